Context: an optimization exercise on an open-source flow, tuned for small area and a short achievable clock period. The choices shown serve that exercise and are no tape-out recipe. Only simulation tests tie the RTL to the original design; equivalence was not proved. Order is by start time. A run may have started before the one above it ended, and the first run may already hold edits. The series may have gaps, and a smaller design here may also do less where the tests do not look. The clock input has no modelled driver; a real chip could not lean on it and would need a root buffer or a full tree.

File: flow/design.v
 module fifo #(
    parameter WIDTH = 32,
    parameter DEPTH = 16
 )
 (
    input  logic             clk_i,
    input  logic             rst_n_i,
    input  logic [WIDTH-1:0] wdata_i,
    input  logic             wr_en_i,
    output logic             full_o,
    output logic [WIDTH-1:0] rdata_o,
    input  logic             rd_en_i,
    output logic             empty_o
 );
    localparam ADDR_WIDTH = $clog2(DEPTH);
    logic [ADDR_WIDTH-1:0] rptr, wptr;
    logic full, empty;
    logic last_was_read;
    logic [WIDTH-1:0] mem [0:DEPTH-1];
    always_ff @(posedge clk_i or negedge rst_n_i) begin
        if (!rst_n_i) begin
            wptr <= 0;
        end else begin
            if (wr_en_i && !full) begin
                mem[wptr] <= wdata_i;
                wptr      <= wptr + 1'b1;
            end
        end
    end
    always_ff @(posedge clk_i or negedge rst_n_i) begin
        if (!rst_n_i) begin
            rptr <= 0;
        end else begin
            if (rd_en_i && !empty) begin
                rptr    <= rptr + 1'b1;
                rdata_o <= mem[rptr];
            end
        end
    end
    always_ff @(posedge clk_i or negedge rst_n_i) begin
        if (!rst_n_i) begin
            last_was_read <= 1;  
        end else begin
            if (rd_en_i && !empty) begin
                last_was_read <= 1;
            end else if (wr_en_i && !full) begin
                last_was_read <= 0;
            end else begin
                last_was_read <= last_was_read;
            end
        end
    end
    assign full    = (wptr == rptr) && !last_was_read;  
    assign empty   = (wptr == rptr) &&  last_was_read;  
    assign full_o  = full;
    assign empty_o = empty;
endmodule
File: flow/run.sh
#!/bin/bash
# synth_recipe.tcl (not shown) runs the flow's synth.tcl, then flattens the netlist and writes it again
# the make line also repeats each setting of config.mk as NAME=value (left out here)
make -C /OpenROAD-flow-scripts/flow DESIGN_CONFIG=/design/flow/config.mk WORK_HOME=/design/flow/orfs CLKGATE_MAP_FILE= SYNTH_SCRIPT=/design/flow/synth_recipe.tcl finish
File: flow/config.mk
export PLATFORM = sky130hd
export DESIGN_NAME = fifo
export DESIGN_NICKNAME = fifo
export VERILOG_FILES = /design/flow/design.v
export SDC_FILE = /design/flow/constraint.sdc
export NUM_CORES = 4
export LEC_CHECK = 0
export CAP_MARGIN = 20
export CORE_MARGIN = 2
export CORE_UTILIZATION = 40
export SLEW_MARGIN = 20
File: flow/constraint.sdc
create_clock -name core_clock -period 3.2 [get_ports {clk_i}]
set_input_delay 0.6400 -clock core_clock [delete_from_list [all_inputs] [get_ports {clk_i}]]
set_output_delay 0.6400 -clock core_clock [all_outputs]
set_load 0.01 [all_outputs]
==> results of run 1 <==
## state kept, by name (all words and copies together) (netlist names)
register and count:
mem 512, rdata_o 32, rptr 4, wptr 4
last_was_read 1
## cells in the final DEF, fill, tap and decap left out, types with 10 or more instances in the layout
cell             instances
a221oi_1                26
edfxtp_1               544
clkinv_1                12
mux2i_1                 33
buf_12                  14
mux2_2                  28
buf_4                   48
a211oi_1                11
a21oi_1                 47
nand2_1                 63
clkdlybuf4s50_1         69
nor2_4                  10
a22o_1                  21
o2bb2ai_1               11
a222oi_1                18
a221o_1                 15
o22ai_1                 14
a22oi_1                 75
xnor2_1                 10
clkbuf_1                19
clkbuf_16               55
nor2_1                  47
## worst max-delay path, stage by stage (launching register included)
cell and delay, ns:
dfrtp_4 0.50, xnor2_1 0.19, nand4_1 0.21, buf_4 0.21, nor2_1 0.10, clkdlybuf4s50_1 0.55
## worst paths after layout
kind	startpoint	to	slack, ns	cells after the start
min in group core_clock	mem[0][27]	rdata_o[27]	0.53	2
max in group asynchronous	rst_n_i	rptr[3]	2.43	2
worst max register to register	rptr[0]	rdata_o[3]	0.53	6
worst max-delay path	rptr[3]	empty_o	0.22	5
worst min register to register	mem[0][27]	rdata_o[27]	0.53	2
worst min-delay path	rst_n_i	wptr[0]	0.34	1
## synth_stat cells, types with 8 or more instances
cell,number
a211oi_1,11
a21oi_1,47
a22oi_1,75
ha_1,8
buf_2,28
nand2_1,63
o22ai_1,14
mux2i_1,33
nand3b_1,8
inv_1,8
or4_1,8
o2bb2ai_1,11
nand3_1,9
clkbuf_1,45
and4_1,9
a221oi_1,26
xnor2_1,10
edfxtp_1,544
o221ai_1,9
or3_1,8
buf_1,8
mux2_2,28
a31oi_1,9
a222oi_1,18
dfrtp_1,8
a22o_1,21
a221o_1,15
nor2_1,57
## final cells by class
| cell class | instances | area (sq um) |
|---|---|---|
| Clock inverter | 24 | 191 |
| Inverter | 8 | 30.0 |
| Tap cell | 688 | 861 |
| Fill cell | 4381 | 27600 |
| Clock buffer | 74 | 1450 |
| Multi-Input combinational cell | 566 | 4230 |
| Timing Repair Buffer | 131 | 1330 |
| Sequential cell | 553 | 16600 |
## through the flow
stage                     TNS (ns)  utilization, %  setup slack [ns]
final                            0            47.2             0.220
after global routing             0            47.2             0.138
after CTS                        0            47.2             0.170
after detailed placement         0            44.0             0.325
after global placement           0            44.0             0.351
after floorplan             -69.47               -            -0.724
## layer usage
layer | wire [um] | global-route usage, %
met1 | 20600 | 23.8
met2 | 25300 | 31.9
met3 | 2700 | 3.20
met4 | 1050 | 5.45
met5 | 26 | 0
## cells by family after synthesis
logic type	share of synthesized area, %
fa+ha+maj	0.476
flops	78.7
buf+inv	2.04
mux	3.32
simple gates	4.47
xor+xnor	0.416
compound gates	10.6
## timing repair
action / CTS / global route
hold buffers: 0 / 0
endpoints found under the setup margin: 1 / 0
buffers inserted: 2 / 0
==> impl_metrics.yaml, run 1 <==
grt:
  grt.total_usage_pct: 18.4
  grt_pass1_wl_um: 74000
  antenna_found_initial: 2
  grt_overflow: 0
  grt_max_degree: 92
  grt_pass1_vias: 11684
routing:
  wl_um: 49700
  routedWlPerCell_um: 24.3
  drc_errors: 0
  via_per_inst: 5.66
  dr_total_vias: 11561
  dr.pass1.iters: 5
  drtAntennaViolNets: 0
  first_iter_violations: 950
final_layout:
  syn2layout_area_growth_pct: 17.2
  instances_no_fill: 2044
  drive_above_1_share_pct: 13.8
  antenna-diode-count: 0
  final_cell_area_sq_mm: 0.0247
  nets: 1359
timing:
  timing.hold.ws_ns: 0.339
  setup_viol: 0
  rsz0062_at_grt: "no"
  maxSlewViolCount: 0
  period_needed_ns: 2.98
  final-hold-violation-count: 0
  fmax_mhz: 336
  clock_skew_ns: 0.0219
  min_period_over_period_pct: 93.1
  tightestPinTransition_ns: 0.857
  slew-limit-headroom_pct: 42.8
synthesis:
  seq_area_frac_synth_pct: 78.7
  syn_avg_cell_area_sq_um: 17.3
  synth_edf_count: 544
  synthTopCellsByArea: "edfxtp_1 (78%), a22oi_1 (2.7%), mux2i_1 (1.6%), mux2_2 (1.5%), nand2_1 (1.1%)"
  synth_top_cell_area_share_pct: 77.6
  synth_seq_cells: 553
  syn_nets: 1259
  netlist_instances: 1215
  synth_ff_type: "edfxtp_1"
  async_flop_share_pct: 1.63
  synth_cell_types: 54
  synth_area_sq_mm: 0.0210
  synth_top_area_cell: "edfxtp_1"
  synth_warnings: 2
placed_design:
  placedCellCount: 1944
  post-dp-hpwl_um: 27500
  routabilityCongestion: 0.765
  dpl_cell_area_sq_mm: 0.0230
  port_buffers: 69
worst_setup_path:
  cp_max_fo: 4
  worst_ep_arrival_time_ns: 2.34
  crit_type: "register to output port"
  endpoint_kind: "output port"
  cp.required_ns: 2.56
  startpoint_type: "register"
clock_network:
  cts-htree-levels: 2
  path_clk_slew_ns: 0.06
  cts-buffers-inserted: 55
  cts_tree: "done"
  cts_root_buffer: "clkbuf_16"
  clock_path_buffers: 3
  cts_resized: 0
  cts_num_sinks: 553
  clk_latency_ns: 0.61
die:
  die_width_um: 233
  row_count: 84
  coreArea_sq_mm: 0.0522
  dieArea_sq_mm: 0.0544
  start_util_pct: 40.3
  pin_count: 70
  die_h_um: 233
hold_path:
  hold_class: "input pin to asynchronous set/reset pin"
job:
  cap_violations: 0
run_status:
  status: "complete, no violations"
Power of run 1 is not shown: the default activity estimate is doubtful for this run.
==> run 2: changes to the inputs <==
==> flow/design.v (replaced) <==
module fifo #(
    parameter WIDTH = 32,
    parameter DEPTH = 16
)
(
    input  logic             clk_i,
    input  logic             rst_n_i,
    input  logic [WIDTH-1:0] wdata_i,
    input  logic             wr_en_i,
    output logic             full_o,
    output logic [WIDTH-1:0] rdata_o,
    input  logic             rd_en_i,
    output logic             empty_o
);
    localparam AW = $clog2(DEPTH);
    logic [AW-1:0] wptr, rptr;
    logic          full_r, empty_r;
    logic [WIDTH-1:0] mem [0:DEPTH-1];
    wire wr_acc = wr_en_i & ~full_r;
    wire rd_acc = rd_en_i & ~empty_r;
    genvar i;
    generate
        for (i = 0; i < DEPTH; i = i + 1) begin : g_mem
            always_ff @(posedge clk_i) begin
                if (wptr == i && !full_r)
                    mem[i] <= wdata_i;
            end
        end
    endgenerate
    always_ff @(posedge clk_i) begin
        if (rd_acc)
            rdata_o <= mem[rptr];
    end
    always_ff @(posedge clk_i or negedge rst_n_i) begin
        if (!rst_n_i) begin
            wptr    <= '0;
            rptr    <= '0;
            full_r  <= 1'b0;
            empty_r <= 1'b1;
        end else begin
            wptr <= wptr + {{(AW-1){1'b0}}, wr_acc};
            rptr <= rptr + {{(AW-1){1'b0}}, rd_acc};
            if (wr_acc && !rd_acc) begin
                empty_r <= 1'b0;
                full_r  <= (wptr + 1'b1 == rptr);
            end else if (rd_acc && !wr_acc) begin
                full_r  <= 1'b0;
                empty_r <= (rptr + 1'b1 == wptr);
            end
        end
    end
    assign full_o  = full_r;
    assign empty_o = empty_r;
endmodule
==> run 2 against run 1 <==
Still clean. Clock skew up 0.0029 ns. Design area rose by 0.13%. Clock-buffer cell count fell by 4. Sequential cell count grew 1. Final cell count increased by 0.98%. Register-to-register slack barely moved. First-iteration DRC count rose by 36%. Critical path depth fell by 4. Global-route usage rose by 1.2 points. Via count is 3.0% higher. Non-clock buffer count is 3 lower.
==> impl_metrics.yaml, run 2 <==
timing:
  period_needed_ns: 2.73
  min_period_over_period_pct: 85.3
  clock_skew_ns: 0.0248
  fmax_mhz: 366
  setup_viol: 0
  final-hold-violation-count: 0
  final.setup.worst_slack_ns: 0.469
  rsz0062_at_grt: "no"
  maxSlewViolCount: 0
  tightestPinTransition_ns: 1.10
  slew-limit-headroom_pct: 26.6
job:
  cap_violations: 0
clock_network:
  clock_path_buffers: 3
  cts_resized: 0
  clk_latency_ns: 0.60
  cts_root_buffer: "clkbuf_16"
  cts-buffers-inserted: 55
  path_clk_slew_ns: 0.06
  cts-htree-levels: 2
  post_cts_buffers: 0
  cts_tree: "done"
  cts_num_sinks: 554
  ctsHoldBuffers: 0
final_layout:
  fillers: 4361
  drive_above_1_share_pct: 13.4
  max_flop_register: "mem"
  largest_register_ffs: 512
  syn2layout_area_growth_pct: 17.4
  nets: 1382
  layout_commonest_cell: "edfxtp_1"
  final_cell_mix: "edfxtp_1 (544), a22oi_1 (89), nand2_1 (74), clkdlybuf4s50_1 (69), clkbuf_16 (57)"
  post-route-util_pct: 47.3
  top_regs: "mem (512), rdata_o (32)"
synthesis:
  syn_nets: 1288
  synth_area_sq_mm: 0.0210
  syn_avg_cell_area_sq_um: 17.0
  synth_common_cells: "edfxtp_1 (544), a22oi_1 (89), nand2_1 (74)"
  async_flop_share_pct: 1.81
  synth_seq_cells: 554
  synth_ff_type: "edfxtp_1"
  yosysMostFrequentCell: "edfxtp_1"
  synthTopCellsByArea: "edfxtp_1 (78%), a22oi_1 (3.2%), mux2i_1 (1.5%), nand2_1 (1.3%), a31oi_1 (1.3%)"
  synth_warnings: 2
  seq_area_frac_synth_pct: 78.9
  synth_cell_types: 47
  synth_top_cell_area_share_pct: 77.7
  netlist_instances: 1239
  synth_edf_count: 544
  synth_top_area_cell: "edfxtp_1"
die:
  row_count: 84
  die_h_um: 233
  start_util_pct: 40.3
  pin_count: 70
  die_width_um: 233
  coreArea_sq_mm: 0.0522
  dieArea_sq_mm: 0.0544
placed_design:
  routabilityCongestion: 0.783
  dp_slack_ns: 0.570
  post-dp-hpwl_um: 28900
  port_buffers: 69
grt:
  antenna_found_initial: 3
  grt_max_degree: 43
  grt_pass1_vias: 11957
  grt_pass1_wl_um: 78400
  grt_overflow: 0
  grt.total_usage_pct: 19.6
routing:
  dr.pass1.iters: 7
  wl_um: 52700
  routedWlPerCell_um: 25.6
  drtAntennaViolNets: 0
  wl_met1_um: 22700
  first_iter_violations: 1292
  wl_met2_um: 25100
  dr_total_vias: 11908
  drc_errors: 0
  via_per_inst: 5.77
  wl_met3_um: 3690
  dr.max_layer_used: "met5"
worst_setup_path:
  slowest_stage: "dfrtp_1"
  cp_top_family: "flip-flops"
  crit_type: "register to output port"
  critical_path.cell_chain: "clkdlybuf4s50_1"
  startpoint_type: "register"
  cp.required_ns: 2.56
  critPathBufInv: 1
  worst_path_largest_cell_delay_ns: 0.78
  cp_max_fo: 13
  endpoint_kind: "output port"
  worst_ep_arrival_time_ns: 2.09
hold_path:
  hold_class: "input pin to asynchronous set/reset pin"
run_status:
  status: "complete, no violations"
run 2: layout make-up:
cell class / instances / area (sq um) / share of cell area [%]
flip-flops and latches: 554 / 16600 / 67.2
repair buffers: 128 / 1230 / 5.00
diodes: 1 / 2.50 / 0.0101
inverters: 6 / 22.5 / 0.0912
well taps: 688 / 861 / 3.49
multi-input cells: 588 / 4180 / 16.9
clock inverters: 29 / 322 / 1.30
clock buffers: 70 / 1480 / 5.97
run 2: path summary, 6_finish.rpt:
path	slack (ns)	endpoint	cells after the start	start
max in group asynchronous	2.48	rptr[3]	1	rst_n_i
worst max-delay path	0.47	full_o	1	full_r
min in group core_clock	0.54	rdata_o[31]	1	mem[0][31]
worst min register to register	0.54	rdata_o[31]	1	mem[0][31]
worst max register to register	0.52	rdata_o[24]	7	rptr[1]
worst min-delay path	0.36	wptr[2]	1	rst_n_i
run 2: cell families (layout without fill, tap and decap cells):
kind of cell | count (synthesis) | in the layout | synth area share [%]
simple gates | 220 | 220 | 4.94
compound gates | 311 | 311 | 11.3
xor+xnor | 13 | 13 | 0.541
fa+ha+maj | 13 | 13 | 0.773
flops | 554 | 554 | 78.9
mux | 31 | 31 | 1.48
buf+inv | 97 | 233 | 2.07
other cells | 0 | 1 | 0
run 2: metal layers:
layer / GRT usage, % / up-vias
met5: 0 / -
met4: 5.63 / 2
met3: 3.39 / 71
met2: 31.5 / 472
met1: 27.6 / 6127
li1: - / 5236
run 2: metrics by stage:
step / cell area, sq um / setup TNS (ns) / cells / hold WS [ns]
floorplan: 21000 / -44.34 / 1239 / 0.344
global placement: 22900 / 0 / 1964 / 0.519
detailed placement: 22900 / 0 / 1964 / 0.526
CTS: 24700 / 0 / 2063 / 0.350
global route: 24700 / 0 / 2064 / 0.379
finish: 24700 / 0 / 2064 / 0.361
run 2: worst register-to-register path, stage by stage, from the launching register on:
cell     delay (ns)
dfrtp_1        0.51
inv_1          0.18
ha_4           0.29
nor2b_4        0.54
buf_4          0.38
a22oi_1        0.13
o221a_2        0.29
a31oi_1        0.19
Power of run 2 is not shown: the default activity estimate is doubtful for this run.
==> run 3: changes to the inputs <==
==> flow/design.v (replaced) <==
module fifo #(
    parameter WIDTH = 32,
    parameter DEPTH = 16
)
(
    input  logic             clk_i,
    input  logic             rst_n_i,
    input  logic [WIDTH-1:0] wdata_i,
    input  logic             wr_en_i,
    output logic             full_o,
    output logic [WIDTH-1:0] rdata_o,
    input  logic             rd_en_i,
    output logic             empty_o
);
    logic [DEPTH-1:0] woh;           
    logic [DEPTH-1:0] roh;           
    logic             full_r;        
    logic             nempty_r;      
    logic             one_r;         
    logic             fifteen_r;     
    logic             full_q;        
    logic             nempty_q;      
    logic [WIDTH-1:0] mem [0:DEPTH-1];
    wire wr_acc  = wr_en_i & ~full_r;
    wire rd_acc  = rd_en_i & nempty_r;
    wire wr_only = wr_acc & ~rd_acc;
    wire rd_only = rd_acc & ~wr_acc;
    wire two      = |(woh & {roh[DEPTH-3:0], roh[DEPTH-1:DEPTH-2]});
    wire fourteen = |(roh & {woh[DEPTH-3:0], woh[DEPTH-1:DEPTH-2]});
    genvar i;
    generate
        for (i = 0; i < DEPTH; i = i + 1) begin : g_mem
            always_ff @(posedge clk_i) begin
                if (woh[i])
                    mem[i] <= wdata_i;
            end
        end
    endgenerate
    logic [WIDTH-1:0] rsel;
    always_comb begin
        rsel = '0;
        for (int k = 0; k < DEPTH; k = k + 1)
            rsel = rsel | (mem[k] & {WIDTH{roh[k]}});
    end
    always_ff @(posedge clk_i) begin
        if (rd_acc)
            rdata_o <= rsel;
    end
    always_ff @(posedge clk_i or negedge rst_n_i) begin
        if (!rst_n_i) begin
            woh <= {{(DEPTH-1){1'b0}}, 1'b1};
        end else if (full_r) begin
            if (rd_acc)
                woh <= roh;
        end else if (wr_acc) begin
            if (wr_only && fifteen_r)
                woh <= '0;
            else
                woh <= {woh[DEPTH-2:0], woh[DEPTH-1]};
        end
    end
    always_ff @(posedge clk_i or negedge rst_n_i) begin
        if (!rst_n_i)
            roh <= {{(DEPTH-1){1'b0}}, 1'b1};
        else if (rd_acc)
            roh <= {roh[DEPTH-2:0], roh[DEPTH-1]};
    end
    always_ff @(posedge clk_i or negedge rst_n_i) begin
        if (!rst_n_i) begin
            full_r    <= 1'b0;
            nempty_r  <= 1'b0;
            one_r     <= 1'b0;
            fifteen_r <= 1'b0;
        end else if (wr_only) begin
            full_r    <= fifteen_r;
            nempty_r  <= 1'b1;
            one_r     <= ~nempty_r;
            fifteen_r <= fourteen;
        end else if (rd_only) begin
            full_r    <= 1'b0;
            nempty_r  <= ~one_r;
            one_r     <= two;
            fifteen_r <= full_r;
        end
    end
    always_ff @(posedge clk_i or negedge rst_n_i) begin
        if (!rst_n_i) begin
            full_q   <= 1'b0;
            nempty_q <= 1'b0;
        end else begin
            full_q   <= (full_q & ~rd_acc) | (wr_only & fifteen_r);
            nempty_q <= wr_acc | (nempty_q & ~(rd_acc & one_r));
        end
    end
    assign full_o  = full_q;
    assign empty_o = ~nempty_q;
endmodule
==> flow/flow/run.sh (new file) <==
#!/bin/bash
# The standard layout (standard.sh) with these changes:
# - the ports get buf_2 buffers, which the resizer may then size freely
#   (MATCH_CELL_FOOTPRINT 0), instead of delay cells it may not swap;
# - clock tree: larger sink clusters and no dummy loads;
# - after CTS the root buffer of the clock tree is removed, so the clock port
#   drives the two buffers below it directly (post_cts.tcl).
# make's output goes to make.log here; each step's log is under orfs/logs/.
set -euo pipefail
here=$(pwd)
bash standard.sh \
  "BUFFER_PORTS_ARGS=-buffer_cell sky130_fd_sc_hd__buf_2" \
  MATCH_CELL_FOOTPRINT=0 \
  "CTS_ARGS=-sink_clustering_enable -repair_clock_nets -dont_use_dummy_load -sink_clustering_size 20 -sink_clustering_max_diameter 60" \
  "POST_CTS_TCL=$here/flow/post_cts.tcl" \
  finish > "$here/make.log" 2>&1
==> flow/flow/post_cts.tcl (new file) <==
# Remove the root buffer of the clock tree: the clock port then drives the
# few buffers below it directly.
set block [ord::get_db_block]
set port_net [[$block findBTerm clk_i] getNet]
set roots {}
foreach it [$port_net getITerms] { lappend roots [$it getInst] }
puts "clock port drives [llength $roots] cells"
if {[llength $roots] == 1} {
  set root [lindex $roots 0]
  set master [[$root getMaster] getName]
  if {[string match "sky130_fd_sc_hd__clkbuf*" $master]} {
    set out_net ""
    foreach it [$root getITerms] {
      if {[$it isOutputSignal]} { set out_net [$it getNet] }
    }
    set loads {}
    foreach it [$out_net getITerms] {
      if {[$it getInst] ne $root} { lappend loads $it }
    }
    puts "root $master [$root getName] drives [llength $loads] cells"
    if {[llength $loads] <= 4} {
      foreach it $loads { $it disconnect }
      foreach it [$root getITerms] { if {[$it getNet] ne "NULL"} { $it disconnect } }
      odb::dbInst_destroy $root
      odb::dbNet_destroy $out_net
      foreach it $loads { $it connect $port_net }
      puts "removed the root clock buffer"
    }
  }
}
estimate_parasitics -placement
report_clock_latency -include_internal_latency 
==> flow/standard.sh (new file) <==
#!/bin/bash
# synth_recipe.tcl (not shown) runs the flow's synth.tcl, then flattens the netlist and writes it again
# the make line also repeats each setting of config.mk as NAME=value (left out here)
make -C /OpenROAD-flow-scripts/flow DESIGN_CONFIG=/design/flow/config.mk WORK_HOME=/design/flow/orfs CLKGATE_MAP_FILE= SYNTH_SCRIPT=/design/flow/synth_recipe.tcl "${@:-finish}"
--- a/flow/config.mk
+++ b/flow/config.mk
@@ -8,4 +8,5 @@
 export CAP_MARGIN = 20
 export CORE_MARGIN = 2
-export CORE_UTILIZATION = 40
+export CORE_UTILIZATION = 70
+export SETUP_SLACK_MARGIN = 1.5
 export SLEW_MARGIN = 20
removed: flow/run.sh
==> run 3 against run 2 <==
Fmax is 54% higher. Critical path depth is 3 higher. Synthesized area is 0.31% lower. Via count is 2.5% higher. Non-clock buffer count is 23 higher. Global-route usage is 17 points higher. Clock-buffer cell count is 34 lower. Critical path type is now register to register. Critical endpoint is now rdata_o[22]. Largest cell class unchanged. Highest routed layer is now met4.
==> impl_metrics.yaml, run 3 <==
die:
  die_width_um: 177
  dieArea_sq_mm: 0.0314
  pin_count: 70
  die_h_um: 177
  coreArea_sq_mm: 0.0296
  row_count: 63
  start_util_pct: 70.9
synthesis:
  synth_warnings: 2
  synth_top_area_cell: "edfxtp_1"
  synthTopCellsByArea: "edfxtp_1 (78%), a22o_1 (5.5%), a221oi_1 (5.4%), dfrtp_1 (4.3%), buf_6 (1.3%)"
  syn_nets: 1087
  syn_avg_cell_area_sq_um: 20.0
  synth_cell_types: 35
  synth_common_cells: "edfxtp_1 (544), a22o_1 (131), a221oi_1 (130)"
  synth_edf_count: 544
  synth_seq_cells: 582
  async_flop_share_pct: 6.53
  yosysMostFrequentCell: "edfxtp_1"
  synth_top_cell_area_share_pct: 77.9
  seq_area_frac_synth_pct: 82.5
  netlist_instances: 1050
  synth_area_sq_mm: 0.0210
  synth_ff_type: "edfxtp_1"
grt:
  grt_pass1_vias: 11338
  grt.total_usage_pct: 37.1
  grt_max_degree: 39
  grt_overflow: 0
  antenna_found_initial: 1
  grt_pass1_wl_um: 80000
worst_setup_path:
  worst_ep_arrival_time_ns: 1.85
  crit_type: "register to register"
  startpoint_type: "register"
  cp_max_fo: 8
  endpoint_kind: "register"
  cp.required_ns: 3.28
  r2r_setup_slack_ns: 1.43
  r2r_end: "rdata_o[22]"
  r2r_start: "roh[5]"
  reg2reg_depth: 4
final_layout:
  max_flop_register: "mem"
  instances_no_fill: 1556
  layout_commonest_cell: "edfxtp_1"
  drive_above_1_share_pct: 23.1
  final_cell_area_sq_mm: 0.0237
  largest_register_ffs: 512
  final_cell_mix: "edfxtp_1 (544), a22o_1 (131), a221oi_1 (102), buf_2 (69), buf_4 (40)"
  nets: 1204
  syn2layout_area_growth_pct: 13.2
  top_regs: "mem (512), rdata_o (32)"
routing:
  dr.pass1.iters: 6
  drtAntennaViolNets: 0
  drc_errors: 0
  wl_um: 61300
  routedWlPerCell_um: 39.4
  first_iter_violations: 2203
  via_per_inst: 7.84
  dr_total_vias: 12201
timing:
  setup_viol: 0
  clock_skew_ns: 0.0385
  tightestPinTransition_ns: 0.962
  fmax_mhz: 565
  rsz0062_at_grt: "yes"
  final-hold-violation-count: 0
  tns_ns: 0
  timing.hold.ws_ns: 0.425
  min_period_over_period_pct: 55.3
  period_needed_ns: 1.77
  slew-limit-headroom_pct: 35.8
  maxSlewViolCount: 0
run_status:
  status: "complete, no violations"
hold_path:
  hold_class: "input pin to asynchronous set/reset pin"
placed_design:
  placedCellCount: 1461
  post-dp-hpwl_um: 25000
  port_buffers: 69
  routabilityCongestion: 0.757
  dpl_cell_area_sq_mm: 0.0216
clock_network:
  clk_latency_ns: 0.38
  cts_num_sinks: 582
  path_clk_slew_ns: 0.08
job:
  cap_violations: 0
-- run 3: changes by cell type after synthesis, moves of 30 or more --
cell / change
nand3_1: -51
a22o_1: +119
a22oi_1: -67
mux2i_1: -30
nand4_1: +32
nor2_1: -40
a31oi_1: -42
nand2_1: -49
a221oi_1: +118
a21oi_1: -42
-- run 3: routing by layer --
layer | up-vias | GRT usage, % | part of all wire (%)
li1 | 4722 | - | -
met5 | - | 0 | 0
met2 | 1160 | 57.1 | 46
met4 | 0 | 14.2 | 4.6
met3 | 210 | 6.81 | 16
met1 | 6109 | 54.4 | 33
-- run 3: final cells by class --
cell class                 instances  area, sq um
tap                              390          488
antenna                            1         2.50
timing repair buffer             151         1530
inverter                           3         15.0
multi-input combinational        393         3400
fill                            1442         5830
sequential                       582        17400
clock buffer                      36          901
-- run 3: how the worst max path moves through the flow --
stage               startpoint  slack (ns)          end
global route            roh[0]        1.39  rdata_o[17]
detailed placement     rd_en_i        0.98     nempty_q
global placement       rd_en_i        1.02     nempty_q
floorplan              rd_en_i        1.40        one_r
finish                  roh[5]        1.43  rdata_o[22]
-- run 3: cells by family (layout without fill, tap and decap cells) --
| logic type | after synthesis | count (layout) | synth area share [%] |
|---|---|---|---|
| muxes | 17 | 17 | 0.907 |
| AOI/OAI and AO/OA | 311 | 311 | 12.6 |
| other | 0 | 1 | 0 |
| DFF | 582 | 582 | 82.5 |
| buffers and inverters | 75 | 190 | 2.38 |
| and+or+nand+nor | 64 | 64 | 1.62 |
| adders and majority gates | 1 | 1 | 0.0597 |
-- run 3: worst max-delay path: stages, from the launching register on --
cell and delay, ns:
dfrtp_4 0.58, buf_12 0.19, a22o_1 0.21, a221oi_1 0.30, nand4_1 0.19
-- run 3: metrics by stage --
step / setup slack, ns / util [%]
after global routing: 1.39 / 80.3
after floorplan: 1.40 / -
final: 1.43 / 80.3
after detailed placement: 0.984 / 72.9
after global placement: 1.02 / 72.9
Power of run 3 is not shown: the default activity estimate is doubtful for this run.
==> run 4: changes to the inputs <==
--- a/flow/config.mk
+++ b/flow/config.mk
@@ -8,5 +8,5 @@
 export CAP_MARGIN = 20
 export CORE_MARGIN = 2
-export CORE_UTILIZATION = 70
+export CORE_UTILIZATION = 55
 export SETUP_SLACK_MARGIN = 1.5
 export SLEW_MARGIN = 20
==> run 4 against run 3 <==
Non-clock buffer count grew 10. Synthesized cell count unchanged. Register-to-register slack gained 0.07 ns. Via count decreased by 4.8%. Die area grew 27%. Setup slack improved by 0.075 ns. Global-route usage shrank 7.0 points. Final cell count grew 8.4%. First-iteration DRC count down 25%. Synthesized area unchanged. Design area is 0.49% lower. Routed wire length decreased by 4.3%. Critical path type unchanged. Largest cell class unchanged. Highest routed layer unchanged.
==> impl_metrics.yaml, run 4 <==
run_status:
  status: "complete, no violations"
routing:
  wl_um: 58600
  drtAntennaViolNets: 0
  first_iter_violations: 1653
  routedWlPerCell_um: 34.8
  via_per_inst: 6.89
  dr_total_vias: 11621
  dr.pass1.iters: 6
  drc_errors: 0
worst_setup_path:
  startpoint_type: "register"
  slowest_stage: "dfrtp_2"
  cp.required_ns: 3.22
  endpoint_kind: "register"
  r2r_start: "woh[8]"
  reg2reg_depth: 1
  worstSetupPathDepth: 1
  worst_path_largest_cell_delay_ns: 0.89
  critPathLaunch: "woh[8]"
  cp_top_family: "flip-flops"
  critPathBufInv: 1
  r2r_end: "mem[8][12]"
  cp_max_fo: 22
  worst_ep_arrival_time_ns: 1.72
  critical_path.cell_chain: "buf_4"
  r2r_setup_slack_ns: 1.51
  crit_type: "register to register"
  critPathCapture: "mem[8][12]"
synthesis:
  synthTopCellsByArea: "edfxtp_1 (78%), a22o_1 (5.5%), a221oi_1 (5.4%), dfrtp_1 (4.3%), buf_6 (1.3%)"
  syn_nets: 1087
  synth_warnings: 2
  synth_top_area_cell: "edfxtp_1"
  async_flop_share_pct: 6.53
  synthAdderAreaFrac_pct: 0.0597
  synth_common_cells: "edfxtp_1 (544), a22o_1 (131), a221oi_1 (130)"
  synth_top_cell_area_share_pct: 77.9
  synth_cell_types: 35
  synth_compound_area_share_pct: 12.6
  seq_area_frac_synth_pct: 82.5
  yosysMostFrequentCell: "edfxtp_1"
  yosys.area_share.xor_xnor_pct: 0
  synth_edf_count: 544
  synth_top_family_by_area: "compound AO/OA/AOI/OAI gates"
  netlist_instances: 1050
  synth_area_sq_mm: 0.0210
  synthMuxAreaShare_pct: 0.907
  syn_avg_cell_area_sq_um: 20.0
  synth_seq_cells: 582
  synthSimpleGateAreaFrac_pct: 1.62
  synth_ff_type: "edfxtp_1"
grt:
  grt.total_usage_pct: 30.1
  grt_use_met1_pct: 45.1
  grt-busiest-layer: "met2"
  grt_overflow: 0
  antenna_found_initial: 1
  grt_pass1_vias: 11008
  met2_usage_pct: 45.3
  grt_pass1_wl_um: 81400
  grt_max_degree: 39
  grt_use_met3_pct: 5.55
hold_path:
  hold_class: "input pin to asynchronous set/reset pin"
timing:
  min_period_over_period_pct: 52.9
  rsz0062_at_grt: "yes"
  period_needed_ns: 1.69
  maxSlewViolCount: 0
  fmax_mhz: 590
  final-hold-violation-count: 0
  tns_ns: 0
  setup_viol: 0
  slew-limit-headroom_pct: 40.2
  tightestPinTransition_ns: 0.897
  clock_skew_ns: 0.0591
placed_design:
  placedCellCount: 1593
  post-dp-hpwl_um: 27400
  port_buffers: 69
  routabilityCongestion: 0.756
die:
  die_h_um: 199
  die_width_um: 199
  dieArea_sq_mm: 0.0397
  row_count: 71
  start_util_pct: 55.8
  pin_count: 70
  coreArea_sq_mm: 0.0376
final_layout:
  largest_register_ffs: 512
  nets: 1214
  drive_above_1_share_pct: 22.1
  top_regs: "mem (512), rdata_o (32)"
  max_flop_register: "mem"
  final_cell_mix: "edfxtp_1 (544), a22o_1 (131), a221oi_1 (120), buf_2 (69), buf_4 (63)"
  post-route-util_pct: 62.8
  instances_no_fill: 1687
  fillers: 2656
  layout_commonest_cell: "edfxtp_1"
  syn2layout_area_growth_pct: 12.6
clock_network:
  cts_num_sinks: 582
  path_clk_slew_ns: 0.08
  clk_latency_ns: 0.39
job:
  cap_violations: 0
run 4: area by class of cell:
| cell class | count | area [sq um] | area share [%] |
|---|---|---|---|
| inverters | 3 | 15.0 | 0.0636 |
| multi-input cells | 393 | 3280 | 13.9 |
| clock buffers | 36 | 901 | 3.82 |
| well taps | 511 | 639 | 2.71 |
| diodes | 1 | 2.50 | 0.0106 |
| repair buffers | 161 | 1380 | 5.84 |
| flip-flops and latches | 582 | 17400 | 73.7 |
run 4: routing by layer:
metal	up-vias	routed length [um]
met5	-	0
met4	0	1530
met3	102	6220
met2	690	26800
met1	6092	24100
li1	4737	-
run 4: cell families after synthesis:
family	count (synthesis)
DFF	582
AOI/OAI and AO/OA	311
buffers and inverters	75
and+or+nand+nor	64
muxes	17
adders and majority gates	1
run 4: worst min path at each step:
stage | slack, ns | cells past startpoint | end | start
global placement | 0.51 | 1 | nempty_q | nempty_q
finish | 0.40 | 1 | one_r | rst_n_i
detailed placement | 0.50 | 1 | nempty_q | nempty_q
floorplan | 0.34 | 0 | fifteen_r | rst_n_i
global route | 0.45 | 1 | one_r | rst_n_i
run 4: metrics by stage:
stage | area [sq um] | setup WS [ns] | hold slack, ns
after floorplan | 21000 | 1.40 | 0.344
after global placement | 21800 | 0.840 | 0.511
after detailed placement | 21800 | 0.797 | 0.503
after global routing | 23600 | 1.45 | 0.446
final | 23600 | 1.51 | 0.396
Power of run 4 is not shown: the default activity estimate is doubtful for this run.
==> run 5: changes to the inputs <==
--- a/flow/config.mk
+++ b/flow/config.mk
@@ -8,5 +8,5 @@
 export CAP_MARGIN = 20
 export CORE_MARGIN = 2
-export CORE_UTILIZATION = 55
-export SETUP_SLACK_MARGIN = 1.5
+export CORE_UTILIZATION = 50
+export SETUP_SLACK_MARGIN = 1.45
 export SLEW_MARGIN = 20
==> run 5 against run 4 <==
Still clean. Routed wire length grew 2.3%. Final cell count grew 1.7%. Critical path depth grew 3. Clock skew shrank 0.017 ns. Non-clock buffer count shrank 3. Utilization shrank 5.8 points.
==> impl_metrics.yaml, run 5 <==
run_status:
  status: "complete, no violations"
synthesis:
  netlist_instances: 1050
  synth_top_cell_area_share_pct: 77.9
  synth_compound_area_share_pct: 12.6
  seq_area_frac_synth_pct: 82.5
  syn_avg_cell_area_sq_um: 20.0
  synthAdderAreaFrac_pct: 0.0597
  yosys.area_share.xor_xnor_pct: 0
  synth_seq_cells: 582
  synthSimpleGateAreaFrac_pct: 1.62
  synth_cell_types: 35
  synth_ff_type: "edfxtp_1"
  synthMuxAreaShare_pct: 0.907
  synth_common_cells: "edfxtp_1 (544), a22o_1 (131), a221oi_1 (130)"
  synth_edf_count: 544
  synth_top_family_by_area: "compound AO/OA/AOI/OAI gates"
  synth_warnings: 2
  async_flop_share_pct: 6.53
  yosysMostFrequentCell: "edfxtp_1"
  synth_top_area_cell: "edfxtp_1"
  synthTopCellsByArea: "edfxtp_1 (78%), a22o_1 (5.5%), a221oi_1 (5.4%), dfrtp_1 (4.3%), buf_6 (1.3%)"
  synth_area_sq_mm: 0.0210
  syn_nets: 1087
grt:
  grt.total_usage_pct: 27.3
  antenna_found_initial: 2
  grt_pass1_vias: 10949
  grt_overflow: 0
  grt_pass1_wl_um: 83300
  grt_max_degree: 39
final_layout:
  final_cell_mix: "edfxtp_1 (544), a22o_1 (131), a221oi_1 (126), buf_2 (68), buf_4 (55)"
  syn2layout_area_growth_pct: 13.3
  top_regs: "mem (512), rdata_o (32)"
  max_flop_register: "mem"
  nets: 1215
  instances_no_fill: 1716
  largest_register_ffs: 512
  layout_commonest_cell: "edfxtp_1"
  drive_above_1_share_pct: 21.7
worst_setup_path:
  cp_max_fo: 8
  crit_type: "register to register"
  r2r_setup_slack_ns: 1.48
  startpoint_type: "register"
  worst_ep_arrival_time_ns: 1.79
  cp.required_ns: 3.27
  endpoint_kind: "register"
die:
  coreArea_sq_mm: 0.0417
  dieArea_sq_mm: 0.0436
  die_h_um: 209
  pin_count: 70
  start_util_pct: 50.3
  die_width_um: 209
  row_count: 75
timing:
  timing.hold.ws_ns: 0.378
  period_needed_ns: 1.72
  min_period_over_period_pct: 53.8
  setup_viol: 0
  fmax_mhz: 581
  tns_ns: 0
  final-hold-violation-count: 0
  slew-limit-headroom_pct: 42.0
  clock_skew_ns: 0.0419
  maxSlewViolCount: 0
  tightestPinTransition_ns: 0.870
  rsz0062_at_grt: "yes"
placed_design:
  post-dp-hpwl_um: 26800
  routabilityCongestion: 0.741
  port_buffers: 69
  placedCellCount: 1619
job:
  cap_violations: 0
routing:
  drtAntennaViolNets: 0
  wl_um: 60000
  drc_errors: 0
  dr_total_vias: 11638
  routedWlPerCell_um: 35.0
  dr.pass1.iters: 7
  first_iter_violations: 1392
  via_per_inst: 6.78
hold_path:
  hold_class: "input pin to asynchronous set/reset pin"
clock_network:
  path_clk_slew_ns: 0.09
  clk_latency_ns: 0.39
  cts_num_sinks: 582
run 5: cell type report:
class                      instances  area, sq um
timing repair buffer             158         1460
antenna                            1         2.50
clock buffer                      39          976
timing repair inverter             1         7.51
fill                            3118        17900
inverter                           3         15.0
sequential                       582        17400
tap                              539          674
multi-input combinational        393         3250
run 5: through the flow:
step | setup WS (ns) | area [sq um] | util [%]
global placement | 0.756 | 21800 | 52.4
detailed placement | 0.731 | 21800 | 52.4
global route | 1.40 | 23800 | 57.0
floorplan | 1.40 | 21000 | -
finish | 1.48 | 23800 | 57.0
run 5: cell families (layout without fill, tap and decap cells):
kind of cell | after synthesis | after routing
buffers and inverters | 75 | 201
AOI/OAI and AO/OA | 311 | 311
adders and majority gates | 1 | 1
DFF | 582 | 582
muxes | 17 | 17
other | 0 | 1
and+or+nand+nor | 64 | 64
run 5: worst max-delay path, stage by stage (launching register included):
cell and delay, ns:
dfrtp_4 0.59, buf_6 0.20, a22o_1 0.21, a221oi_1 0.23
nand4_1 0.20
run 5: routing by layer:
layer	vias to the layer above	GRT usage, %	wire length, um
met2	655	43.3	28700
li1	4732	-	-
met3	102	4.60	5630
met1	6147	39.3	24100
met4	2	8.03	1500
met5	-	0	13
run 5: worst paths after layout:
check	to	from	cells past startpoint
max	rdata_o[11]	roh[10]	4
min	woh[3]	rst_n_i	1
max reg2reg	rdata_o[11]	roh[10]	4
min reg2reg	rdata_o[1]	mem[13][1]	2
max in group asynchronous	roh[12]	rst_n_i	1
min in group core_clock	rdata_o[1]	mem[13][1]	2
Power of run 5 is not shown: the default activity estimate is doubtful for this run.
==> run 6: changes to the inputs <==
--- a/flow/flow/run.sh
+++ b/flow/flow/run.sh
@@ -3,5 +3,7 @@
 # - the ports get buf_2 buffers, which the resizer may then size freely
 #   (MATCH_CELL_FOOTPRINT 0), instead of delay cells it may not swap;
-# - clock tree: larger sink clusters and no dummy loads;
+# - timing-driven global placement weights more nets, and more strongly;
+# - clock tree: sink clusters of at most 20 flip-flops within 60 um, and no
+#   dummy loads;
 # - after CTS the root buffer of the clock tree is removed, so the clock port
 #   drives the two buffers below it directly (post_cts.tcl).
@@ -12,4 +14,5 @@
   "BUFFER_PORTS_ARGS=-buffer_cell sky130_fd_sc_hd__buf_2" \
   MATCH_CELL_FOOTPRINT=0 \
+  "GLOBAL_PLACEMENT_ARGS=-timing_driven_net_weight_max 10 -timing_driven_nets_percentage 30" \
   "CTS_ARGS=-sink_clustering_enable -repair_clock_nets -dont_use_dummy_load -sink_clustering_size 20 -sink_clustering_max_diameter 60" \
   "POST_CTS_TCL=$here/flow/post_cts.tcl" \
--- a/flow/config.mk
+++ b/flow/config.mk
@@ -8,5 +8,5 @@
 export CAP_MARGIN = 20
 export CORE_MARGIN = 2
-export CORE_UTILIZATION = 50
-export SETUP_SLACK_MARGIN = 1.45
+export CORE_UTILIZATION = 55
+export SETUP_SLACK_MARGIN = 1.5
 export SLEW_MARGIN = 20
==> run 6 against run 5 <==
Via count rose by 0.82%. Sequential share of layout area fell by 0.23 points. Still clean. Fmax decreased by 0.48%. Critical path depth fell by 3. Final cell count down 1.0%. Synthesized area unchanged. First-iteration DRC count increased by 10%.
==> impl_metrics.yaml, run 6 <==
synthesis:
  synth_seq_cells: 582
  synth_top_cell_area_share_pct: 77.9
  syn_nets: 1087
  synth_top_area_cell: "edfxtp_1"
  yosysMostFrequentCell: "edfxtp_1"
  synth_warnings: 2
  seq_area_frac_synth_pct: 82.5
  synth_common_cells: "edfxtp_1 (544), a22o_1 (131), a221oi_1 (130)"
  synth_cell_types: 35
  synth_edf_count: 544
  async_flop_share_pct: 6.53
  synth_area_sq_mm: 0.0210
  synth_ff_type: "edfxtp_1"
  syn_avg_cell_area_sq_um: 20.0
  netlist_instances: 1050
  synthTopCellsByArea: "edfxtp_1 (78%), a22o_1 (5.5%), a221oi_1 (5.4%), dfrtp_1 (4.3%), buf_6 (1.3%)"
grt:
  grt_pass1_vias: 11351
  antenna_found_initial: 2
  grt_pass1_wl_um: 83800
  grt_overflow: 0
  grt.total_usage_pct: 30.8
  grt_max_degree: 39
final_layout:
  max_flop_register: "mem"
  drive_above_1_share_pct: 23.5
  layout_commonest_cell: "edfxtp_1"
  top_regs: "mem (512), rdata_o (32)"
  syn2layout_area_growth_pct: 13.8
  nets: 1224
  largest_register_ffs: 512
  final_cell_mix: "edfxtp_1 (544), a22o_1 (131), a221oi_1 (113), buf_2 (69), buf_4 (64)"
job:
  cap_violations: 0
worst_setup_path:
  startpoint_type: "register"
  endpoint_kind: "register"
  worst_ep_arrival_time_ns: 1.74
  cp_max_fo: 20
  critPathBufInv: 1
  cp.required_ns: 3.21
  crit_type: "register to register"
  worst_path_largest_cell_delay_ns: 0.85
  cp_top_family: "flip-flops"
  slowest_stage: "dfrtp_2"
  critical_path.cell_chain: "buf_4"
die:
  die_width_um: 199
  die_h_um: 199
  row_count: 71
  dieArea_sq_mm: 0.0397
  coreArea_sq_mm: 0.0376
  pin_count: 70
  start_util_pct: 55.8
placed_design:
  post-dp-hpwl_um: 28400
  dp_slack_ns: 0.956
  routabilityCongestion: 0.799
  port_buffers: 69
timing:
  rsz0062_at_grt: "yes"
  min_period_over_period_pct: 54.0
  final.setup.worst_slack_ns: 1.47
  setup_viol: 0
  period_needed_ns: 1.73
  slew-limit-headroom_pct: 39.8
  clock_skew_ns: 0.0416
  fmax_mhz: 578
  maxSlewViolCount: 0
  final-hold-violation-count: 0
  tightestPinTransition_ns: 0.903
  tns_ns: 0
run_status:
  status: "complete, no violations"
routing:
  first_iter_violations: 1538
  via_per_inst: 6.91
  dr_total_vias: 11734
  wl_um: 60600
  routedWlPerCell_um: 35.7
  dr.pass1.iters: 6
  drc_errors: 0
  drtAntennaViolNets: 0
clock_network:
  clk_latency_ns: 0.39
  path_clk_slew_ns: 0.08
  cts_num_sinks: 582
hold_path:
  hold_class: "input pin to asynchronous set/reset pin"
## run 6: worst paths after layout
kind                              from  cells past startpoint     endpoint  slack, ns
max                             woh[8]                      1    mem[8][2]       1.47
min                            rst_n_i                      1       roh[6]       0.38
max reg2reg                     woh[8]                      1    mem[8][2]       1.47
min reg2reg                mem[13][11]                      2  rdata_o[11]       0.53
max in group asynchronous      rst_n_i                      1       roh[4]       2.14
min in group core_clock    mem[13][11]                      2  rdata_o[11]       0.53
## run 6: metrics by stage
step / area [sq um] / hold WS, ns / util, % / instances
3_5_place_dp: 21800 / 0.471 / 57.9 / 1589
2_1_floorplan: 21000 / 0.344 / - / 1050
3_3_place_gp: 21800 / 0.468 / 57.9 / 1589
6_report: 23900 / 0.378 / 63.5 / 1698
5_1_grt: 23800 / 0.454 / 63.5 / 1696
## run 6: layer usage
metal | track usage, % | vias to the layer above | wire length, um
li1 | - | 4755 | -
met1 | 44.4 | 6047 | 23200
met2 | 47.6 | 797 | 28100
met3 | 6.78 | 133 | 7520
met4 | 9.18 | 2 | 1730
met5 | 0 | - | 13
## run 6: area by class of cell
| type | count | area, sq um |
|---|---|---|
| multi-input cells | 393 | 3330 |
| repair buffers | 168 | 1490 |
| flip-flops and latches | 582 | 17400 |
| fillers | 2600 | 13700 |
| clock buffers | 39 | 976 |
| well taps | 511 | 639 |
| diodes | 2 | 5.00 |
| inverters | 3 | 15.0 |
## run 6: logic make-up after synthesis
logic type               Yosys count  synth area share (%)
AO/OA/AOI/OAI                    311                  12.6
AND/OR/NAND/NOR                   64                  1.62
buffers and inverters             75                  2.38
adder cells (fa/ha/maj)            1                0.0597
flip-flops                       582                  82.5
multiplexers                      17                 0.907
Power of run 6 is not shown: the default activity estimate is doubtful for this run.
==> run 7: changes to the inputs <==
--- a/flow/config.mk
+++ b/flow/config.mk
@@ -9,4 +9,4 @@
 export CORE_MARGIN = 2
 export CORE_UTILIZATION = 55
-export SETUP_SLACK_MARGIN = 1.5
+export SETUP_SLACK_MARGIN = 1.55
 export SLEW_MARGIN = 20
==> run 7 against run 6 <==
Still clean on timing, DRC and antenna. Non-clock buffer count up 9. First-iteration DRC count grew 21%. Critical path depth up 3. Fmax increased by 1.5%. Largest cell class unchanged.
==> impl_metrics.yaml, run 7 <==
run_status:
  status: "complete, no violations"
synthesis:
  synth_top_cell_area_share_pct: 77.9
  synth_ff_type: "edfxtp_1"
  synth_edf_count: 544
  synth_area_sq_mm: 0.0210
  synth_seq_cells: 582
  yosysMostFrequentCell: "edfxtp_1"
  synth_cell_types: 35
  syn_avg_cell_area_sq_um: 20.0
  async_flop_share_pct: 6.53
  synth_common_cells: "edfxtp_1 (544), a22o_1 (131), a221oi_1 (130)"
  syn_nets: 1087
  netlist_instances: 1050
  seq_area_frac_synth_pct: 82.5
  synthTopCellsByArea: "edfxtp_1 (78%), a22o_1 (5.5%), a221oi_1 (5.4%), dfrtp_1 (4.3%), buf_6 (1.3%)"
  synth_warnings: 2
  synth_top_area_cell: "edfxtp_1"
final_layout:
  final_cell_area_sq_mm: 0.0242
  regArea_sq_mm: 0.0174
  post-route-util_pct: 64.5
  multi_input_area_sq_mm: 0.00352
  layout_commonest_cell: "edfxtp_1"
  fillers: 2509
  largest_register_ffs: 512
  drive_above_1_share_pct: 26.6
  syn2layout_area_growth_pct: 15.6
  max_flop_register: "mem"
  final_cell_mix: "edfxtp_1 (544), a22o_1 (131), a221oi_1 (91), buf_2 (66), buf_4 (57)"
  top_regs: "mem (512), rdata_o (32)"
  nets: 1232
timing:
  tightestPinTransition_ns: 0.884
  final.setup.worst_slack_ns: 1.50
  setup_viol: 0
  final-hold-violation-count: 0
  slew-limit-headroom_pct: 41.0
  period_needed_ns: 1.70
  clock_skew_ns: 0.0320
  tns_ns: 0
  min_period_over_period_pct: 53.2
  fmax_mhz: 587
  maxSlewViolCount: 0
  rsz0062_at_grt: "yes"
routing:
  dr.pass1.iters: 5
  dr_total_vias: 12199
  wl_met1_um: 23900
  drc_errors: 0
  routedWlPerCell_um: 37.1
  wl_met2_um: 29800
  wl_met3_um: 7370
  via_per_inst: 7.15
  wl_um: 63300
  drtAntennaViolNets: 0
  first_iter_violations: 1856
  dr.max_layer_used: "met4"
clock_network:
  cts_num_sinks: 582
  clk_latency_ns: 0.38
  path_clk_slew_ns: 0.08
worst_setup_path:
  endpoint_kind: "register"
  worst_ep_arrival_time_ns: 1.81
  crit_type: "register to register"
  cp_max_fo: 6
  startpoint_type: "register"
  cp.required_ns: 3.31
die:
  dieArea_sq_mm: 0.0397
  start_util_pct: 55.8
  pin_count: 70
  row_count: 71
  die_h_um: 199
  die_width_um: 199
  coreArea_sq_mm: 0.0376
job:
  cap_violations: 0
grt:
  grt_pass1_wl_um: 86800
  antenna_found_initial: 2
  grt.total_usage_pct: 31.9
  grt_pass1_vias: 11814
  grt_overflow: 0
  grt_max_degree: 39
placed_design:
  dp_slack_ns: 0.937
  post-dp-hpwl_um: 30200
  port_buffers: 69
  dpl_cell_area_sq_mm: 0.0218
  routabilityCongestion: 0.867
hold_path:
  hold_class: "input pin to asynchronous set/reset pin"
-- run 7: cell counts after synthesis --
Identical to the previous run, type by type.
-- run 7: routing by layer --
metal / vias up / track usage (%)
met3: 167 / 7.04
met2: 979 / 50.4
met1: 6276 / 44.4
li1: 4777 / -
met5: - / 0
met4: 0 / 11.0
-- run 7: per-stage QoR --
step | hold slack (ns) | std cells
floorplan | 0.344 | 1050
detailed placement | 0.467 | 1586
global route | 0.418 | 1704
global placement | 0.471 | 1586
finish | 0.371 | 1706
-- run 7: area by class of cell --
class	count	share of cell area, %
Antenna cell	2	0.0206
Clock buffer	38	3.92
Inverter	3	0.0619
Multi-Input combinational cell	393	14.5
Sequential cell	582	71.8
Tap cell	511	2.64
Timing Repair Buffer	177	7.03
-- run 7: worst paths after layout --
kind                       slack [ns]  cells after the start  startpoint         end
max                              1.50                      4      roh[4]  rdata_o[1]
min                              0.37                      1     rst_n_i      full_q
max reg2reg                      1.50                      4      roh[4]  rdata_o[1]
min reg2reg                      0.48                      1    nempty_q    nempty_q
max in group asynchronous        2.14                      1     rst_n_i     woh[13]
min in group core_clock          0.48                      1    nempty_q    nempty_q
-- run 7: cell families (layout without fill, tap and decap cells) --
family / count (synthesis) / count (layout) / share of synthesized area (%)
compound gates: 311 / 311 / 12.6
fa+ha+maj: 1 / 1 / 0.0597
buf+inv: 75 / 218 / 2.38
flops: 582 / 582 / 82.5
mux: 17 / 17 / 0.907
other cells: 0 / 2 / 0
simple gates: 64 / 64 / 1.62
-- run 7: critical path, stage by stage (launching register included) --
cell and delay, ns:
dfrtp_4 0.59, clkbuf_4 0.24, a22o_1 0.23, a221oi_2 0.24
nand4_1 0.13
Power of run 7 is not shown: the default activity estimate is doubtful for this run.
==> run 8: changes to the inputs <==
--- a/flow/design.v
+++ b/flow/design.v
@@ -15,4 +15,5 @@
     logic [DEPTH-1:0] woh;           
     logic [DEPTH-1:0] roh;           
+    logic [DEPTH-1:0] roh_b;         
     logic             full_r;        
     logic             nempty_r;      
@@ -41,5 +42,5 @@
         rsel = '0;
         for (int k = 0; k < DEPTH; k = k + 1)
-            rsel = rsel | (mem[k] & {WIDTH{roh[k]}});
+            rsel = rsel | (mem[k] & {{(WIDTH/2){roh_b[k]}}, {(WIDTH/2){roh[k]}}});
     end
     always_ff @(posedge clk_i) begin
@@ -61,8 +62,11 @@
     end
     always_ff @(posedge clk_i or negedge rst_n_i) begin
-        if (!rst_n_i)
-            roh <= {{(DEPTH-1){1'b0}}, 1'b1};
-        else if (rd_acc)
-            roh <= {roh[DEPTH-2:0], roh[DEPTH-1]};
+        if (!rst_n_i) begin
+            roh   <= {{(DEPTH-1){1'b0}}, 1'b1};
+            roh_b <= {{(DEPTH-1){1'b0}}, 1'b1};
+        end else if (rd_acc) begin
+            roh   <= {roh[DEPTH-2:0], roh[DEPTH-1]};
+            roh_b <= {roh_b[DEPTH-2:0], roh_b[DEPTH-1]};
+        end
     end
     always_ff @(posedge clk_i or negedge rst_n_i) begin
==> flow/flow/run.sh (replaced) <==
#!/bin/bash
# The standard layout (standard.sh) with these changes:
# - the ports get buf_2 buffers, which the resizer may then size freely
#   (MATCH_CELL_FOOTPRINT 0), instead of delay cells it may not swap;
# - after global placement each output port's buffer is moved next to the
#   cell that drives it (post_gpl.tcl), so the buffer drives the wire to the
#   pin; detailed placement then legalizes it;
# - clock tree: sink clusters of at most 20 flip-flops within 60 um, and no
#   dummy loads;
# - after CTS the root buffer of the clock tree is removed, so the clock port
#   drives the few buffers below it directly (post_cts.tcl).
# make's output goes to make.log here; each step's log is under orfs/logs/.
set -euo pipefail
here=$(pwd)
bash standard.sh \
  "BUFFER_PORTS_ARGS=-buffer_cell sky130_fd_sc_hd__buf_2" \
  MATCH_CELL_FOOTPRINT=0 \
  "POST_GLOBAL_PLACE_TCL=$here/flow/post_gpl.tcl" \
  "CTS_ARGS=-sink_clustering_enable -repair_clock_nets -dont_use_dummy_load -sink_clustering_size 20 -sink_clustering_max_diameter 60" \
  "POST_CTS_TCL=$here/flow/post_cts.tcl" \
  finish > "$here/make.log" 2>&1
==> flow/flow/post_gpl.tcl (new file) <==
# Move each output port's buffer next to the cell that drives it, so that the
# buffer, not the weak register output, drives the wire to the pin. Detailed
# placement legalizes the moved buffers later.
set block [ord::get_db_block]
set moved 0
foreach bt [$block getBTerms] {
  if {[$bt getIoType] ne "OUTPUT"} continue
  set net [$bt getNet]
  if {$net eq "NULL"} continue
  set buf ""
  foreach it [$net getITerms] {
    if {[$it isOutputSignal]} { set buf [$it getInst] }
  }
  if {$buf eq ""} continue
  set src ""
  foreach it [$buf getITerms] {
    if {[$it isInputSignal] && [$it getNet] ne "NULL"} {
      foreach d [[$it getNet] getITerms] {
        if {[$d isOutputSignal]} { set src [$d getInst] }
      }
    }
  }
  if {$src eq ""} continue
  set loc [$src getLocation]
  $buf setLocation [lindex $loc 0] [lindex $loc 1]
  incr moved
}
puts "moved $moved output buffers next to their drivers"
--- a/flow/config.mk
+++ b/flow/config.mk
@@ -9,4 +9,4 @@
 export CORE_MARGIN = 2
 export CORE_UTILIZATION = 55
-export SETUP_SLACK_MARGIN = 1.55
+export SETUP_SLACK_MARGIN = 1.6
 export SLEW_MARGIN = 20
==> run 8 against run 7 <==
Sequential cell count increased by 16. Design area increased by 4.7%. Utilization increased by 1.2 points. Die area increased by 2.5%. Non-clock buffer count increased by 55. Setup slack improved by 0.062 ns. Critical path depth unchanged. Global-route usage decreased by 2.8 points. Critical path type unchanged. Highest routed layer unchanged.
==> impl_metrics.yaml, run 8 <==
die:
  row_count: 72
  die_h_um: 202
  dieArea_sq_mm: 0.0407
  coreArea_sq_mm: 0.0386
  start_util_pct: 55.6
  pin_count: 70
  die_width_um: 202
final_layout:
  drive_above_1_share_pct: 33.9
  layout_commonest_cell: "edfxtp_1"
  syn2layout_area_growth_pct: 18.1
  top_regs: "mem (512), rdata_o (32)"
  final_cell_mix: "edfxtp_1 (544), a22o_1 (131), buf_4 (119), a221oi_2 (67), buf_2 (67)"
  nets: 1321
  max_flop_register: "mem"
  largest_register_ffs: 512
run_status:
  status: "complete, no violations"
clock_network:
  cts_num_sinks: 598
  path_clk_slew_ns: 0.08
  clk_latency_ns: 0.39
routing:
  drc_errors: 0
  dr_total_vias: 12129
  wl_um: 60400
  first_iter_violations: 1419
  drtAntennaViolNets: 0
  routedWlPerCell_um: 33.5
  via_per_inst: 6.73
  dr.pass1.iters: 6
placed_design:
  port_buffers: 69
  post-dp-hpwl_um: 28600
synthesis:
  async_flop_share_pct: 9.03
  synth_common_cells: "edfxtp_1 (544), a22o_1 (131), a221oi_1 (127)"
  synth_edf_count: 544
  synth_cell_types: 35
  synth_seq_cells: 598
  synth_warnings: 2
  synthTopCellsByArea: "edfxtp_1 (76%), dfrtp_1 (5.9%), a22o_1 (5.3%), a221oi_1 (5.2%), mux2_2 (1.6%)"
  synth_top_area_cell: "edfxtp_1"
  synth_ff_type: "edfxtp_1"
  seq_area_frac_synth_pct: 82.3
  syn_avg_cell_area_sq_um: 19.8
  syn_nets: 1121
  synth_area_sq_mm: 0.0215
  netlist_instances: 1084
  synth_top_cell_area_share_pct: 76.0
  yosysMostFrequentCell: "edfxtp_1"
worst_setup_path:
  worst_path_largest_cell_delay_ns: 0.53
  r2r_start: "roh[5]"
  worst_ep_arrival_time_ns: 1.74
  crit_type: "register to register"
  endpoint_kind: "register"
  r2r_setup_slack_ns: 1.56
  reg2reg_depth: 4
  slowest_stage: "dfrtp_4"
  r2r_end: "rdata_o[9]"
  critPathBufInv: 1
  cp_max_fo: 5
  cp.required_ns: 3.30
  critical_path.cell_chain: "buf_4, a22o_1, a221oi_2, nand4_1"
  cp_top_family: "flip-flops"
  startpoint_type: "register"
timing:
  clock_skew_ns: 0.0557
  tightestPinTransition_ns: 0.755
  rsz0062_at_grt: "yes"
  final-hold-violation-count: 0
  tns_ns: 0
  setup_viol: 0
  slew-limit-headroom_pct: 49.7
  fmax_mhz: 609
  period_needed_ns: 1.64
  min_period_over_period_pct: 51.3
  maxSlewViolCount: 0
grt:
  grt_overflow: 0
  grt.total_usage_pct: 29.0
  grt_pass1_vias: 11752
  grt_pass1_wl_um: 83700
  grt_max_degree: 48
  antenna_found_initial: 1
hold_path:
  hold_class: "input pin to asynchronous set/reset pin"
job:
  cap_violations: 0
## run 8: cells by family (layout without fill, tap and decap cells)
group / count (synthesis) / in the layout / synth area share (%)
flip-flops: 598 / 598 / 82.3
AO/OA/AOI/OAI: 311 / 311 / 12.4
buffers and inverters: 77 / 275 / 1.99
AND/OR/NAND/NOR: 64 / 64 / 1.57
multiplexers: 33 / 33 / 1.72
adder cells (fa/ha/maj): 1 / 1 / 0.0582
other: 0 / 1 / 0
## run 8: worst max path at each step
stage | slack [ns] | end | from | cells after the start
global placement | 1.01 | woh[15] | full_r | 5
global route | 1.54 | rdata_o[23] | roh_b[15] | 4
detailed placement | 1.0 | roh[4] | rd_en_i | 5
finish | 1.56 | rdata_o[9] | roh[5] | 4
floorplan | 1.54 | woh[2] | rd_en_i | 7
## run 8: metrics by stage
step / hold WS [ns] / util [%] / instance area [sq um] / setup WS, ns / std cells
floorplan: 0.344 / - / 21600 / 1.54 / 1084
global placement: 0.464 / 58.0 / 22400 / 1.01 / 1628
detailed placement: 0.471 / 58.1 / 22500 / 0.997 / 1629
global route: 0.322 / 65.7 / 25400 / 1.54 / 1801
finish: 0.290 / 65.7 / 25400 / 1.56 / 1801
## run 8: worst register-to-register path: stages (launching register included)
cell      delay (ns)
dfrtp_4         0.53
buf_4           0.18
a22o_1          0.24
a221oi_2        0.23
nand4_1         0.17
## run 8: cell type report
type                            count  area, sq um
Inverter                            3         16.3
Sequential cell                   598        17900
Fill cell                        2594        13300
Antenna cell                        1         2.50
Tap cell                          518          648
Multi-Input combinational cell    409         3860
Timing Repair Buffer              232         1980
Clock buffer                       40         1000
## run 8: metal layers
layer | GRT usage, % | part of all wire [%] | vias to the layer above
met1 | 40.4 | 39 | 6346
met5 | 0 | 0 | -
met4 | 10.3 | 3.5 | 0
met2 | 48.0 | 49 | 645
li1 | - | - | 4992
met3 | 3.56 | 8.3 | 146
Power of run 8 is not shown: the default activity estimate is doubtful for this run.
==> run 9: changes to the inputs <==
--- a/flow/config.mk
+++ b/flow/config.mk
@@ -8,5 +8,5 @@
 export CAP_MARGIN = 20
 export CORE_MARGIN = 2
-export CORE_UTILIZATION = 55
+export CORE_UTILIZATION = 60
 export SETUP_SLACK_MARGIN = 1.6
 export SLEW_MARGIN = 20
==> run 9 against run 8 <==
First-iteration DRC count stayed put. Synthesized area is the same. Sequential cell count unchanged. Design area shrank 1.0%. Largest cell class unchanged. Still clean.
==> impl_metrics.yaml, run 9 <==
timing:
  min_period_over_period_pct: 50.6
  fmax_mhz: 618
  period_needed_ns: 1.62
  final.setup.worst_slack_ns: 1.58
  tightestPinTransition_ns: 0.670
  clock_skew_ns: 0.0386
  tns_ns: 0
  slew-limit-headroom_pct: 55.3
  maxSlewViolCount: 0
  setup_viol: 0
  final-hold-violation-count: 0
  rsz0062_at_grt: "yes"
clock_network:
  path_clk_slew_ns: 0.08
  cts_num_sinks: 598
  clk_latency_ns: 0.38
routing:
  wl_um: 58400
  dr_total_vias: 12061
  first_iter_violations: 1419
  drc_errors: 0
  dr.pass1.iters: 5
  routedWlPerCell_um: 33.8
  via_per_inst: 6.98
  drtAntennaViolNets: 0
synthesis:
  synthAdderAreaFrac_pct: 0.0582
  syn_nets: 1121
  synth_top_area_cell: "edfxtp_1"
  yosysMostFrequentCell: "edfxtp_1"
  synth_ff_type: "edfxtp_1"
  synthSimpleGateAreaFrac_pct: 1.57
  synth_top_family_by_area: "compound AO/OA/AOI/OAI gates"
  async_flop_share_pct: 9.03
  synth_cell_types: 35
  synthMuxAreaShare_pct: 1.72
  synth_edf_count: 544
  syn_avg_cell_area_sq_um: 19.8
  synth_compound_area_share_pct: 12.4
  seq_area_frac_synth_pct: 82.3
  synth_warnings: 2
  yosys.area_share.xor_xnor_pct: 0
  synth_common_cells: "edfxtp_1 (544), a22o_1 (131), a221oi_1 (127)"
  synthTopCellsByArea: "edfxtp_1 (76%), dfrtp_1 (5.9%), a22o_1 (5.3%), a221oi_1 (5.2%), mux2_2 (1.6%)"
  netlist_instances: 1084
  synth_seq_cells: 598
  synth_area_sq_mm: 0.0215
  synth_top_cell_area_share_pct: 76.0
placed_design:
  post-dp-hpwl_um: 28600
  dp_slack_ns: 0.991
  port_buffers: 69
die:
  pin_count: 70
  start_util_pct: 60.7
  coreArea_sq_mm: 0.0354
  die_h_um: 193
  dieArea_sq_mm: 0.0374
  die_width_um: 193
  row_count: 69
grt:
  grt_overflow: 0
  grt_use_met3_pct: 4.78
  met2_usage_pct: 50.4
  grt.total_usage_pct: 30.4
  grt_use_met1_pct: 42.3
  antenna_found_initial: 1
  grt_pass1_wl_um: 81300
  grt_max_degree: 33
  grt-busiest-layer: "met2"
  grt_pass1_vias: 11689
worst_setup_path:
  endpoint_kind: "register"
  startpoint_type: "register"
  critical_path.cell_chain: "buf_6, a22o_1, a221oi_1, nand4_1"
  cp_max_fo: 9
  critPathLaunch: "roh_b[0]"
  worst_ep_arrival_time_ns: 1.72
  worst_path_largest_cell_delay_ns: 0.56
  cp.required_ns: 3.31
  r2r_start: "roh_b[0]"
  slowest_stage: "dfstp_4"
  crit_type: "register to register"
final_layout:
  top_regs: "mem (512), rdata_o (32)"
  max_flop_register: "mem"
  drive_above_1_share_pct: 33.3
  syn2layout_area_growth_pct: 16.8
  nets: 1306
  final_cell_mix: "edfxtp_1 (544), a22o_1 (131), buf_4 (107), a221oi_2 (69), buf_2 (68)"
  largest_register_ffs: 512
  layout_commonest_cell: "edfxtp_1"
hold_path:
  hold_class: "input pin to asynchronous set/reset pin"
run_status:
  status: "complete, no violations"
job:
  cap_violations: 0
-- run 9: cell type report --
class | instances | area (sq um)
Antenna cell | 1 | 2.50
Clock buffer | 37 | 926
Fill cell | 2259 | 10300
Inverter | 3 | 18.8
Multi-Input combinational cell | 410 | 3890
Sequential cell | 598 | 17900
Tap cell | 461 | 577
Timing Repair Buffer | 219 | 1850
-- run 9: cells by family (layout without fill, tap and decap cells) --
| kind of cell | after synthesis | after routing |
|---|---|---|
| AOI/OAI and AO/OA | 311 | 311 |
| and+or+nand+nor | 64 | 65 |
| muxes | 33 | 33 |
| DFF | 598 | 598 |
| adders and majority gates | 1 | 1 |
| buffers and inverters | 77 | 259 |
| other | 0 | 1 |
-- run 9: worst max-delay path: cells and delay by family (launching register included) --
kind                   cells  cell delay (ns)
and+or+nand+nor            1             0.16
AOI/OAI and AO/OA          2             0.44
buffers and inverters      1             0.19
DFF                        1             0.56
-- run 9: per-stage QoR --
step / area [sq um] / utilization, % / hold WS (ns) / cells
2_1_floorplan: 21600 / - / 0.344 / 1084
3_3_place_gp: 22400 / 63.2 / 0.526 / 1575
3_5_place_dp: 22400 / 63.2 / 0.470 / 1575
5_1_grt: 25100 / 71.0 / 0.213 / 1729
6_report: 25100 / 71.0 / 0.183 / 1729
-- run 9: path summary, 6_finish.rpt --
path / to / slack (ns) / cells past startpoint
setup / recovery: rdata_o[21] / 1.58 / 4
hold / removal: roh[15] / 0.18 / 1
setup reg to reg: rdata_o[21] / 1.58 / 4
hold reg to reg: rdata_o[11] / 0.56 / 2
max in group asynchronous: woh[1] / 2.25 / 2
min in group core_clock: rdata_o[11] / 0.56 / 2
-- run 9: per-layer routing --
layer,part of all wire (%),vias to the layer above
met5,0,-
met4,2.9,0
met3,8.4,117
met2,49,659
met1,39,6316
li1,-,4969
Power of run 9 is not shown: the default activity estimate is doubtful for this run.
==> run 10: changes to the inputs <==
--- a/flow/design.v
+++ b/flow/design.v
@@ -15,5 +15,4 @@
     logic [DEPTH-1:0] woh;           
     logic [DEPTH-1:0] roh;           
-    logic [DEPTH-1:0] roh_b;         
     logic             full_r;        
     logic             nempty_r;      
@@ -42,5 +41,5 @@
         rsel = '0;
         for (int k = 0; k < DEPTH; k = k + 1)
-            rsel = rsel | (mem[k] & {{(WIDTH/2){roh_b[k]}}, {(WIDTH/2){roh[k]}}});
+            rsel = rsel | (mem[k] & {WIDTH{roh[k]}});
     end
     always_ff @(posedge clk_i) begin
@@ -62,11 +61,8 @@
     end
     always_ff @(posedge clk_i or negedge rst_n_i) begin
-        if (!rst_n_i) begin
-            roh   <= {{(DEPTH-1){1'b0}}, 1'b1};
-            roh_b <= {{(DEPTH-1){1'b0}}, 1'b1};
-        end else if (rd_acc) begin
-            roh   <= {roh[DEPTH-2:0], roh[DEPTH-1]};
-            roh_b <= {roh_b[DEPTH-2:0], roh_b[DEPTH-1]};
-        end
+        if (!rst_n_i)
+            roh <= {{(DEPTH-1){1'b0}}, 1'b1};
+        else if (rd_acc)
+            roh <= {roh[DEPTH-2:0], roh[DEPTH-1]};
     end
     always_ff @(posedge clk_i or negedge rst_n_i) begin
--- a/flow/config.mk
+++ b/flow/config.mk
@@ -8,5 +8,5 @@
 export CAP_MARGIN = 20
 export CORE_MARGIN = 2
-export CORE_UTILIZATION = 60
-export SETUP_SLACK_MARGIN = 1.6
+export CORE_UTILIZATION = 55
+export SETUP_SLACK_MARGIN = 1.5
 export SLEW_MARGIN = 20
==> run 10 against run 9 <==
Clock-buffer cell count up 1. Fmax down 4.0%. Design area down 4.7%. Final cell count shrank 1.7%. Setup slack got worse by 0.068 ns. Highest routed layer unchanged. Routed wire length is 2.9% higher.
==> impl_metrics.yaml, run 10 <==
synthesis:
  synth_ff_type: "edfxtp_1"
  synth_seq_cells: 582
  netlist_instances: 1050
  synth_warnings: 2
  synth_top_area_cell: "edfxtp_1"
  syn_avg_cell_area_sq_um: 20.0
  synth_edf_count: 544
  synthTopCellsByArea: "edfxtp_1 (78%), a22o_1 (5.5%), a221oi_1 (5.4%), dfrtp_1 (4.3%), buf_6 (1.3%)"
  synth_common_cells: "edfxtp_1 (544), a22o_1 (131), a221oi_1 (130)"
  yosysMostFrequentCell: "edfxtp_1"
  synth_top_cell_area_share_pct: 77.9
  synth_cell_types: 35
  seq_area_frac_synth_pct: 82.5
  syn_nets: 1087
  async_flop_share_pct: 6.53
  synth_area_sq_mm: 0.0210
worst_setup_path:
  reg2reg_depth: 4
  startpoint_type: "register"
  endpoint_kind: "register"
  r2r_end: "rdata_o[4]"
  slowest_stage: "dfstp_4"
  worst_ep_arrival_time_ns: 1.77
  crit_type: "register to register"
  critPathLaunch: "roh[0]"
  critical_path.cell_chain: "buf_4, a22o_1, a221oi_1, nand4_1"
  cp.required_ns: 3.29
  r2r_setup_slack_ns: 1.51
  worst_path_largest_cell_delay_ns: 0.52
  cp_max_fo: 14
  critPathCapture: "rdata_o[4]"
  r2r_start: "roh[0]"
hold_path:
  hold_class: "input pin to asynchronous set/reset pin"
final_layout:
  nets: 1224
  largest_register_ffs: 512
  final_cell_mix: "edfxtp_1 (544), a22o_1 (131), a221oi_1 (106), buf_2 (66), buf_4 (62)"
  syn2layout_area_growth_pct: 14.2
  top_regs: "mem (512), rdata_o (32)"
  max_flop_register: "mem"
  layout_commonest_cell: "edfxtp_1"
  drive_above_1_share_pct: 24.1
  instances_no_fill: 1699
timing:
  maxSlewViolCount: 0
  slew-limit-headroom_pct: 38.1
  rsz0062_at_grt: "yes"
  final-hold-violation-count: 0
  clock_skew_ns: 0.0378
  tns_ns: 0
  tightestPinTransition_ns: 0.928
  period_needed_ns: 1.69
  fmax_mhz: 593
  min_period_over_period_pct: 52.7
  setup_viol: 0
run_status:
  status: "complete, no violations"
routing:
  via_per_inst: 6.89
  routedWlPerCell_um: 35.4
  dr_total_vias: 11708
  dr.pass1.iters: 7
  drtAntennaViolNets: 0
  drc_errors: 0
  wl_um: 60100
  first_iter_violations: 1522
die:
  start_util_pct: 55.8
  die_width_um: 199
  pin_count: 70
  row_count: 71
  coreArea_sq_mm: 0.0376
  die_h_um: 199
  dieArea_sq_mm: 0.0397
placed_design:
  port_buffers: 69
  post-dp-hpwl_um: 27400
  placedCellCount: 1593
clock_network:
  path_clk_slew_ns: 0.09
  clk_latency_ns: 0.38
  cts_num_sinks: 582
grt:
  grt_max_degree: 39
  antenna_found_initial: 1
  grt_overflow: 0
  grt_pass1_wl_um: 83800
  grt.total_usage_pct: 30.9
  grt_pass1_vias: 11233
job:
  cap_violations: 0
[run 10: cell types whose count changed after synthesis, moves of 2 or more]
cell,change
mux2_2,-19
dfrtp_1,-15
buf_6,+12
buf_2,-10
clkbuf_1,-5
a221oi_1,+3
a221oi_2,-3
mux2_1,+3
o21ai_0,-2
o21ai_1,+2
[run 10: area by class of cell]
cell class                 instances  area, sq um
sequential                       582        17400
tap                              511          639
multi-input combinational        393         3380
antenna                            3         7.51
clock buffer                      38          951
timing repair buffer             169         1550
fill                            2633        13600
inverter                           3         15.0
[run 10: cell families (layout without fill, tap and decap cells)]
kind of cell	count (synthesis)	after routing	share of synthesized area [%]
AND/OR/NAND/NOR	64	64	1.62
adder cells (fa/ha/maj)	1	1	0.0597
multiplexers	17	17	0.907
AO/OA/AOI/OAI	311	311	12.6
other	0	3	0
buffers and inverters	75	210	2.38
flip-flops	582	582	82.5
[run 10: worst max-delay path, delay by kind of cell (launching register included)]
| kind | cells | cell delay (ns) |
|---|---|---|
| AOI/OAI and AO/OA | 2 | 0.49 |
| buffers and inverters | 1 | 0.23 |
| DFF | 1 | 0.52 |
| and+or+nand+nor | 1 | 0.16 |
[run 10: per-stage QoR]
stage               hold slack, ns  instance area [sq um]  setup slack [ns]  util [%]
detailed placement           0.478                  21800             0.804      58.0
global route                 0.448                  23900              1.44      63.7
floorplan                    0.344                  21000              1.40         -
global placement             0.511                  21800             0.840      58.0
finish                       0.386                  23900              1.51      63.7
[run 10: worst min-delay path by stage]
stage | end | cells past startpoint
after floorplan | fifteen_r | 0
after global placement | nempty_q | 1
after detailed placement | full_q | 2
after global routing | woh[10] | 1
final | full_q | 1
[run 10: layer usage]
metal / share of wire [%] / up-vias / GRT usage [%]
met5: 0 / - / 1.53
li1: - / 4766 / -
met2: 46 / 650 / 47.7
met3: 10 / 106 / 6.41
met4: 2.6 / 0 / 9.31
met1: 41 / 6186 / 44.7
Power of run 10 is not shown: the default activity estimate is doubtful for this run.
==> run 11: changes to the inputs <==
--- a/flow/design.v
+++ b/flow/design.v
@@ -15,4 +15,5 @@
     logic [DEPTH-1:0] woh;           
     logic [DEPTH-1:0] roh;           
+    logic [DEPTH-1:0] roh_b;         
     logic             full_r;        
     logic             nempty_r;      
@@ -41,5 +42,5 @@
         rsel = '0;
         for (int k = 0; k < DEPTH; k = k + 1)
-            rsel = rsel | (mem[k] & {WIDTH{roh[k]}});
+            rsel = rsel | (mem[k] & {{(WIDTH/2){roh_b[k]}}, {(WIDTH/2){roh[k]}}});
     end
     always_ff @(posedge clk_i) begin
@@ -61,8 +62,11 @@
     end
     always_ff @(posedge clk_i or negedge rst_n_i) begin
-        if (!rst_n_i)
-            roh <= {{(DEPTH-1){1'b0}}, 1'b1};
-        else if (rd_acc)
-            roh <= {roh[DEPTH-2:0], roh[DEPTH-1]};
+        if (!rst_n_i) begin
+            roh   <= {{(DEPTH-1){1'b0}}, 1'b1};
+            roh_b <= {{(DEPTH-1){1'b0}}, 1'b1};
+        end else if (rd_acc) begin
+            roh   <= {roh[DEPTH-2:0], roh[DEPTH-1]};
+            roh_b <= {roh_b[DEPTH-2:0], roh_b[DEPTH-1]};
+        end
     end
     always_ff @(posedge clk_i or negedge rst_n_i) begin
--- a/flow/config.mk
+++ b/flow/config.mk
@@ -8,5 +8,5 @@
 export CAP_MARGIN = 20
 export CORE_MARGIN = 2
-export CORE_UTILIZATION = 55
-export SETUP_SLACK_MARGIN = 1.5
+export CORE_UTILIZATION = 60
+export SETUP_SLACK_MARGIN = 1.55
 export SLEW_MARGIN = 20
==> run 11 against run 10 <==
Global-route usage fell by 1.4 points. Clock skew fell by 0.022 ns. Critical path type unchanged. Via count fell by 0.70%. Register-to-register slack barely moved. Still clean. Synthesized cell count rose by 3.2%. Critical path depth fell by 1. Final cell count fell by 2.3%. First-iteration DRC count fell by 21%.
==> impl_metrics.yaml, run 11 <==
run_status:
  status: "complete, no violations"
worst_setup_path:
  slowest_stage: "dfrtp_4"
  reg2reg_depth: 3
  crit_type: "register to register"
  critPathBufInv: 1
  cp.required_ns: 3.25
  critPathCapture: "rdata_o[11]"
  worst_path_largest_cell_delay_ns: 0.61
  cp_max_fo: 13
  r2r_setup_slack_ns: 1.52
  endpoint_kind: "register"
  worstSetupPathDepth: 3
  r2r_start: "roh[2]"
  critical_path.cell_chain: "buf_4, a221oi_1, nand4_1"
  cp_top_family: "flip-flops"
  critPathLaunch: "roh[2]"
  worst_ep_arrival_time_ns: 1.73
  r2r_end: "rdata_o[11]"
  startpoint_type: "register"
die:
  coreArea_sq_mm: 0.0354
  row_count: 69
  die_width_um: 193
  dieArea_sq_mm: 0.0374
  die_h_um: 193
  pin_count: 70
  start_util_pct: 60.7
job:
  cap_violations: 0
final_layout:
  largest_register_ffs: 512
  nets: 1238
  drive_above_1_share_pct: 24.4
  layout_commonest_cell: "edfxtp_1"
  syn2layout_area_growth_pct: 11.7
  top_regs: "mem (512), rdata_o (32)"
  antenna-diode-count: 0
  final_cell_mix: "edfxtp_1 (544), a22o_1 (131), a221oi_1 (116), buf_2 (67), buf_4 (61)"
  max_flop_register: "mem"
routing:
  drc_errors: 0
  dr_total_vias: 11626
  wl_met2_um: 27300
  wl_met3_um: 5060
  dr.pass1.iters: 5
  wl_um: 56100
  routedWlPerCell_um: 33.8
  via_per_inst: 7.00
  first_iter_violations: 1206
  drtAntennaViolNets: 0
  dr.max_layer_used: "met4"
  wl_met1_um: 22300
synthesis:
  synth_seq_cells: 598
  synth_edf_count: 544
  netlist_instances: 1084
  syn_avg_cell_area_sq_um: 19.8
  yosysMostFrequentCell: "edfxtp_1"
  synth_common_cells: "edfxtp_1 (544), a22o_1 (131), a221oi_1 (127)"
  synth_cell_types: 35
  synth_top_cell_area_share_pct: 76.0
  synthTopCellsByArea: "edfxtp_1 (76%), dfrtp_1 (5.9%), a22o_1 (5.3%), a221oi_1 (5.2%), mux2_2 (1.6%)"
  synth_area_sq_mm: 0.0215
  synth_top_area_cell: "edfxtp_1"
  synth_warnings: 2
  async_flop_share_pct: 9.03
  seq_area_frac_synth_pct: 82.3
  syn_nets: 1121
  synth_ff_type: "edfxtp_1"
grt:
  grt_pass1_wl_um: 78900
  grt_overflow: 0
  antenna_found_initial: 0
  grt_pass1_vias: 11127
  grt.total_usage_pct: 29.4
  grt_max_degree: 36
hold_path:
  hold_class: "input pin to asynchronous set/reset pin"
timing:
  slew-limit-headroom_pct: 45.7
  timing.hold.ws_ns: 0.370
  min_period_over_period_pct: 52.4
  final-hold-violation-count: 0
  clock_skew_ns: 0.0157
  maxSlewViolCount: 0
  fmax_mhz: 596
  setup_viol: 0
  period_needed_ns: 1.68
  rsz0062_at_grt: "yes"
  tns_ns: 0
  tightestPinTransition_ns: 0.815
placed_design:
  post-dp-hpwl_um: 28000
  port_buffers: 69
clock_network:
  cts_num_sinks: 598
  clk_latency_ns: 0.36
  path_clk_slew_ns: 0.08
run 11: cell count changes after synthesis, sizes merged:
| cell | delta |
|---|---|
| mux2 | +16 |
| dfrtp | +15 |
| clkbuf | +4 |
| buf | -2 |
| a21oi | +1 |
| a31oi | -1 |
| dfstp | +1 |
run 11: through the flow:
stage | instances | utilization (%) | instance area, sq um | setup WS, ns
3_5_place_dp | 1570 | 63.1 | 22300 | 1.06
5_1_grt | 1660 | 67.9 | 24000 | 1.53
6_report | 1660 | 67.9 | 24000 | 1.52
3_3_place_gp | 1570 | 63.0 | 22300 | 1.09
2_1_floorplan | 1084 | - | 21600 | 1.54
run 11: worst min path at each step:
stage / startpoint / endpoint / depth (start not counted)
global route: rst_n_i / full_q / 1
detailed placement: full_q / full_q / 2
floorplan: rst_n_i / fifteen_r / 0
global placement: nempty_q / nempty_q / 1
finish: rst_n_i / woh[7] / 1
run 11: layer usage:
metal	GRT usage [%]	vias to the layer above
met3	4.27	107
met1	42.9	6054
met4	6.59	0
met5	0	-
li1	-	4831
met2	48.1	634
run 11: logic make-up after synthesis:
logic type / Yosys count / share of synthesized area (%)
muxes: 33 / 1.72
and+or+nand+nor: 64 / 1.57
buffers and inverters: 77 / 1.99
AOI/OAI and AO/OA: 311 / 12.4
adders and majority gates: 1 / 0.0582
DFF: 598 / 82.3
run 11: worst reg2reg max path: cells and delay by family (launching register included):
kind            cells  cell delay, ns
compound gates      1            0.30
buf+inv             1            0.26
flops               1            0.61
simple gates        1            0.21
run 11: area by class of cell:
class / count / area (sq um)
fill: 2325 / 11400
multi-input combinational: 409 / 3500
clock buffer: 36 / 901
sequential: 598 / 17800
timing repair buffer: 153 / 1190
inverter: 3 / 16.3
tap: 461 / 577
Power of run 11 is not shown: the default activity estimate is doubtful for this run.

re-timing with driven ports:
No port has a modelled driver above. Below, the same layouts with a new extraction and two added sets of constraints.
Step 1, drivers: a clkbuf_16 drives clk_i and a buf_2 each remaining input, both assumed.
Step 2, shift: input delay + t, output delay - t, t = (earliest + latest rising clock arrival at the registers) / 2. This alone moves slack from input paths to output paths.
Slacks: no drivers / after step 1 / after step 2; pairs: no drivers / after step 1.
| run | t, ns | setup WS [ns] | worst slew at a driven data input, ns |
|---|---|---|---|
| run 1 | 0.651 | 0.220 / 0.166 / 0.326 | 0.10 |
| run 2 | 0.649 | 0.469 / 0.413 / 0.522 | 0.11 |
| run 3 | 0.457 | 1.431 / 1.431 / 1.290 | 0.07 |
| run 4 | 0.479 | 1.506 / 1.392 / 1.192 | 0.06 |
| run 5 | 0.488 | 1.479 / 1.370 / 1.239 | 0.08 |
| run 6 | 0.483 | 1.471 / 1.407 / 1.305 | 0.06 |
| run 7 | 0.482 | 1.497 / 1.424 / 1.302 | 0.08 |
| run 8 | 0.477 | 1.558 / 1.507 / 1.321 | 0.08 |
| run 9 | 0.465 | 1.582 / 1.484 / 1.278 | 0.08 |
| run 10 | 0.471 | 1.514 / 1.478 / 1.281 | 0.06 |
| run 11 | 0.465 | 1.522 / 1.498 / 1.281 | 0.07 |
After both steps setup and hold are still met in every run listed. The setup slack of run 4, which loses most, moves by -0.114 ns with the drivers and by -0.314 ns with both steps.
